This design comes from an exercise in tuning for small area on the open sky130 flow, not from production work.
At most, simulation tests tie the RTL to the original design; equivalence was not proved.
Order is by start time. A run may have started before the one above it ended, and the first run may already hold edits.
Some runs may be left out. An edit can pass the tests and still lose a function that they never use.
Function not checked in run 3: the RTL went through the layout flow alone.
The clock cells of runs 5 to 7 come from the design's own scripts or RTL, not from TritonCTS.
No driver is modelled on the clock port, so clock power and skew are understated where the tree is cut down; a real chip needs a root buffer or a tree.
Power and IR drop assume default switching activity.

==> flow/design.v <==
`timescale 1ns/10ps
module mm_medtop (
    clock,
    reset,
    x,
    dvi,
    med,
    dvo
);
input clock;
input reset;
input [7:0] x;
input dvi;
output [7:0] med;
reg [7:0] med;
output dvo;
reg dvo;
reg ok;
wire [7:0] _med;
reg [3:0] xcnt;
reg [9:0] okd;
reg [7:0] win [0:9-1];
reg [7:0] won [0:9-1];
reg [7:0] gmed_gcmp_8_x [0:9-1];
reg [7:0] gmed_gcmp_7_x [0:9-1];
reg [7:0] gmed_gcmp_6_x [0:9-1];
reg [7:0] gmed_gcmp_5_x [0:9-1];
reg [7:0] gmed_gcmp_4_x [0:9-1];
reg [7:0] gmed_gcmp_3_x [0:9-1];
reg [7:0] gmed_gcmp_2_x [0:9-1];
reg [7:0] gmed_gcmp_1_x [0:9-1];
always @(posedge clock) begin: MM_MEDTOP_GMED_GCMP_0_RTL
    integer ii;
    if (reset == 1) begin
        gmed_gcmp_1_x[0] <= 0;
        gmed_gcmp_1_x[1] <= 0;
        gmed_gcmp_1_x[2] <= 0;
        gmed_gcmp_1_x[3] <= 0;
        gmed_gcmp_1_x[4] <= 0;
        gmed_gcmp_1_x[5] <= 0;
        gmed_gcmp_1_x[6] <= 0;
        gmed_gcmp_1_x[7] <= 0;
        gmed_gcmp_1_x[8] <= 0;
    end
    else begin
        gmed_gcmp_1_x[0] <= win[0];
        for (ii=1; ii<(9 - 1); ii=ii+2) begin
            gmed_gcmp_1_x[ii] <= (win[ii] < win[(ii + 1)]) ? win[ii] : win[(ii + 1)];
            gmed_gcmp_1_x[(ii + 1)] <= (win[ii] > win[(ii + 1)]) ? win[ii] : win[(ii + 1)];
        end
    end
end
always @(posedge clock) begin: MM_MEDTOP_GMED_GCMP_1_RTL
    integer ii;
    if (reset == 1) begin
        gmed_gcmp_2_x[0] <= 0;
        gmed_gcmp_2_x[1] <= 0;
        gmed_gcmp_2_x[2] <= 0;
        gmed_gcmp_2_x[3] <= 0;
        gmed_gcmp_2_x[4] <= 0;
        gmed_gcmp_2_x[5] <= 0;
        gmed_gcmp_2_x[6] <= 0;
        gmed_gcmp_2_x[7] <= 0;
        gmed_gcmp_2_x[8] <= 0;
    end
    else begin
        gmed_gcmp_2_x[8] <= gmed_gcmp_1_x[8];
        for (ii=0; ii<(9 - 1); ii=ii+2) begin
            gmed_gcmp_2_x[ii] <= (gmed_gcmp_1_x[ii] < gmed_gcmp_1_x[(ii + 1)]) ? gmed_gcmp_1_x[ii] : gmed_gcmp_1_x[(ii + 1)];
            gmed_gcmp_2_x[(ii + 1)] <= (gmed_gcmp_1_x[ii] > gmed_gcmp_1_x[(ii + 1)]) ? gmed_gcmp_1_x[ii] : gmed_gcmp_1_x[(ii + 1)];
        end
    end
end
always @(posedge clock) begin: MM_MEDTOP_GMED_GCMP_2_RTL
    integer ii;
    if (reset == 1) begin
        gmed_gcmp_3_x[0] <= 0;
        gmed_gcmp_3_x[1] <= 0;
        gmed_gcmp_3_x[2] <= 0;
        gmed_gcmp_3_x[3] <= 0;
        gmed_gcmp_3_x[4] <= 0;
        gmed_gcmp_3_x[5] <= 0;
        gmed_gcmp_3_x[6] <= 0;
        gmed_gcmp_3_x[7] <= 0;
        gmed_gcmp_3_x[8] <= 0;
    end
    else begin
        gmed_gcmp_3_x[0] <= gmed_gcmp_2_x[0];
        for (ii=1; ii<(9 - 1); ii=ii+2) begin
            gmed_gcmp_3_x[ii] <= (gmed_gcmp_2_x[ii] < gmed_gcmp_2_x[(ii + 1)]) ? gmed_gcmp_2_x[ii] : gmed_gcmp_2_x[(ii + 1)];
            gmed_gcmp_3_x[(ii + 1)] <= (gmed_gcmp_2_x[ii] > gmed_gcmp_2_x[(ii + 1)]) ? gmed_gcmp_2_x[ii] : gmed_gcmp_2_x[(ii + 1)];
        end
    end
end
always @(posedge clock) begin: MM_MEDTOP_GMED_GCMP_3_RTL
    integer ii;
    if (reset == 1) begin
        gmed_gcmp_4_x[0] <= 0;
        gmed_gcmp_4_x[1] <= 0;
        gmed_gcmp_4_x[2] <= 0;
        gmed_gcmp_4_x[3] <= 0;
        gmed_gcmp_4_x[4] <= 0;
        gmed_gcmp_4_x[5] <= 0;
        gmed_gcmp_4_x[6] <= 0;
        gmed_gcmp_4_x[7] <= 0;
        gmed_gcmp_4_x[8] <= 0;
    end
    else begin
        gmed_gcmp_4_x[8] <= gmed_gcmp_3_x[8];
        for (ii=0; ii<(9 - 1); ii=ii+2) begin
            gmed_gcmp_4_x[ii] <= (gmed_gcmp_3_x[ii] < gmed_gcmp_3_x[(ii + 1)]) ? gmed_gcmp_3_x[ii] : gmed_gcmp_3_x[(ii + 1)];
            gmed_gcmp_4_x[(ii + 1)] <= (gmed_gcmp_3_x[ii] > gmed_gcmp_3_x[(ii + 1)]) ? gmed_gcmp_3_x[ii] : gmed_gcmp_3_x[(ii + 1)];
        end
    end
end
always @(posedge clock) begin: MM_MEDTOP_GMED_GCMP_4_RTL
    integer ii;
    if (reset == 1) begin
        gmed_gcmp_5_x[0] <= 0;
        gmed_gcmp_5_x[1] <= 0;
        gmed_gcmp_5_x[2] <= 0;
        gmed_gcmp_5_x[3] <= 0;
        gmed_gcmp_5_x[4] <= 0;
        gmed_gcmp_5_x[5] <= 0;
        gmed_gcmp_5_x[6] <= 0;
        gmed_gcmp_5_x[7] <= 0;
        gmed_gcmp_5_x[8] <= 0;
    end
    else begin
        gmed_gcmp_5_x[0] <= gmed_gcmp_4_x[0];
        for (ii=1; ii<(9 - 1); ii=ii+2) begin
            gmed_gcmp_5_x[ii] <= (gmed_gcmp_4_x[ii] < gmed_gcmp_4_x[(ii + 1)]) ? gmed_gcmp_4_x[ii] : gmed_gcmp_4_x[(ii + 1)];
            gmed_gcmp_5_x[(ii + 1)] <= (gmed_gcmp_4_x[ii] > gmed_gcmp_4_x[(ii + 1)]) ? gmed_gcmp_4_x[ii] : gmed_gcmp_4_x[(ii + 1)];
        end
    end
end
always @(posedge clock) begin: MM_MEDTOP_GMED_GCMP_5_RTL
    integer ii;
    if (reset == 1) begin
        gmed_gcmp_6_x[0] <= 0;
        gmed_gcmp_6_x[1] <= 0;
        gmed_gcmp_6_x[2] <= 0;
        gmed_gcmp_6_x[3] <= 0;
        gmed_gcmp_6_x[4] <= 0;
        gmed_gcmp_6_x[5] <= 0;
        gmed_gcmp_6_x[6] <= 0;
        gmed_gcmp_6_x[7] <= 0;
        gmed_gcmp_6_x[8] <= 0;
    end
    else begin
        gmed_gcmp_6_x[8] <= gmed_gcmp_5_x[8];
        for (ii=0; ii<(9 - 1); ii=ii+2) begin
            gmed_gcmp_6_x[ii] <= (gmed_gcmp_5_x[ii] < gmed_gcmp_5_x[(ii + 1)]) ? gmed_gcmp_5_x[ii] : gmed_gcmp_5_x[(ii + 1)];
            gmed_gcmp_6_x[(ii + 1)] <= (gmed_gcmp_5_x[ii] > gmed_gcmp_5_x[(ii + 1)]) ? gmed_gcmp_5_x[ii] : gmed_gcmp_5_x[(ii + 1)];
        end
    end
end
always @(posedge clock) begin: MM_MEDTOP_GMED_GCMP_6_RTL
    integer ii;
    if (reset == 1) begin
        gmed_gcmp_7_x[0] <= 0;
        gmed_gcmp_7_x[1] <= 0;
        gmed_gcmp_7_x[2] <= 0;
        gmed_gcmp_7_x[3] <= 0;
        gmed_gcmp_7_x[4] <= 0;
        gmed_gcmp_7_x[5] <= 0;
        gmed_gcmp_7_x[6] <= 0;
        gmed_gcmp_7_x[7] <= 0;
        gmed_gcmp_7_x[8] <= 0;
    end
    else begin
        gmed_gcmp_7_x[0] <= gmed_gcmp_6_x[0];
        for (ii=1; ii<(9 - 1); ii=ii+2) begin
            gmed_gcmp_7_x[ii] <= (gmed_gcmp_6_x[ii] < gmed_gcmp_6_x[(ii + 1)]) ? gmed_gcmp_6_x[ii] : gmed_gcmp_6_x[(ii + 1)];
            gmed_gcmp_7_x[(ii + 1)] <= (gmed_gcmp_6_x[ii] > gmed_gcmp_6_x[(ii + 1)]) ? gmed_gcmp_6_x[ii] : gmed_gcmp_6_x[(ii + 1)];
        end
    end
end
always @(posedge clock) begin: MM_MEDTOP_GMED_GCMP_7_RTL
    integer ii;
    if (reset == 1) begin
        gmed_gcmp_8_x[0] <= 0;
        gmed_gcmp_8_x[1] <= 0;
        gmed_gcmp_8_x[2] <= 0;
        gmed_gcmp_8_x[3] <= 0;
        gmed_gcmp_8_x[4] <= 0;
        gmed_gcmp_8_x[5] <= 0;
        gmed_gcmp_8_x[6] <= 0;
        gmed_gcmp_8_x[7] <= 0;
        gmed_gcmp_8_x[8] <= 0;
    end
    else begin
        gmed_gcmp_8_x[8] <= gmed_gcmp_7_x[8];
        for (ii=0; ii<(9 - 1); ii=ii+2) begin
            gmed_gcmp_8_x[ii] <= (gmed_gcmp_7_x[ii] < gmed_gcmp_7_x[(ii + 1)]) ? gmed_gcmp_7_x[ii] : gmed_gcmp_7_x[(ii + 1)];
            gmed_gcmp_8_x[(ii + 1)] <= (gmed_gcmp_7_x[ii] > gmed_gcmp_7_x[(ii + 1)]) ? gmed_gcmp_7_x[ii] : gmed_gcmp_7_x[(ii + 1)];
        end
    end
end
always @(posedge clock) begin: MM_MEDTOP_GMED_GCMP_8_RTL
    integer ii;
    if (reset == 1) begin
        won[0] <= 0;
        won[1] <= 0;
        won[2] <= 0;
        won[3] <= 0;
        won[4] <= 0;
        won[5] <= 0;
        won[6] <= 0;
        won[7] <= 0;
        won[8] <= 0;
    end
    else begin
        won[0] <= gmed_gcmp_8_x[0];
        for (ii=1; ii<(9 - 1); ii=ii+2) begin
            won[ii] <= (gmed_gcmp_8_x[ii] < gmed_gcmp_8_x[(ii + 1)]) ? gmed_gcmp_8_x[ii] : gmed_gcmp_8_x[(ii + 1)];
            won[(ii + 1)] <= (gmed_gcmp_8_x[ii] > gmed_gcmp_8_x[(ii + 1)]) ? gmed_gcmp_8_x[ii] : gmed_gcmp_8_x[(ii + 1)];
        end
    end
end
assign _med = won[4];
always @(okd) begin: MM_MEDTOP_RTL_ROR
    integer ii;
    reg o;
    o = okd[0];
    for (ii=1; ii<9; ii=ii+1) begin
        o = (okd[ii] || o);
    end
    ok = o ? 1'b0 : 1'b1;
end
always @(posedge clock) begin: MM_MEDTOP_RTL_IN
    if (reset == 1) begin
        med <= 0;
        dvo <= 0;
        xcnt <= 1;
        okd <= 0;
        win[0] <= 0;
        win[1] <= 0;
        win[2] <= 0;
        win[3] <= 0;
        win[4] <= 0;
        win[5] <= 0;
        win[6] <= 0;
        win[7] <= 0;
        win[8] <= 0;
    end
    else begin
        okd <= (okd >>> 1);
        dvo <= okd[0];
        med <= _med;
        if (((xcnt == 9) && dvi)) begin
            win[($signed({1'b0, xcnt}) - 1)] <= x;
            okd[9] <= 1'b1;
            xcnt <= 1;
        end
        else if ((ok && dvi)) begin
            win[($signed({1'b0, xcnt}) - 1)] <= x;
            xcnt <= (xcnt + 1);
        end
    end
end
endmodule
==> flow/run.sh <==
#!/bin/bash
# synth_recipe.tcl (not shown) runs the flow's synth.tcl, then flattens the netlist and writes it again
# the make line also repeats each setting of config.mk as NAME=value (left out here)
make -C /OpenROAD-flow-scripts/flow DESIGN_CONFIG=/design/flow/config.mk WORK_HOME=/design/flow/orfs CLKGATE_MAP_FILE= SYNTH_SCRIPT=/design/flow/synth_recipe.tcl finish
==> flow/config.mk <==
export PLATFORM = sky130hd
export DESIGN_NAME = mm_medtop
export DESIGN_NICKNAME = mm_medtop
export VERILOG_FILES = /design/flow/design.v
export SDC_FILE = /design/flow/constraint.sdc
export NUM_CORES = 4
export LEC_CHECK = 0
export CAP_MARGIN = 20
export CORE_MARGIN = 2
export CORE_UTILIZATION = 40
export SLEW_MARGIN = 20
==> flow/constraint.sdc <==
create_clock -name core_clock -period 5.0 [get_ports {clock}]
set_input_delay 1.0000 -clock core_clock [delete_from_list [all_inputs] [get_ports {clock}]]
set_output_delay 1.0000 -clock core_clock [all_outputs]
set_load 0.01 [all_outputs]
==> impl_metrics.env, run 1 <==
export IMPL_cts_buffers=57
export IMPL_grt_remaining_overflow=0
export IMPL_nNetsFinal=2765
export IMPL_syn_num_nets=2778
export IMPL_layout_commonest_cell="dfxtp_1"
export IMPL_worst_pin_slew_ns=0.989
export IMPL_wl_per_cell_um=14.9
export IMPL_globalRouteMet1Util_pct=19.7
export IMPL_status="complete, no violations"
export IMPL_clk_latency_ns=0.62
export IMPL_setup_viol=0
export IMPL_cp_end_kind="register"
export IMPL_reg2reg_to="win[6][7]"
export IMPL_drtAntennaViolNets=0
export IMPL_grt_busiest_layer="met2"
export IMPL_crit_chain="clkdlybuf4s50_1, nor4b_1, nand3_1, a21oi_2, and4_1, or2_2"
export IMPL_syn_area_um2=25400
export IMPL_period_share_pct=56.0
export IMPL_diodes=0
export IMPL_ctsRootBufferMaster="clkbuf_16"
export IMPL_cts_sinks=551
export IMPL_power_w=0.0128
export IMPL_utilization_pct=45.3
export IMPL_hold_path_class="register to register"
export IMPL_drv_cap=0
export IMPL_core_area_um2=62900
export IMPL_critPathArrivalTime_ns=3.11
export IMPL_worstSetupPathType="input port to register"
export IMPL_drt_total_wl_um=50700
export IMPL_skew_ns=0.0256
export IMPL_hold_buffers=0
export IMPL_grt_pass1_vias=17159
export IMPL_startpoint_type="input port"
export IMPL_slowest_delay_ns=0.50
export IMPL_num_rows=92
export IMPL_use_met2_pct=26.6
export IMPL_die_w_um=256
export IMPL_drive_gt1_share_pct=6.28
export IMPL_cts_clk_slew_worst_paths_ns=0.06
export IMPL_drc=0
export IMPL_mostFrequentLayoutCells="dfxtp_1 (479), mux2i_1 (369), nand2_1 (346)"
export IMPL_drtIter0Drc=888
export IMPL_critPathLaunch="dvi"
export IMPL_synth_cell_type_count=45
export IMPL_ctsResizeCount=0
export IMPL_hold_viol=0
export IMPL_slew_headroom_pct=34.0
export IMPL_antenna_found_initial=0
export IMPL_grtUsageTotal_pct=15.3
export IMPL_cts_setup_buffers=0
export IMPL_crit_path_end="win[6][7]"
export IMPL_syn_to_final_growth_pct=12.3
export IMPL_synth_seq_cells=551
export IMPL_rsz0062_at_grt="false"
export IMPL_fin_tns_setup_ns=0
export IMPL_final_max_slew_viol_count=0
export IMPL_ir_drop_v=0.000349
export IMPL_cp_required_ns=5.31
export IMPL_synthFlopType="dfxtp_1"
export IMPL_slowest_stage="clkdlybuf4s50_1"
export IMPL_htreeDepth=2
export IMPL_r2r_start="xcnt[0]"
export IMPL_rrSetupSlack_ns=2.52
export IMPL_portBuffers=19
export IMPL_initial_core_util_pct=40.3
export IMPL_viasPerCell=4.96
export IMPL_p_leak_nw=11.9
export IMPL_die_h_um=256
export IMPL_grt_pass1_wl_um=84200
export IMPL_fmax_mhz=357
export IMPL_path_max_fanout=9
export IMPL_gp_congestion=0.836
export IMPL_ff2ff_path_depth=5
export IMPL_syn_avg_cell_area_um2=10.0
export IMPL_yosys_warnings=10
export IMPL_max_clock_path_buffers=3
export IMPL_grt_max_degree=182
export IMPL_dp_hpwl_um=38300
export IMPL_ys_seq_area_share_pct=46.4
export IMPL_pin_count=20
export IMPL_hold_slack_ns=0.433
export IMPL_synth_edf_count=72
export IMPL_vias=16916
export IMPL_async_flop_share_pct=0
export IMPL_fp_dieArea_um2=65400
export IMPL_syn_inst=2526
export IMPL_grt_use_met3_pct=2.07
export IMPL_first_pass_iters=5
export IMPL_powerDensity_nw_per_um2=451
export IMPL_period_needed_ns=2.80
export IMPL_cts_tree="built"
## registers in the layout, indices dropped and copies added, names as in the netlist
register       flops
gmed_gcmp_6_x     48
dvo                1
okd               10
gmed_gcmp_5_x     64
med                8
win               72
gmed_gcmp_4_x     72
won                8
gmed_gcmp_8_x     16
gmed_gcmp_7_x     32
gmed_gcmp_2_x     72
xcnt               4
gmed_gcmp_3_x     72
gmed_gcmp_1_x     72
## per-stage QoR
| stage | cell area, um2 | worst slack [ns] | cells |
|---|---|---|---|
| 2_1_floorplan | 25400 | 2.43 | 2526 |
| 3_3_place_gp | 26300 | 1.53 | 3300 |
| 3_5_place_dp | 26300 | 1.56 | 3300 |
| 4_1_cts | 28500 | 2.23 | 3408 |
| 5_1_grt | 28500 | 2.00 | 3408 |
| 6_report | 28500 | 2.20 | 3408 |
## metal layers
layer	vias up	wire, um
li1	8676	-
met1	7939	23900
met2	213	24400
met3	88	1260
met4	0	1170
met5	-	0
## report_power, final
| group | switching [W] | leakage, nW | internal [W] | total (W) |
|---|---|---|---|---|
| Clock | 0.00184 | 1.07 | 0.00293 | 0.00477 |
| Combinational | 0.00168 | 6.16 | 0.00141 | 0.00309 |
| Sequential | 0.000187 | 4.63 | 0.00478 | 0.00497 |
| Total | 0.00371 | 11.9 | 0.00912 | 0.0128 |
## area by class of cell
type	count	area (um2)
Fill cell	5948	34400
Multi-Input combinational cell	1614	12200
Sequential cell	551	11800
Clock buffer	72	1680
Tap cell	846	1060
Inverter	249	942
Clock inverter	36	527
Timing Repair Buffer	40	345
## logic make-up (layout without fill, tap and decap cells)
kind of cell    after synthesis  after routing  synth area share, %
mux                         369            369                 14.6
buf+inv                     361            397                 5.69
simple gates                696            696                 13.4
compound gates              304            304                 8.01
flops                       551            551                 46.4
xor+xnor                      4              4                0.138
fa+ha+maj                   241            241                 11.9
## Yosys cell counts, types with 38 or more instances
| master | number | area share (%) |
|---|---|---|
| nand4_1 | 80 | 2.0 |
| a211oi_1 | 38 | 1.1 |
| ha_1 | 241 | 12 |
| clkbuf_1 | 66 | 0.98 |
| mux2i_1 | 369 | 15 |
| a21oi_1 | 90 | 1.8 |
| o21ai_0 | 61 | 1.2 |
| edfxtp_1 | 72 | 8.5 |
| inv_1 | 248 | 3.7 |
| nand2_1 | 346 | 5.1 |
| dfxtp_1 | 479 | 38 |
| and2_1 | 73 | 1.8 |
| nor2b_1 | 67 | 1.7 |
| nor2_1 | 70 | 1.0 |
## how the worst min path moves through the flow
stage                         from                   to  cells past startpoint
3_3_place_gp             won[4][0]               med[0]                      1
5_1_grt                  won[4][3]               med[3]                      1
3_5_place_dp   gmed_gcmp_4_x[0][2]  gmed_gcmp_5_x[0][2]                      1
6_report       gmed_gcmp_2_x[0][0]  gmed_gcmp_3_x[0][0]                      1
2_1_floorplan  gmed_gcmp_1_x[8][0]  gmed_gcmp_2_x[8][0]                      1
4_1_cts                  won[4][3]               med[3]                      1
## critical path: cells and delay by family
family,cells,cell delay [ns]
simple gates,4,1.16
compound gates,1,0.45
buf+inv,1,0.50
==> run 2, diff against run 1 <==
==> flow/design.v (replaced) <==
`timescale 1ns/10ps
module mm_medtop (
    clock,
    reset,
    x,
    dvi,
    med,
    dvo
);
input clock;
input reset;
input [7:0] x;
input dvi;
output [7:0] med;
output dvo;
reg [7:0] s0, s1, s2, s3, s4;
reg [3:0] xcnt;    
reg [3:0] bc;      
function lt8;
    input [7:0] a;
    input [7:0] b;
    integer i;
    reg r;
    begin
        r = 1'b0;
        for (i = 0; i < 8; i = i + 1)
            r = (~a[i] & b[i]) | ((~a[i] | b[i]) & r);
        lt8 = r;
    end
endfunction
wire ok = (bc == 4'd0) || (bc == 4'd1) || (bc == 4'd11);
wire last = (xcnt == 4'd9);
wire acc = dvi && (last || ok);
wire lt0 = lt8(x, s0) || (xcnt <= 4'd1);
wire lt1 = lt8(x, s1) || (xcnt <= 4'd2);
wire lt2 = lt8(x, s2) || (xcnt <= 4'd3);
wire lt3 = lt8(x, s3) || (xcnt <= 4'd4);
wire lt4 = lt8(x, s4) || (xcnt <= 4'd5);
assign med = s4;
assign dvo = (bc == 4'd11);
always @(posedge clock) begin
    if (acc) begin
        s0 <= lt0 ? x : s0;
        s1 <= lt0 ? s0 : (lt1 ? x : s1);
        s2 <= lt1 ? s1 : (lt2 ? x : s2);
        s3 <= lt2 ? s2 : (lt3 ? x : s3);
        if (xcnt >= 4'd5)
            s4 <= lt3 ? s3 : (lt4 ? x : s4);
    end
end
always @(posedge clock) begin
    if (reset) begin
        xcnt <= 4'd1;
        bc <= 4'd0;
    end
    else begin
        if (bc == 4'd11)
            bc <= 4'd0;
        else if (bc != 4'd0)
            bc <= bc + 4'd1;
        if (last && dvi) begin
            xcnt <= 4'd1;
            bc <= 4'd1;
        end
        else if (ok && dvi)
            xcnt <= xcnt + 4'd1;
    end
end
endmodule
==> impl_metrics.env, run 2 <==
export IMPL_grt_pass1_vias=1830
export IMPL_syn_inst=253
export IMPL_core_area_um2=6760
export IMPL_crit_chain="clkdlybuf4s50_1, nand2b_1, maj3_2, maj3_2, maj3_2, o21ai_2, a21oi_4, a21oi_1"
export IMPL_fin_tns_setup_ns=0
export IMPL_syn_avg_cell_area_um2=11.0
export IMPL_worstSetupPathType="input port to register"
export IMPL_hp_start="bc[1]"
export IMPL_ys_top_cells_by_area="edfxtp_1 (43%), dfxtp_1 (5.8%), maj3_1 (4.3%)"
export IMPL_synth_cell_type_count=50
export IMPL_cts_buffers=5
export IMPL_drt_total_wl_um=5310
export IMPL_syn_num_nets=271
export IMPL_grt_max_degree=16
export IMPL_grt_remaining_overflow=0
export IMPL_ir_drop_v=0.000188
export IMPL_ctsResizeCount=0
export IMPL_slew_headroom_pct=48.0
export IMPL_fillers=641
export IMPL_holdPathEnd="bc[1]"
export IMPL_p_sw_share_pct=34.0
export IMPL_pin_count=20
export IMPL_reg2reg_to="s2[7]"
export IMPL_seqCellArea_um2=1360
export IMPL_fmax_mhz=269
export IMPL_setup_viol=0
export IMPL_cp_end_kind="register"
export IMPL_max_clock_path_buffers=2
export IMPL_async_flop_share_pct=0
export IMPL_skew_ns=0.0133
export IMPL_synth_edf_count=40
export IMPL_wl_per_cell_um=14.7
export IMPL_gp_congestion=0.822
export IMPL_portBuffers=19
export IMPL_cp_required_ns=4.94
export IMPL_slowest_stage="clkdlybuf4s50_1"
export IMPL_mostFrequentLayoutCells="edfxtp_1 (40), inv_1 (29), clkdlybuf4s50_1 (19)"
export IMPL_drtAntennaViolNets=0
export IMPL_drv_cap=0
export IMPL_cts_setup_buffers=0
export IMPL_cts_clk_slew_worst_paths_ns=0.09
export IMPL_hold_buffers=0
export IMPL_antenna_found_initial=0
export IMPL_hold_path_class="register to register"
export IMPL_drive_gt1_share_pct=12.1
export IMPL_status="complete, no violations"
export IMPL_fp_dieArea_um2=7650
export IMPL_hold_viol=0
export IMPL_die_w_um=87.4
export IMPL_rrSetupSlack_ns=2.36
export IMPL_path_max_fanout=10
export IMPL_vias=1916
export IMPL_yosysTopAreaCell="edfxtp_1"
export IMPL_p_leak_nw=1.20
export IMPL_critPathTopFamily="adder cells"
export IMPL_grt_pass1_wl_um=8710
export IMPL_cts_sinks=48
export IMPL_power_w=0.00133
export IMPL_viasPerCell=5.32
export IMPL_syn_area_um2=2790
export IMPL_yosys_warnings=1
export IMPL_use_met2_pct=23.6
export IMPL_power_frac_seq_pct=49.1
export IMPL_final_max_slew_viol_count=0
export IMPL_grt_busiest_layer="met2"
export IMPL_dp_hpwl_um=4130
export IMPL_worst_path_buf_inv=1
export IMPL_first_pass_iters=4
export IMPL_drtIter0Drc=106
export IMPL_num_rows=30
export IMPL_period_share_pct=74.3
export IMPL_layout_commonest_cell="edfxtp_1"
export IMPL_synthTopCellsByCount="edfxtp_1 (40), inv_1 (29), o21ai_0 (18), nor2_1 (17)"
export IMPL_ys_seq_area_share_pct=48.9
export IMPL_synth_seq_cells=48
export IMPL_syn_to_final_growth_pct=13.8
export IMPL_drc=0
export IMPL_synthFlopType="edfxtp_1"
export IMPL_cpMostUsedCell="maj3_2"
export IMPL_whs_path_depth=2
export IMPL_powerDensity_nw_per_um2=421
export IMPL_rsz0062_at_grt="false"
export IMPL_intPower_w=0.000881
export IMPL_globalRouteMet1Util_pct=20.1
export IMPL_worst_pin_slew_ns=0.780
export IMPL_p_switching_w=0.000453
export IMPL_synth_most_common_cell="edfxtp_1"
export IMPL_synth_top_area_share_pct=43.1
export IMPL_critPathArrivalTime_ns=3.65
export IMPL_multiInputGateArea_um2=1300
export IMPL_p_clk_share_pct=17.6
export IMPL_r2r_start="s1[2]"
export IMPL_period_needed_ns=3.71
export IMPL_combPwrFrac_pct=33.3
export IMPL_grtUsageTotal_pct=14.8
export IMPL_cts_tree="built"
export IMPL_ctsRootBufferMaster="clkbuf_8"
export IMPL_ff2ff_path_depth=7
export IMPL_clk_latency_ns=0.31
export IMPL_slowest_delay_ns=0.58
export IMPL_nNetsFinal=297
export IMPL_die_h_um=87.4
export IMPL_grt_use_met3_pct=3.22
export IMPL_htreeDepth=2
export IMPL_diodes=0
export IMPL_initial_core_util_pct=41.2
export IMPL_startpoint_type="input port"
run 2: changes by cell type after synthesis, moves of 79 or more:
cell	previous run	this run
dfxtp_1	479	8
mux2i_1	369	12
nand2_1	346	11
ha_1	241	7
inv_1	248	29
a21oi_1	90	10
nand4_1	80	1
run 2: stage by stage:
stage / hold WS (ns) / area (um2) / instances / utilization [%] / setup WS [ns]
2_1_floorplan: 0.532 / 2790 / 253 / - / 1.81
3_3_place_gp: 0.562 / 3080 / 352 / 45.6 / 1.01
3_5_place_dp: 0.566 / 3080 / 352 / 45.6 / 0.963
4_1_cts: 0.581 / 3170 / 360 / 46.9 / 1.28
5_1_grt: 0.617 / 3170 / 360 / 46.9 / 1.07
6_report: 0.575 / 3170 / 360 / 46.9 / 1.29
run 2: worst max path at each step:
stage                     startpoint  endpoint  slack [ns]  cells past startpoint
final                           x[0]     s1[5]        1.29                      8
after global routing            x[0]     s1[7]        1.07                      8
after CTS                       x[0]     s1[7]        1.28                      8
after detailed placement        x[0]     s1[7]        0.96                      8
after global placement          x[0]     s1[7]        1.01                      8
after floorplan                 x[0]     s1[0]        1.81                      7
run 2: kinds of logic after synthesis:
group | share of synthesized area [%]
AND/OR/NAND/NOR | 10.9
adder cells (fa/ha/maj) | 9.48
buffers and inverters | 4.31
multiplexers | 9.57
flip-flops | 48.9
AO/OA/AOI/OAI | 15.6
XOR/XNOR | 1.26
run 2: worst reg2reg max path: cells and delay by family (launching register included):
| family | cells | cell delay [ns] |
|---|---|---|
| AO/OA/AOI/OAI | 5 | 1.71 |
| buffers and inverters | 1 | 0.05 |
| flip-flops | 1 | 0.42 |
| AND/OR/NAND/NOR | 1 | 0.10 |
run 2: area by class of cell:
cell class / count / share of cell area (%)
multi-input cells: 173 / 41.1
clock buffers: 5 / 2.17
flip-flops and latches: 48 / 42.9
inverters: 30 / 3.55
well taps: 80 / 3.16
clock inverters: 3 / 0.592
repair buffers: 21 / 6.47
run 2: power by group through the flow:
stage | logic, W | clock network (W) | registers (W)
2_1_floorplan | 0.000345 | 0 | 0.000646
3_3_place_gp | 0.000438 | 0 | 0.000661
3_5_place_dp | 0.000446 | 0 | 0.000663
4_1_cts | 0.000448 | 0.000241 | 0.000654
5_1_grt | 0.000499 | 0.000258 | 0.000671
6_report | 0.000444 | 0.000235 | 0.000655
run 2: routing by layer:
| metal | share of wire (%) | up-vias |
|---|---|---|
| met5 | 0 | - |
| met4 | 1.5 | 0 |
| met3 | 2.8 | 7 |
| met2 | 45 | 32 |
| met1 | 50 | 900 |
| li1 | - | 977 |
==> run 3, diff against run 2 <==
==> flow/design.v (replaced) <==
`timescale 1ns/10ps
module mm_medtop (
    clock,
    reset,
    x,
    dvi,
    med,
    dvo
);
input clock;
input reset;
input [7:0] x;
input dvi;
output [7:0] med;
output dvo;
reg [7:0] s0, s1, s2, s3, s4;
reg [3:0] n;       
reg [3:0] bc;      
function lt8;
    input [7:0] a;
    input [7:0] b;
    integer i;
    reg r;
    begin
        r = 1'b0;
        for (i = 0; i < 8; i = i + 1)
            r = (~a[i] & b[i]) | (~a[i] & r) | (b[i] & r);
        lt8 = r;
    end
endfunction
wire busy = (bc != 4'd0) && (bc != 4'd5) && (bc != 4'd15);
wire last = (n == 4'd9);
wire acc = dvi && !busy;
wire lt0 = lt8(x, s0) || (n <= 4'd1);
wire lt1 = lt8(x, s1) || (n <= 4'd2);
wire lt2 = lt8(x, s2) || (n <= 4'd3);
wire lt3 = lt8(x, s3) || (n <= 4'd4);
wire lt4 = lt8(x, s4) || (n <= 4'd5);
assign med = s4;
assign dvo = (bc == 4'd15);
always @(posedge clock) begin
    if (acc) begin
        if (lt0) s0 <= x;
        if (lt1) s1 <= lt0 ? s0 : x;
        if (lt2) s2 <= lt1 ? s1 : x;
        if (lt3) s3 <= lt2 ? s2 : x;
        if (lt4 && n != 4'd1) s4 <= lt3 ? s3 : x;
    end
end
always @(posedge clock) begin
    if (reset) begin
        n <= 4'd1;
        bc <= 4'd0;
    end
    else begin
        if (bc != 4'd0)
            bc <= bc + 4'd1;
        if (acc) begin
            if (last) begin
                n <= 4'd1;
                bc <= 4'd5;
            end
            else
                n <= n + 4'd1;
        end
    end
end
endmodule
==> flow/flow/run.sh (new file) <==
#!/bin/bash
# Own layout flow: the standard synthesis, then an area-oriented re-mapping of
# its combinational cells (registers kept exactly as the standard synthesis
# made them), then the standard ORFS layout steps.
set -uo pipefail
W=$(pwd)
F=$W/flow
R=$W/orfs/results/$FLOW_PLATFORM/mm_medtop/base
LIB=$FLOW_HOME/platforms/$FLOW_PLATFORM/lib/sky130_fd_sc_hd__tt_025C_1v80.lib

bash standard.sh synth > $W/synth_standard.log 2>&1 || { echo "standard synthesis failed"; exit 1; }
cp $R/1_2_yosys.v $W/std_synth.v

# registers of a netlist: "type name" per line, sorted
regs() {
  grep -oE '^\s*sky130_fd_sc_hd__(s?e?df|dl|sdl)[a-z0-9_]*\s+\S+' "$1" | awk '{print $1, $2}' | sort
}
regs $W/std_synth.v > $W/regs_std.txt

DU=$(grep -oE -- '-dont_use [^ ]+' $W/orfs/logs/$FLOW_PLATFORM/mm_medtop/base/1_2_yosys.log | awk '{print $2}' | sort -u | tr '\n' ' ')
best=""
bestarea=""
for s in $F/area*.abc; do
  n=$(basename $s .abc)
  REMAP_IN=$W/std_synth.v REMAP_OUT=$W/remap_$n.v REMAP_LIB=$LIB REMAP_ABC=$s \
    REMAP_TOP=$FLOW_TOP REMAP_DONTUSE="$DU" \
    yosys -c $F/remap.tcl > $W/remap_$n.log 2>&1 || continue
  regs $W/remap_$n.v > $W/regs_$n.txt
  if ! cmp -s $W/regs_std.txt $W/regs_$n.txt; then echo "$n: registers differ, not used"; continue; fi
  a=$(grep "Chip area" $W/remap_$n.v.stat | awk '{print $NF}')
  echo "$n: area $a"
  if [[ -z "$bestarea" ]] || awk "BEGIN{exit !($a < $bestarea)}"; then best=$n; bestarea=$a; fi
done
std=$(grep "Chip area" $W/orfs/reports/$FLOW_PLATFORM/mm_medtop/base/synth_stat.txt | awk '{print $NF}')
echo "standard synthesis area $std; best re-mapping: ${best:-none} $bestarea"
if [[ -n "$best" ]] && awk "BEGIN{exit !($bestarea < $std)}"; then
  cp $W/remap_$best.v $R/1_2_yosys.v
  touch $R/1_2_yosys.v
fi

bash standard.sh "$@" finish > $W/layout.log 2>&1 || { echo "layout failed"; tail -20 $W/layout.log; exit 1; }
==> flow/flow/area1.abc (new file) <==
strash
dch
map -a
==> flow/flow/area2.abc (new file) <==
strash
&get -n
&dch
&nf -R 1000
&put
==> flow/flow/area3.abc (new file) <==
strash
dch
amap
==> flow/flow/remap.tcl (new file) <==
# Re-maps the combinational cells of a synthesized netlist for area, keeping
# every register instance (name, cell type, connections) as it is.
# env: REMAP_IN, REMAP_OUT, REMAP_LIB, REMAP_ABC, REMAP_TOP, REMAP_DONTUSE
yosys -import
set lib $::env(REMAP_LIB)
set top $::env(REMAP_TOP)
read_liberty -ignore_miss_func $lib
read_verilog $::env(REMAP_IN)
hierarchy -top $top
# register and latch cells stay as they are
set f [open $::env(REMAP_IN)]
set types [lsort -unique [regexp -all -inline {sky130_fd_sc_hd__[a-z0-9_]+} [read $f]]]
close $f
set keep {}
foreach t $types {
  if { [regexp {__(s?e?df|dl|sdl)} $t] } {
    lappend keep $t
    setattr -mod -set keep_hierarchy 1 $t
  }
}
puts "REMAP keeping register cells: $keep"
flatten
yosys rename -hide $top/w:*.*
opt_clean -purge
set du {}
foreach c $::env(REMAP_DONTUSE) { lappend du -dont_use $c }
abc -liberty $lib {*}$du -script $::env(REMAP_ABC) -D 5000
opt_clean -purge
hilomap -singleton -hicell sky130_fd_sc_hd__conb_1 HI -locell sky130_fd_sc_hd__conb_1 LO
splitnets
opt_clean -purge
select $top
tee -o $::env(REMAP_OUT).stat stat -liberty $lib
write_verilog -noattr -nohex -nodec -selected $::env(REMAP_OUT)
==> flow/standard.sh (new file) <==
#!/bin/bash
# synth_recipe.tcl (not shown) runs the flow's synth.tcl, then flattens the netlist and writes it again
# the make line also repeats each setting of config.mk as NAME=value (left out here)
make -C /OpenROAD-flow-scripts/flow DESIGN_CONFIG=/design/flow/config.mk WORK_HOME=/design/flow/orfs CLKGATE_MAP_FILE= SYNTH_SCRIPT=/design/flow/synth_recipe.tcl "${@:-finish}"
removed: flow/run.sh
==> impl_metrics.env, run 3 <==
export IMPL_route_met3_wl_um=194
export IMPL_worstSetupPathType="input port to register"
export IMPL_hold_buffers=0
export IMPL_gp_congestion=0.779
export IMPL_fin_tns_setup_ns=0
export IMPL_cp_end_kind="register"
export IMPL_grt_pass1_wl_um=7250
export IMPL_slew_headroom_pct=39.1
export IMPL_powerDensity_nw_per_um2=516
export IMPL_utilization_pct=49.2
export IMPL_cts_clk_slew_worst_paths_ns=0.08
export IMPL_final_max_slew_viol_count=0
export IMPL_diodes=0
export IMPL_pin_count=20
export IMPL_setup_viol=0
export IMPL_layout_commonest_cell="edfxtp_1"
export IMPL_first_pass_iters=4
export IMPL_num_rows=27
export IMPL_dr_wl_met2_um=1860
export IMPL_drv_cap=0
export IMPL_ctsRootBufferMaster="clkbuf_8"
export IMPL_power_frac_seq_pct=51.1
export IMPL_syn_avg_cell_area_um2=10.1
export IMPL_skew_ns=0.00642
export IMPL_grt_pass1_vias=1579
export IMPL_yosys_warnings=1
export IMPL_viasPerCell=5.44
export IMPL_status="complete, no violations"
export IMPL_wl_per_cell_um=13.2
export IMPL_fp_dieArea_um2=6410
export IMPL_initial_core_util_pct=41.8
export IMPL_die_h_um=80.1
export IMPL_combPwrFrac_pct=29.1
export IMPL_mostFrequentLayoutCells="edfxtp_1 (40), nand2_1 (36), o21ai_0 (33)"
export IMPL_drtIter0Drc=83
export IMPL_drive_gt1_share_pct=4.25
export IMPL_drtAntennaViolNets=0
export IMPL_p_switching_w=0.000447
export IMPL_clk_latency_ns=0.30
export IMPL_portBuffers=19
export IMPL_cts_setup_buffers=0
export IMPL_cp_required_ns=4.94
export IMPL_grtUsageTotal_pct=14.9
export IMPL_wl_met1_um=2260
export IMPL_drc=0
export IMPL_dp_hpwl_um=3250
export IMPL_p_clk_share_pct=19.8
export IMPL_startpoint_type="input port"
export IMPL_rsz0062_at_grt="false"
export IMPL_finish_instance_area_um2=2730
export IMPL_cts_buffers=5
export IMPL_syn_num_nets=240
export IMPL_critPathArrivalTime_ns=3.47
export IMPL_ir_drop_v=0.000216
export IMPL_max_clock_path_buffers=2
export IMPL_htreeDepth=2
export IMPL_period_needed_ns=3.53
export IMPL_p_sw_share_pct=31.8
export IMPL_p_leak_nw=0.938
export IMPL_ctsResizeCount=0
export IMPL_grt_max_degree=16
export IMPL_nNetsFinal=269
export IMPL_drt_total_wl_um=4380
export IMPL_intPower_w=0.000959
export IMPL_syn_area_um2=2310
export IMPL_syn_inst=229
export IMPL_hold_viol=0
export IMPL_grt_remaining_overflow=0
export IMPL_worst_pin_slew_ns=0.903
export IMPL_cts_sinks=48
export IMPL_syn_to_final_growth_pct=17.8
export IMPL_cts_tree="built"
export IMPL_core_area_um2=5540
export IMPL_antenna_found_initial=0
export IMPL_die_w_um=80.1
export IMPL_power_w=0.00141
export IMPL_path_max_fanout=15
export IMPL_hold_path_class="register to register"
export IMPL_fmax_mhz=283
export IMPL_period_share_pct=70.6
export IMPL_top_layer="met4"
export IMPL_placedInstanceArea_um2=2610
export IMPL_hold_slack_ns=0.524
export IMPL_vias=1802
[run 3: worst max-delay path, cell delays in order]
cell,delay (ns)
clkdlybuf4s50_1,0.50
clkinv_1,0.19
a22oi_1,0.11
o2bb2ai_1,0.17
maj3_1,0.18
o21ai_0,0.08
a21oi_1,0.15
o32a_1,0.45
clkinv_1,0.12
nor2_1,0.50
[run 3: through the flow]
step,setup WS [ns],cells
detailed placement,1.01,322
global placement,1.07,322
finish,1.47,331
CTS,1.28,330
global route,1.17,331
floorplan,1.84,229
[run 3: layout make-up]
cell class                      instances  area, um2
Timing Repair Buffer                   22        210
Fill cell                             538       2820
Clock buffer                            5       68.8
Tap cell                               72       90.1
Sequential cell                        48       1360
Inverter                               19       71.3
Multi-Input combinational cell        162        881
Clock inverter                          3       42.5
[run 3: power by group through the flow]
stage | clock (W) | sequential, W | combinational, W
CTS | 0.000287 | 0.000717 | 0.000412
detailed placement | 0 | 0.000726 | 0.000410
finish | 0.000278 | 0.000719 | 0.000409
global placement | 0 | 0.000725 | 0.000404
floorplan | 0 | 0.000715 | 0.000286
global route | 0.000299 | 0.000737 | 0.000474
[run 3: worst paths after layout]
path / start / endpoint / slack (ns) / cells after the start
setup / recovery: x[0] / s1[2] / 1.47 / 10
hold / removal: n[3] / n[3] / 0.52 / 1
setup reg to reg: s1[1] / s1[2] / 2.52 / 8
hold reg to reg: n[3] / n[3] / 0.52 / 1
[run 3: per-layer routing]
| layer | GRT usage [%] | up-vias |
|---|---|---|
| li1 | - | 913 |
| met1 | 21.7 | 847 |
| met2 | 21.6 | 36 |
| met3 | 3.37 | 6 |
| met4 | 5.59 | 0 |
| met5 | 0 | - |
==> run 4, diff against run 3 <==
--- a/flow/design.v
+++ b/flow/design.v
@@ -38,14 +38,16 @@
 wire lt4 = lt8(x, s4) || (n <= 4'd5);
 assign med = s4;
 assign dvo = (bc == 4'd15);
+wire [4:0] ltv = {lt4 && (n != 4'd1), lt3, lt2, lt1, lt0} & {5{acc}};
+wire [4:0] sh = {ltv[3] & ltv[4], ltv[2], ltv[1], ltv[0], 1'b0};
+wire [4:0] in = ltv & ~sh;
+wire [4:0] kp = ~ltv;
 always @(posedge clock) begin
-    if (acc) begin
-        if (lt0) s0 <= x;
-        if (lt1) s1 <= lt0 ? s0 : x;
-        if (lt2) s2 <= lt1 ? s1 : x;
-        if (lt3) s3 <= lt2 ? s2 : x;
-        if (lt4 && n != 4'd1) s4 <= lt3 ? s3 : x;
-    end
+    s0 <= ({8{in[0]}} & x) | ({8{kp[0]}} & s0);
+    s1 <= ({8{sh[1]}} & s0) | ({8{in[1]}} & x) | ({8{kp[1]}} & s1);
+    s2 <= ({8{sh[2]}} & s1) | ({8{in[2]}} & x) | ({8{kp[2]}} & s2);
+    s3 <= ({8{sh[3]}} & s2) | ({8{in[3]}} & x) | ({8{kp[3]}} & s3);
+    s4 <= ({8{sh[4]}} & s3) | ({8{in[4]}} & x) | ({8{kp[4]}} & s4);
 end
 always @(posedge clock) begin
     if (reset) begin
==> flow/flow/run.sh (replaced) <==
#!/bin/bash
# Own layout flow: the standard synthesis, then an area-oriented re-mapping of
# its combinational cells (registers kept exactly as the standard synthesis
# made them, checked by name and cell type, and the re-mapped netlist proved
# equivalent to the standard one), then the standard ORFS layout steps with
# smaller port buffers and a clock tree without dummy loads.
set -uo pipefail
W=$(pwd)
F=$W/flow
P=$FLOW_PLATFORM
R=$W/orfs/results/$P/mm_medtop/base
LIB=$FLOW_HOME/platforms/$P/lib/sky130_fd_sc_hd__tt_025C_1v80.lib

bash standard.sh synth > $W/synth_standard.log 2>&1 || { echo "standard synthesis failed"; exit 1; }
cp $R/1_2_yosys.v $W/std_synth.v

# registers of a netlist: "type name" per line, sorted
regs() {
  grep -oE '^\s*sky130_fd_sc_hd__(s?e?df|dl|sdl)[a-z0-9_]*\s+\S+' "$1" | awk '{print $1, $2}' | sort
}
regs $W/std_synth.v > $W/regs_std.txt

DU=$(grep -oE -- '-dont_use [^ ]+' $W/orfs/logs/$P/mm_medtop/base/1_2_yosys.log | awk '{print $2}' | sort -u | tr '\n' ' ')
remap() {
  local n=$1 s=$2
  REMAP_IN=$W/std_synth.v REMAP_OUT=$W/remap_$n.v REMAP_LIB=$LIB REMAP_ABC=$s \
    REMAP_TOP=$FLOW_TOP REMAP_DONTUSE="$DU" \
    timeout 600 yosys -c $F/remap.tcl > $W/remap_$n.log 2>&1 || return 1
  regs $W/remap_$n.v > $W/regs_$n.txt
  cmp -s $W/regs_std.txt $W/regs_$n.txt || { echo "registers differ" >> $W/remap_$n.log; return 1; }
  EQ_GOLD=$W/std_synth.v EQ_GATE=$W/remap_$n.v EQ_LIB=$LIB EQ_TOP=$FLOW_TOP \
    timeout 600 yosys -c $F/equiv.tcl > $W/equiv_$n.log 2>&1 || return 1
  touch $W/remap_$n.ok
}
for s in $F/s*.abc; do
  remap $(basename $s .abc) $s &
done
wait
best=""
bestarea=$(grep "Chip area" $W/orfs/reports/$P/mm_medtop/base/synth_stat.txt | awk '{print $NF}')
echo "standard synthesis: area $bestarea"
for s in $F/s*.abc; do
  n=$(basename $s .abc)
  [[ -f $W/remap_$n.ok ]] || { echo "$n: not usable"; continue; }
  a=$(grep "Chip area" $W/remap_$n.v.stat | awk '{print $NF}')
  echo "$n: area $a"
  if awk "BEGIN{exit !($a < $bestarea)}"; then best=$n; bestarea=$a; fi
done
if [[ -n "$best" ]]; then
  echo "using re-mapping $best"
  cp $W/remap_$best.v $R/1_2_yosys.v
  touch $R/1_2_yosys.v
fi

bash standard.sh \
  "BUFFER_PORTS_ARGS=-buffer_cell sky130_fd_sc_hd__buf_1" \
  "CTS_ARGS=-sink_clustering_enable -repair_clock_nets -dont_use_dummy_load" \
  finish > $W/layout.log 2>&1 || { echo "layout failed"; tail -20 $W/layout.log; exit 1; }
==> flow/flow/equiv.tcl (new file) <==
# Proves that two netlists of the same top module are equivalent, registers
# paired by instance name. env: EQ_GOLD, EQ_GATE, EQ_LIB, EQ_TOP
yosys -import
set top $::env(EQ_TOP)
read_liberty -ignore_miss_func $::env(EQ_LIB)
read_verilog $::env(EQ_GOLD)
yosys rename $top gold
read_verilog $::env(EQ_GATE)
yosys rename $top gate
hierarchy -check
flatten gold gate
opt_clean
async2sync
equiv_make gold gate equiv
hierarchy -top equiv
equiv_simple -seq 1
equiv_induct -seq 1
equiv_status -assert
--- a/flow/flow/remap.tcl
+++ b/flow/flow/remap.tcl
@@ -30,5 +30,6 @@
 splitnets
 opt_clean -purge
 select $top
+select -assert-none $top/t:$*
 tee -o $::env(REMAP_OUT).stat stat -liberty $lib
 write_verilog -noattr -nohex -nodec -selected $::env(REMAP_OUT)
==> flow/flow/s1.abc (new file) <==
strash
dch -f
map -a
mfs2
strash
dch -f
map -a
==> flow/flow/s2.abc (new file) <==
strash
&get -n
&deepsyn -T 20
&put
&get -n
&dch
&nf -R 1000 -p
&put
==> flow/flow/s3.abc (new file) <==
strash
&get -n
&deepsyn -T 20
&put
dch
map -a
==> flow/flow/s4.abc (new file) <==
strash
&get -n
&deepsyn -T 20
&put
dch -f
map -a
topo
dnsize
removed: flow/flow/area1.abc
removed: flow/flow/area2.abc
removed: flow/flow/area3.abc
==> impl_metrics.env, run 4 <==
export IMPL_status="complete, no violations"
export IMPL_drt_total_wl_um=4950
export IMPL_period_share_pct=77.5
export IMPL_ctsResizeCount=0
export IMPL_grtUsageTotal_pct=17.8
export IMPL_post_place_ws_ns=0.784
export IMPL_syn_area_um2=2160
export IMPL_startpoint_type="input port"
export IMPL_rrSetupSlack_ns=1.93
export IMPL_critPathArrivalTime_ns=4.04
export IMPL_dp_hpwl_um=3640
export IMPL_worstSetupPathType="input port to register"
export IMPL_nNetsFinal=266
export IMPL_max_clock_path_buffers=2
export IMPL_period_needed_ns=3.87
export IMPL_grt_pass1_vias=1835
export IMPL_setup_ws_ns=1.13
export IMPL_ff2ff_path_depth=12
export IMPL_fin_cells=323
export IMPL_fillers=531
export IMPL_syn_to_final_growth_pct=10.7
export IMPL_hold_buffers=0
export IMPL_r2r_start="s1[0]"
export IMPL_htreeDepth=2
export IMPL_rsz0062_at_grt="false"
export IMPL_cts_tree="built"
export IMPL_grt_remaining_overflow=0
export IMPL_hold_viol=0
export IMPL_powerDensity_nw_per_um2=503
export IMPL_die_w_um=77.4
export IMPL_drtAntennaViolNets=0
export IMPL_ctsRootBufferMaster="clkbuf_8"
export IMPL_hold_path_class="register to register"
export IMPL_critPathLaunch="x[1]"
export IMPL_wl_per_cell_um=15.3
export IMPL_die_h_um=77.4
export IMPL_fmax_mhz=258
export IMPL_worst_pin_slew_ns=0.678
export IMPL_yosys_warnings=1
export IMPL_crit_path_end="s1[5]"
export IMPL_finish_instance_area_um2=2390
export IMPL_mostFrequentLayoutCells="clkinv_1 (44), dfxtp_1 (40), a222oi_1 (24)"
export IMPL_slowest_stage="maj3_1"
export IMPL_crit_cells=13
export IMPL_first_pass_iters=5
export IMPL_num_rows=26
export IMPL_dp_cells=318
export IMPL_crit_chain="buf_1, clkinv_1, maj3_1, maj3_1, a21oi_1, o2bb2ai_1, o21ai_0, a21oi_1, a221oi_1, nor2b_1, and2_0, a222oi_1, clkinv_1"
export IMPL_cts_setup_buffers=0
export IMPL_viasPerCell=5.86
export IMPL_portBuffers=19
export IMPL_fp_dieArea_um2=5990
export IMPL_syn_num_nets=240
export IMPL_vias=1893
export IMPL_path_max_fanout=9
export IMPL_initial_core_util_pct=41.9
export IMPL_core_area_um2=5140
export IMPL_slowest_delay_ns=0.43
export IMPL_reg2reg_to="s1[5]"
export IMPL_ir_drop_v=0.000235
export IMPL_setup_viol=0
export IMPL_drive_gt1_share_pct=2.37
export IMPL_pin_count=20
export IMPL_clk_latency_ns=0.31
export IMPL_antenna_found_initial=0
export IMPL_cp_required_ns=5.17
export IMPL_grt_max_degree=17
export IMPL_syn_avg_cell_area_um2=9.41
export IMPL_seqCellArea_um2=1040
export IMPL_drtIter0Drc=152
export IMPL_cts_buffers=5
export IMPL_drc=0
export IMPL_cts_clk_slew_worst_paths_ns=0.08
export IMPL_cp_end_kind="register"
export IMPL_critPathTopFamily="compound AO/OA/AOI/OAI gates"
export IMPL_diodes=0
export IMPL_skew_ns=0.0207
export IMPL_layout_commonest_cell="clkinv_1"
export IMPL_fin_tns_setup_ns=0
export IMPL_multiInputGateArea_um2=952
export IMPL_cts_sinks=48
export IMPL_hold_slack_ns=0.472
export IMPL_slew_headroom_pct=54.6
export IMPL_p_leak_nw=0.807
export IMPL_placedInstanceArea_um2=2320
export IMPL_drv_cap=0
export IMPL_worst_path_buf_inv=3
export IMPL_final_max_slew_viol_count=0
export IMPL_gp_congestion=0.774
export IMPL_syn_inst=229
export IMPL_grt_pass1_wl_um=8650
## run 4: worst register-to-register path: stages (launching register included)
cell	delay, ns
dfxtp_1	0.34
nor2b_1	0.14
maj3_1	0.36
maj3_1	0.36
a21oi_1	0.12
o2bb2ai_1	0.08
o21ai_0	0.07
a21oi_1	0.08
a221oi_1	0.32
nor2b_1	0.22
and2_0	0.34
a222oi_1	0.40
clkinv_1	0.10
## run 4: stage by stage
stage | power, W | util (%)
3_3_place_gp | 0.000993 | 45.0
3_5_place_dp | 0.000995 | 45.1
4_1_cts | 0.00121 | 46.4
2_1_floorplan | 0.000887 | -
6_report | 0.00120 | 46.4
5_1_grt | 0.00129 | 46.4
## run 4: report_power, final
| part | total (W) | switching [W] | internal (W) |
|---|---|---|---|
| Sequential | 0.000636 | 0.000114 | 0.000522 |
| Clock | 0.000208 | 0.000118 | 0.0000903 |
| Combinational | 0.000355 | 0.000193 | 0.000162 |
## run 4: layer usage
layer | vias up | part of all wire [%] | routed length, um | GRT usage, %
met3 | 6 | 3.8 | 188 | 4.07
li1 | 950 | - | - | -
met5 | - | 0 | 0 | 0
met2 | 42 | 39 | 1950 | 24.9
met1 | 895 | 55 | 2740 | 27.0
met4 | 0 | 1.5 | 76 | 5.89
## run 4: worst min-delay path by stage
stage | start | depth (start not counted) | to
floorplan | s2[7] | 2 | s3[7]
global placement | s4[7] | 2 | s4[7]
detailed placement | s4[7] | 2 | s4[7]
CTS | s2[7] | 2 | s3[7]
global route | s2[7] | 2 | s3[7]
finish | s2[7] | 2 | s3[7]
## run 4: final cells by class
cell class	count	share of cell area, %
tap	70	3.67
sequential	48	43.6
multi-input combinational	137	39.9
clock buffer	5	2.88
inverter	44	6.92
timing repair buffer	19	2.99
==> run 5, diff against run 4 <==
--- a/flow/flow/run.sh
+++ b/flow/flow/run.sh
@@ -3,7 +3,8 @@
 # its combinational cells (registers kept exactly as the standard synthesis
 # made them, checked by name and cell type, and the re-mapped netlist proved
 # equivalent to the standard one), then the standard ORFS layout steps with
-# smaller port buffers and a clock tree without dummy loads.
+# smaller port buffers, and one level of clock buffers (cts.tcl) in place of
+# ORFS's clock tree.
 set -uo pipefail
 W=$(pwd)
 F=$W/flow
@@ -52,7 +53,28 @@
   touch $R/1_2_yosys.v
 fi
 
-bash standard.sh \
-  "BUFFER_PORTS_ARGS=-buffer_cell sky130_fd_sc_hd__buf_1" \
-  "CTS_ARGS=-sink_clustering_enable -repair_clock_nets -dont_use_dummy_load" \
-  finish > $W/layout.log 2>&1 || { echo "layout failed"; tail -20 $W/layout.log; exit 1; }
+PORTS="BUFFER_PORTS_ARGS=-buffer_cell sky130_fd_sc_hd__buf_1"
+bash standard.sh "$PORTS" place > $W/place.log 2>&1 || { echo "placement failed"; tail -20 $W/place.log; exit 1; }
+
+CLK=$(grep -oE 'create_clock .*get_ports \{?[A-Za-z0-9_]+' $FLOW_SDC | grep -oE '[A-Za-z0-9_]+$')
+done_cts=""
+for cfg in "4 clkbuf_4" "3 clkbuf_8" "2 clkbuf_16" "4 clkbuf_8" "4 clkbuf_16"; do
+  set -- $cfg
+  o=$W/cts_$1_$2
+  RES=$R LIBS=$LIB PLATFORM_DIR=$FLOW_HOME/platforms/$P CTS_K=$1 CTS_BUF=sky130_fd_sc_hd__$2 \
+    CLOCK_PORT=$CLK CTS_OUT=$o openroad -no_init -exit $F/cts.tcl > $o.log 2>&1 || continue
+  sl=$(grep "largest register clock-pin slew" $o.log | awk '{print $NF}')
+  echo "clock buffers $1 x $2: estimated slew $sl"
+  if [[ -n "$sl" ]] && awk "BEGIN{exit !($sl < 0.115)}"; then
+    cp $o.odb $R/4_1_cts.odb
+    cp $o.sdc $R/4_cts.sdc
+    done_cts=1
+    break
+  fi
+done
+if [[ -z "$done_cts" ]]; then
+  echo "own clock buffering not used: standard CTS"
+  export CTS_ARGS="-sink_clustering_enable -repair_clock_nets -dont_use_dummy_load"
+fi
+
+bash standard.sh "$PORTS" finish > $W/finish.log 2>&1 || { echo "layout failed"; tail -20 $W/finish.log; exit 1; }
==> flow/flow/cts.tcl (new file) <==
# Clock buffering in place of ORFS's CTS step: the registers are split into
# CTS_K groups by position (k-means), and each group gets one clock buffer of
# type CTS_BUF at its centre, driven by the clock port. Every register is then
# one buffer from the clock port, so clock arrival is balanced across them.
# env: RES (results folder), LIBS, PLATFORM_DIR, CTS_K, CTS_BUF, CLOCK_PORT,
# CTS_OUT (where to write the .odb and .sdc)
foreach l $::env(LIBS) { read_liberty $l }
read_db $::env(RES)/3_place.odb
read_sdc $::env(RES)/3_place.sdc
source $::env(PLATFORM_DIR)/setRC.tcl
set K $::env(CTS_K)
set block [ord::get_db_block]
set master [[ord::get_db] findMaster $::env(CTS_BUF)]
set clknet [$block findNet $::env(CLOCK_PORT)]
set its {}
foreach it [$clknet getITerms] {
  set b [[$it getInst] getBBox]
  lappend its [list $it [expr {([$b xMin] + [$b xMax]) / 2.0}] [expr {([$b yMin] + [$b yMax]) / 2.0}]]
}
set its [lsort -real -index 1 $its]
set n [llength $its]
for {set k 0} {$k < $K} {incr k} {
  set e [lindex $its [expr {int(($k + 0.5) * $n / $K)}]]
  set cx($k) [lindex $e 1]
  set cy($k) [lindex $e 2]
}
for {set iter 0} {$iter < 100} {incr iter} {
  for {set k 0} {$k < $K} {incr k} { set sx($k) 0; set sy($k) 0; set cnt($k) 0 }
  set asg {}
  foreach e $its {
    set best 0
    set bd 1e18
    for {set k 0} {$k < $K} {incr k} {
      set d [expr {abs([lindex $e 1] - $cx($k)) + abs([lindex $e 2] - $cy($k))}]
      if {$d < $bd} { set bd $d; set best $k }
    }
    lappend asg $best
    set sx($best) [expr {$sx($best) + [lindex $e 1]}]
    set sy($best) [expr {$sy($best) + [lindex $e 2]}]
    incr cnt($best)
  }
  for {set k 0} {$k < $K} {incr k} {
    if {$cnt($k) > 0} {
      set cx($k) [expr {$sx($k) / $cnt($k)}]
      set cy($k) [expr {$sy($k) / $cnt($k)}]
    }
  }
}
for {set k 0} {$k < $K} {incr k} {
  set net($k) [odb::dbNet_create $block clknet_$k]
  $net($k) setSigType CLOCK
  set inst [odb::dbInst_create $block $master clkbuf_$k]
  [$inst findITerm A] connect $clknet
  [$inst findITerm X] connect $net($k)
  $inst setLocation [expr {int($cx($k))}] [expr {int($cy($k))}]
  $inst setPlacementStatus PLACED
  puts "clock buffer clkbuf_$k: $cnt($k) registers"
}
foreach e $its a $asg {
  set it [lindex $e 0]
  $it disconnect
  $it connect $net($a)
}
detailed_placement
check_placement -verbose
set_propagated_clock [all_clocks]
estimate_parasitics -placement
report_clock_skew
report_worst_slack -min
report_worst_slack -max
set w 0
for {set k 0} {$k < $K} {incr k} {
  foreach p [get_pins -of_objects [get_nets clknet_$k]] {
    if {[get_property $p direction] != "input"} continue
    foreach prop {slew_max_rise slew_max_fall} {
      set v [get_property $p $prop]
      if {$v > $w} { set w $v }
    }
  }
}
puts "largest register clock-pin slew (placement estimate): $w"
write_db $::env(CTS_OUT).odb
write_sdc -no_timestamp $::env(CTS_OUT).sdc
--- a/flow/config.mk
+++ b/flow/config.mk
@@ -7,5 +7,5 @@
 export LEC_CHECK = 0
 export CAP_MARGIN = 20
 export CORE_MARGIN = 2
-export CORE_UTILIZATION = 40
+export CORE_UTILIZATION = 60
 export SLEW_MARGIN = 20
==> impl_metrics.env, run 5 <==
export IMPL_status="complete, no violations"
export IMPL_rsz0062_at_grt="false"
export IMPL_fillers=255
export IMPL_syn_to_final_growth_pct=8.01
export IMPL_gp_congestion=0.861
export IMPL_worst_pin_slew_ns=0.653
export IMPL_syn_area_um2=2160
export IMPL_critPathArrivalTime_ns=4.15
export IMPL_grt_pass1_wl_um=8410
export IMPL_fin_tns_setup_ns=0
export IMPL_yosys_warnings=1
export IMPL_mostFrequentLayoutCells="clkinv_1 (44), dfxtp_1 (40), a222oi_1 (24)"
export IMPL_ir_drop_v=0.000336
export IMPL_syn_inst=229
export IMPL_hold_viol=0
export IMPL_p_leak_nw=0.793
export IMPL_globalRouteMet1Util_pct=36.4
export IMPL_grt_use_met3_pct=2.11
export IMPL_grtUsageTotal_pct=24.7
export IMPL_grt_pass1_vias=1824
export IMPL_initial_core_util_pct=63.6
export IMPL_viasPerCell=6.93
export IMPL_portBuffers=19
export IMPL_worstSetupPathType="input port to register"
export IMPL_skew_ns=0.0113
export IMPL_period_share_pct=82.0
export IMPL_diodes=0
export IMPL_grt_remaining_overflow=0
export IMPL_vias=2059
export IMPL_num_rows=21
export IMPL_cp_required_ns=5.05
export IMPL_drtAntennaViolNets=0
export IMPL_cts_clk_slew_worst_paths_ns=0.10
export IMPL_slew_headroom_pct=56.3
export IMPL_cp_end_kind="register"
export IMPL_fmax_mhz=244
export IMPL_final_max_slew_viol_count=0
export IMPL_wl_per_cell_um=17.5
export IMPL_drtIter0Drc=352
export IMPL_use_met2_pct=40.2
export IMPL_period_needed_ns=4.10
export IMPL_first_pass_iters=7
export IMPL_layout_commonest_cell="clkinv_1"
export IMPL_dp_hpwl_um=3790
export IMPL_die_w_um=63.9
export IMPL_syn_num_nets=240
export IMPL_grt_max_degree=18
export IMPL_clk_latency_ns=0.16
export IMPL_hold_path_class="register to register"
export IMPL_pin_count=20
export IMPL_nNetsFinal=264
export IMPL_powerDensity_nw_per_um2=498
export IMPL_grt_busiest_layer="met2"
export IMPL_antenna_found_initial=0
export IMPL_drt_total_wl_um=5210
export IMPL_utilization_pct=68.7
export IMPL_fp_dieArea_um2=4090
export IMPL_drc=0
export IMPL_drive_gt1_share_pct=1.59
export IMPL_drv_cap=0
export IMPL_setup_viol=0
export IMPL_die_h_um=63.9
export IMPL_syn_avg_cell_area_um2=9.41
export IMPL_path_max_fanout=9
export IMPL_startpoint_type="input port"
export IMPL_core_area_um2=3390
==> run 5: worst max-delay path, cell delays in order <==
cell	delay, ns
buf_1	0.25
clkinv_1	0.32
maj3_1	0.43
maj3_1	0.36
a21oi_1	0.13
o2bb2ai_1	0.08
o21ai_0	0.08
a21oi_1	0.09
a221oi_1	0.33
nor2b_1	0.24
and2_0	0.34
a222oi_1	0.40
clkinv_1	0.10
==> run 5: path summary, 6_finish.rpt <==
| path | startpoint | end | slack (ns) | depth (start not counted) |
|---|---|---|---|---|
| min reg2reg | s4[0] | s4[0] | 0.49 | 2 |
| max | x[1] | s1[6] | 0.90 | 13 |
| max reg2reg | s1[0] | s1[6] | 1.91 | 12 |
| min | s4[0] | s4[0] | 0.49 | 2 |
==> run 5: stage by stage <==
stage / power, W / cell area (um2) / setup slack (ns) / instances / hold slack, ns
2_1_floorplan: 0.000887 / 2160 / 1.50 / 229 / 0.444
3_3_place_gp: 0.000981 / 2280 / 0.976 / 294 / 0.459
3_5_place_dp: 0.00100 / 2280 / 0.801 / 294 / 0.469
5_1_grt: 0.00123 / 2330 / 0.577 / 297 / 0.519
6_report: 0.00116 / 2330 / 0.898 / 297 / 0.485
==> run 5: report_power, final <==
part | total, W | internal [W] | switching, W
clock network | 0.000150 | 0.0000556 | 0.0000946
logic | 0.000364 | 0.000162 | 0.000202
registers | 0.000644 | 0.000521 | 0.000123
==> run 5: layout make-up <==
type                       count  area (um2)  share of cell area (%)
timing repair buffer          19        71.3                    3.06
multi-input combinational    137         952                    40.9
buffer                         3        41.3                    1.77
sequential                    48        1040                    44.7
inverter                      44         165                    7.09
tap                           46        57.6                    2.47
==> run 5: per-layer routing <==
layer | routed length (um) | vias to the layer above
li1 | - | 940
met1 | 2200 | 976
met2 | 2430 | 136
met3 | 521 | 7
met4 | 57 | 0
met5 | 0 | -
==> run 6, diff against run 5 <==
==> flow/design.v (replaced) <==
`timescale 1ns/10ps
module mm_medtop (
    clock,
    reset,
    x,
    dvi,
    med,
    dvo
);
input clock;
input reset;
input [7:0] x;
input dvi;
output [7:0] med;
output dvo;
reg [7:0] n0;
wire [7:0] s0 = ~n0;
reg [7:0] n1;
wire [7:0] s1 = ~n1;
reg [7:0] s2;
reg [7:0] n3;
wire [7:0] s3 = ~n3;
reg [7:0] s4;
reg [4:0] c;
reg t;
function lt8;
    input [7:0] a;
    input [7:0] b;
    integer i;
    reg r;
    begin
        r = 1'b0;
        for (i = 0; i < 8; i = i + 1)
            r = (~a[i] & b[i]) | (~a[i] & r) | (b[i] & r);
        lt8 = r;
    end
endfunction
wire busy = c[4];
wire bfirst = busy && (c[3:0] == 4'd0);
wire blast = busy && c[3] && c[1];
wire acc = dvi && (!busy || bfirst || blast);
wire lt0 = lt8(x, s0) || (busy ? !t : (c[3:0] == 4'd0));
wire lt1 = lt8(x, s1) || busy || (c[3:0] <= 4'd1);
wire lt2 = lt8(x, s2) || (c[3:0] <= 4'd2);
wire lt3 = lt8(x, s3) || (c[3:0] <= 4'd3);
wire lt4 = lt8(x, s4) || (c[3:0] <= 4'd4);
wire [4:0] ltv = {lt4 && !bfirst, lt3, lt2, lt1, lt0} & {5{acc}};
wire [4:0] sh = {ltv[3] & ltv[4], ltv[2], ltv[1], ltv[0], 1'b0};
wire [4:0] in = ltv & ~sh;
wire [4:0] kp = ~ltv;
assign med = s4;
assign dvo = blast;
always @(posedge clock) begin
    n0 <= ~(({8{in[0]}} & x) | ({8{kp[0]}} & s0));
    n1 <= ~(({8{sh[1]}} & s0) | ({8{in[1]}} & x) | ({8{kp[1]}} & s1));
    s2 <= ({8{sh[2]}} & s1) | ({8{in[2]}} & x) | ({8{kp[2]}} & s2);
    n3 <= ~(({8{sh[3]}} & s2) | ({8{in[3]}} & x) | ({8{kp[3]}} & s3));
    s4 <= ({8{sh[4]}} & s3) | ({8{in[4]}} & x) | ({8{kp[4]}} & s4);
end
always @(posedge clock) begin
    if (bfirst)
        t <= dvi;
    else if (!busy)
        t <= 1'b0;
end
always @(posedge clock) begin
    if (reset)
        c <= 5'd0;
    else if (blast)
        c <= {3'b000, t & dvi, t ^ dvi};
    else if (busy)
        c <= c + 5'd1;
    else if (dvi)
        c <= (c[3:0] == 4'd8) ? 5'b10000 : c + 5'd1;
end
endmodule
==> flow/flow/s1.abc (replaced) <==
strash
&get -n
&deepsyn -T 20
&put
&get -n
&dch
&nf -R 1000 -p
&put
==> flow/flow/s2.abc (replaced) <==
strash
&get -n
&deepsyn -T 20
&put
&get -n
&dch -f
&nf -R 1000 -p -a
&put
==> flow/flow/s3.abc (replaced) <==
strash
&get -n
&deepsyn -T 20
&put
&get -n
&dch
&nf -R 1000 -p -C 32 -F 8 -A 8
&put
==> flow/flow/s4.abc (replaced) <==
strash
&get -n
&deepsyn -T 20
&put
dch
map -a
==> impl_metrics.env, run 6 <==
export IMPL_first_pass_iters=5
export IMPL_critPathLaunch="x[1]"
export IMPL_num_rows=21
export IMPL_final_max_slew_viol_count=0
export IMPL_grt_max_degree=19
export IMPL_slowest_delay_ns=0.40
export IMPL_clk_latency_ns=0.16
export IMPL_grt_remaining_overflow=0
export IMPL_drtAntennaViolNets=0
export IMPL_powerDensity_nw_per_um2=388
export IMPL_power_w=0.000859
export IMPL_crit_cells=9
export IMPL_cpMostUsedCell="a21oi_1"
export IMPL_reg2reg_to="n3[7]"
export IMPL_drt_total_wl_um=5270
export IMPL_r2r_start="c[1]"
export IMPL_skew_ns=0.0208
export IMPL_grt_pass1_vias=1874
export IMPL_ff2ff_path_depth=6
export IMPL_drv_cap=0
export IMPL_die_w_um=62.4
export IMPL_yosys_warnings=1
export IMPL_status="complete, no violations"
export IMPL_worst_pin_slew_ns=0.593
export IMPL_gp_congestion=0.910
export IMPL_initial_core_util_pct=61.7
export IMPL_rsz0062_at_grt="false"
export IMPL_dp_hpwl_um=3860
export IMPL_grtUsageTotal_pct=27.3
export IMPL_grt_pass1_wl_um=8860
export IMPL_syn_num_nets=230
export IMPL_hold_viol=0
export IMPL_placedInstanceArea_um2=2170
export IMPL_slew_headroom_pct=60.3
export IMPL_syn_inst=219
export IMPL_crit_chain="buf_1, a22oi_1, a21oi_1, a21oi_1, o21ai_0, o221ai_1, a221o_1, nand2_1, clkinv_1"
export IMPL_p_leak_nw=0.740
export IMPL_combPwrFrac_pct=21.8
export IMPL_ir_drop_v=0.000271
export IMPL_diodes=0
export IMPL_p_clk_share_pct=17.0
export IMPL_period_share_pct=68.9
export IMPL_drc=0
export IMPL_path_max_fanout=11
export IMPL_layout_commonest_cell="dfxtp_1"
export IMPL_period_needed_ns=3.44
export IMPL_drive_gt1_share_pct=1.24
export IMPL_p_sw_share_pct=31.6
export IMPL_critPathTopFamily="compound AO/OA/AOI/OAI gates"
export IMPL_antenna_found_initial=0
export IMPL_die_h_um=62.4
export IMPL_cp_end_kind="register"
export IMPL_startpoint_type="input port"
export IMPL_fmax_mhz=290
export IMPL_syn_area_um2=2040
export IMPL_pin_count=20
export IMPL_power_frac_seq_pct=61.2
export IMPL_fin_tns_setup_ns=0
export IMPL_syn_to_final_growth_pct=8.33
export IMPL_wl_per_cell_um=18.4
export IMPL_nNetsFinal=254
export IMPL_rrSetupSlack_ns=2.28
export IMPL_mostFrequentLayoutCells="dfxtp_1 (37), o22ai_1 (27), a21oi_1 (24)"
export IMPL_cp_required_ns=4.79
export IMPL_drtIter0Drc=388
export IMPL_finish_instance_area_um2=2210
export IMPL_cts_clk_slew_worst_paths_ns=0.09
export IMPL_viasPerCell=6.99
export IMPL_hold_path_class="register to register"
export IMPL_intPower_w=0.000587
export IMPL_vias=2007
export IMPL_core_area_um2=3310
export IMPL_critPathArrivalTime_ns=3.24
export IMPL_setup_viol=0
export IMPL_syn_avg_cell_area_um2=9.33
export IMPL_worstSetupPathType="input port to register"
export IMPL_fp_dieArea_um2=3890
export IMPL_portBuffers=19
export IMPL_slowest_stage="clkinv_1"
export IMPL_worst_path_buf_inv=2
export IMPL_p_switching_w=0.000271
-- run 6: cell count changes in the layout (fill, tap and decap cells not counted), moves of 3 or more --
cell      change
clkinv_1     -25
o22ai_1      +19
a222oi_1     -16
a21oi_1      +12
a22oi_1       +7
o21ai_0       +5
o221ai_1      -5
nor2_1        +4
o211ai_1      -4
a221oi_1      +3
dfxtp_1       -3
-- run 6: final cells by class --
type / count / area [um2]
multi-input cells: 154 / 961
plain buffers: 3 / 41.3
flip-flops and latches: 46 / 1010
repair buffers: 19 / 71.3
fillers: 309 / 1100
inverters: 19 / 71.3
well taps: 46 / 57.6
-- run 6: worst min-delay path by stage --
stage	start	endpoint	slack, ns	cells after the start
after floorplan	n3[5]	s4[5]	0.44	1
after global placement	n3[5]	s4[5]	0.46	1
after detailed placement	n3[7]	s4[7]	0.47	1
after global routing	n3[7]	s4[7]	0.51	1
final	n3[7]	s4[7]	0.48	1
-- run 6: through the flow --
step / utilization [%] / hold WS (ns) / cells / worst slack [ns]
after detailed placement: 65.6 / 0.470 / 284 / 1.50
final: 66.9 / 0.478 / 287 / 1.56
after global routing: 66.9 / 0.513 / 287 / 1.46
after global placement: 65.6 / 0.460 / 284 / 1.54
after floorplan: - / 0.437 / 219 / 2.37
-- run 6: power by group through the flow --
stage                     Clock, W  Combinational (W)  Sequential, W
after floorplan                  0           0.000126       0.000513
after global placement           0           0.000176       0.000525
after detailed placement         0           0.000184       0.000528
after global routing      0.000162           0.000208       0.000534
final                     0.000146           0.000187       0.000525
-- run 6: metal layers --
metal	routed length, um	vias up	global-route usage, %
met4	60	0	3.06
met5	0	-	0
met3	373	8	1.27
li1	-	936	-
met2	2490	93	46.6
met1	2350	970	40.3
==> run 7, diff against run 6 <==
--- a/flow/flow/run.sh
+++ b/flow/flow/run.sh
@@ -58,7 +58,7 @@
 
 CLK=$(grep -oE 'create_clock .*get_ports \{?[A-Za-z0-9_]+' $FLOW_SDC | grep -oE '[A-Za-z0-9_]+$')
 done_cts=""
-for cfg in "4 clkbuf_4" "3 clkbuf_8" "2 clkbuf_16" "4 clkbuf_8" "4 clkbuf_16"; do
+for cfg in "4 clkbuf_4" "3 buf_6" "3 clkbuf_8" "2 clkbuf_16" "4 clkbuf_8" "4 clkbuf_16"; do
   set -- $cfg
   o=$W/cts_$1_$2
   RES=$R LIBS=$LIB PLATFORM_DIR=$FLOW_HOME/platforms/$P CTS_K=$1 CTS_BUF=sky130_fd_sc_hd__$2 \
==> flow/flow/s5.abc (new file) <==
strash
&get -n
&deepsyn -T 20 -S 1
&put
&get -n
&dch
&nf -R 1000 -p -C 32 -F 8 -A 8
&put
==> flow/flow/s6.abc (new file) <==
strash
&get -n
&deepsyn -T 40
&put
&get -n
&dch -f
&nf -R 1000 -p -C 32 -F 8 -A 8 -a
&put
==> flow/flow/s7.abc (new file) <==
strash
dc2
&get -n
&deepsyn -T 20
&put
&get -n
&dch -r
&nf -R 1000 -p -C 32 -F 8 -A 8
&put
==> flow/flow/s8.abc (new file) <==
strash
&get -n
&deepsyn -T 20 -S 3
&put
&get -n
&dch
&nf -R 1000 -p -C 32 -F 8 -A 8
&put
==> impl_metrics.env, run 7 <==
export IMPL_r2r_start="c[3]"
export IMPL_hold_viol=0
export IMPL_syn_inst=216
export IMPL_critPathArrivalTime_ns=3.59
export IMPL_vias=1924
export IMPL_nNetsFinal=251
export IMPL_holdPathEnd="s4[5]"
export IMPL_status="complete, no violations"
export IMPL_ir_drop_v=0.000204
export IMPL_diodes=0
export IMPL_grt_max_degree=18
export IMPL_utilization_pct=66.5
export IMPL_p_leak_nw=0.735
export IMPL_fmax_mhz=280
export IMPL_grt_pass1_vias=1776
export IMPL_viasPerCell=6.77
export IMPL_core_area_um2=3310
export IMPL_ff2ff_path_depth=7
export IMPL_initial_core_util_pct=61.6
export IMPL_rsz0062_at_grt="false"
export IMPL_syn_to_final_growth_pct=7.98
export IMPL_yosys_warnings=1
export IMPL_drtIter0Drc=243
export IMPL_final_max_slew_viol_count=0
export IMPL_syn_area_um2=2040
export IMPL_path_max_fanout=10
export IMPL_pin_count=20
export IMPL_worst_pin_slew_ns=0.548
export IMPL_drv_cap=0
export IMPL_hp_start="n3[5]"
export IMPL_clk_latency_ns=0.13
export IMPL_fp_dieArea_um2=3880
export IMPL_antenna_found_initial=0
export IMPL_rrSetupSlack_ns=2.33
export IMPL_mostFrequentLayoutCells="dfxtp_1 (37), o22ai_1 (27), a21oi_1 (24)"
export IMPL_hold_slack_ns=0.476
export IMPL_cp_end_kind="register"
export IMPL_powerDensity_nw_per_um2=382
export IMPL_slew_headroom_pct=63.3
export IMPL_startpoint_type="input port"
export IMPL_grt_pass1_wl_um=8270
export IMPL_wl_per_cell_um=17.6
export IMPL_gp_congestion=0.895
export IMPL_num_rows=21
export IMPL_whs_path_depth=1
export IMPL_drc=0
export IMPL_period_share_pct=71.4
export IMPL_period_needed_ns=3.57
export IMPL_cts_clk_slew_worst_paths_ns=0.10
export IMPL_worstSetupPathType="input port to register"
export IMPL_drive_gt1_share_pct=1.26
export IMPL_power_w=0.000841
export IMPL_skew_ns=0.0183
export IMPL_layout_commonest_cell="dfxtp_1"
export IMPL_die_w_um=62.3
export IMPL_syn_num_nets=227
export IMPL_fin_tns_setup_ns=0
export IMPL_syn_avg_cell_area_um2=9.44
export IMPL_setup_viol=0
export IMPL_portBuffers=19
export IMPL_grtUsageTotal_pct=25.3
export IMPL_grt_remaining_overflow=0
export IMPL_reg2reg_to="s2[3]"
export IMPL_hold_path_class="register to register"
export IMPL_first_pass_iters=5
export IMPL_die_h_um=62.3
export IMPL_drt_total_wl_um=4990
export IMPL_drtAntennaViolNets=0
export IMPL_dp_hpwl_um=3840
export IMPL_cp_required_ns=5.03
[run 7: area by class of cell]
type	instances	area, um2
tap	46	57.6
multi-input combinational	151	956
sequential	46	1010
inverter	19	71.3
buffer	3	33.8
timing repair buffer	19	71.3
fill	291	1110
[run 7: worst max-delay path, cell delays in order]
cell and delay (ns):
buf_1 0.37, clkinv_1 0.27, a222oi_1 0.39, a221oi_1 0.09
a221oi_1 0.25, a221oi_1 0.08, o32a_1 0.38, nand2_1 0.26
nor2_1 0.21, a222oi_1 0.28
[run 7: layer usage]
metal,track usage [%],vias up,share of wire (%)
met5,0,-,0
met1,32.4,909,43
met4,5.28,0,1.3
met3,1.63,6,5.8
met2,47.0,79,50
li1,-,930,-
[run 7: power breakdown]
group          internal [W]  switching [W]  leakage (nW)
sequential         0.000448      0.0000707         0.399
clock             0.0000483      0.0000879        0.0182
combinational     0.0000847       0.000101         0.317
[run 7: worst max-delay path by stage]
| stage | start | end | slack [ns] | depth (start not counted) |
|---|---|---|---|---|
| 3_5_place_dp | x[2] | n3[6] | 1.36 | 10 |
| 5_1_grt | x[2] | n3[0] | 1.19 | 10 |
| 2_1_floorplan | x[2] | n3[0] | 2.27 | 9 |
| 3_3_place_gp | x[3] | n3[6] | 1.43 | 10 |
| 6_report | x[2] | n3[6] | 1.43 | 10 |
[run 7: metrics by stage]
| stage | instances | setup slack (ns) | area, um2 |
|---|---|---|---|
| final | 284 | 1.43 | 2200 |
| after global routing | 284 | 1.19 | 2200 |
| after floorplan | 216 | 2.27 | 2040 |
| after global placement | 281 | 1.43 | 2170 |
| after detailed placement | 281 | 1.36 | 2170 |

## separate check: timing with driven ports
The flow's constraints put no driver on any port. The routed layouts listed below were extracted and timed again, unchanged, in two steps. Step 1, drivers: a clkbuf_16 drives clock and a buf_2 each remaining input, both assumed. Step 2 also shifts input and output timing later by t, the mid clock arrival at the registers, as if the neighbouring blocks saw the same clock. a / b / c = ideal ports / drivers / drivers and shift; a / b = the first two.
run | shift t [ns] | setup WS [ns] | hold WS [ns] | latest minus earliest clock arrival (ns) | worst slew at a driven data input, ns
run 1 | 0.666 | 2.198 / 2.232 / 1.566 | 0.433 / 0.433 / 0.433 | 0.032 / 0.032 | 0.03
run 2 | 0.331 | 1.287 / 1.297 / 0.966 | 0.575 / 0.575 / 0.575 | 0.014 / 0.013 | 0.03
run 3 | 0.324 | 1.469 / 1.477 / 1.153 | 0.524 / 0.524 / 0.524 | 0.007 / 0.006 | 0.03
run 4 | 0.324 | 1.126 / 1.131 / 0.807 | 0.472 / 0.472 / 0.472 | 0.021 / 0.020 | 0.03
run 5 | 0.200 | 0.898 / 0.922 / 0.722 | 0.485 / 0.485 / 0.485 | 0.011 / 0.012 | 0.03
run 6 | 0.195 | 1.555 / 1.577 / 1.382 | 0.478 / 0.478 / 0.478 | 0.021 / 0.021 | 0.03
run 7 | 0.176 | 1.432 / 1.460 / 1.284 | 0.476 / 0.476 / 0.476 | 0.018 / 0.018 | 0.04
After both steps setup and hold are still met in every run listed. For run 1, which loses most, drivers alone change the setup slack by +0.034 ns; drivers and shift together by -0.632 ns.
